This is an optimization exercise on Yosys and OpenROAD, whose aim is small area, a short achievable clock period and few clock cycles per item, not a production implementation.
Only simulation tests tie the RTL to the original design; equivalence was not proved.
Order is by start time. A run may have started before the one above it ended, and the first run may already hold edits.
Some runs may be left out. An edit can pass the tests and still lose a function that they never use.
Power and IR drop assume default switching activity.

File: design/flow/run.sh
#!/bin/bash
# synth_recipe.tcl (not shown) runs the flow's synth.tcl, then flattens the netlist and writes it again
# the make line also repeats each setting of config.mk as NAME=value (left out here)
make -C /OpenROAD-flow-scripts/flow DESIGN_CONFIG=/design/flow/config.mk WORK_HOME=/design/flow/orfs CLKGATE_MAP_FILE= SYNTH_SCRIPT=/design/flow/synth_recipe.tcl finish
File: design/flow/constraint.sdc
create_clock -name core_clock -period 9.0 [get_ports {clk}]
set_input_delay 1.8000 -clock core_clock [delete_from_list [all_inputs] [get_ports {clk}]]
set_output_delay 1.8000 -clock core_clock [all_outputs]
set_load 0.01 [all_outputs]
File: design/flow/config.mk
export PLATFORM = sky130hd
export DESIGN_NAME = UnidadFiltrado
export DESIGN_NICKNAME = UnidadFiltrado
export VERILOG_FILES = /design/flow/design.v
export SDC_FILE = /design/flow/constraint.sdc
export NUM_CORES = 4
export LEC_CHECK = 0
export CAP_MARGIN = 20
export CORE_MARGIN = 2
export CORE_UTILIZATION = 40
export SLEW_MARGIN = 20
File: design/flow/design.v
`timescale 1ns / 1ps
module registro(
	input wire clk,reset,enable,
	input wire [28-1:0] D,
	output wire [28-1:0] Q
 );
reg [28-1:0] Q_actual,Q_next;
always@(posedge clk , posedge reset)
if(reset)
	Q_actual <=28'b0;
else
	Q_actual<= Q_next;
always @*
if(enable)
	Q_next = D;
else
	Q_next = Q_actual;
assign Q = Q_next;
endmodule
`timescale 1ns / 1ps
module registroaux(
	input wire clk,reset,
	input wire [28-1:0] D,
	output reg [28-1:0] Q
 );
always@(posedge clk,posedge reset)
if(reset)
	Q <= 0;
else
	Q <= D;
endmodule
`timescale 1ns / 1ps
module registroespecial(
	input wire clk,reset,
	input wire [2*28-1:0] D,
	output reg [2*28-1:0] Q
 );
always@(posedge clk,posedge reset)
if(reset)
	Q <= 0;
else
	Q <= D;
endmodule
`timescale 1ns / 1ps
module concatenar
(
	input wire signed [28-1:0] entrada,
	output wire signed [2*28-1:0] salida
    );
wire [31:0] aux;
wire [31:0] aux1;
assign aux = 32'h00000000;
assign aux1 = 32'hffffffff;	 
assign salida = (entrada[28-1]==0) ? {2'b00,aux[12-1:0],entrada[12+15-1:0],aux[15-1:0]}:
					  {2'b11,aux1[12-1:0],entrada[12+15-1:0],aux[15-1:0]};
endmodule
`timescale 1ns / 1ps
module multiplicador
	(
		input wire signed [28-1:0]num1,
		input wire signed [28-1:0]num2,
		output wire signed [2*28-1:0] result
    );
	assign result = num1*num2;
endmodule
`timescale 1ns / 1ps
module sumador
	(
	input wire signed [2*28-1:0]num1,
	input wire signed [2*28-1:0]num2,
	output wire signed [2*28-1:0]result
    );
wire signed [2*28-1:0]aux;
wire [65:0]aux1,aux2;
assign aux1 = 66'h00000000000000000;
assign aux2 = 66'hfffffffffffffffff;
assign aux = num1 + num2;
assign result = (num1[2*28-1]==0 && num2[2*28-1]==0 && aux[2*28-1]==1) ? {2'b00,aux2[2*28-3:0]}:
					 (num1[2*28-1]==1 && num2[2*28-1]==1 && aux[2*28-1]==0) ? {2'b11,aux1[2*28-3:0]}:
					  aux;
endmodule
`timescale 1ns / 1ps
module truncamiento
	(
	input wire signed [2*28-1:0] dato,
	output wire signed [28-1:0]resultado
    );
wire [31:0]aux1,aux0;
assign aux0 = 32'h00000000;
assign aux1 = 32'hffffffff;
assign resultado = (dato[2*28-1]==0 && dato[2*28-3:(2*15)+12]==0) ? {dato[2*28-1],dato[(2*15)+12-1:15]}:
					    (dato[2*28-1]==0 && dato[2*28-3:(2*15)+12]>0) ? {dato[2*28-1],aux1[(12+15)-1:0]}:
						 (dato[2*28-1]==1 && dato[2*28-3:(2*15)+12]==aux1[12-1:0]) ? {dato[2*28-1],dato[(2*15)+12-1:15]}:
					    {dato[2*28-1],aux0[(12+15)-1:0]};
endmodule
`timescale 1ns / 1ps
module unidadaritmetica(
	input wire [28-1:0] dato1,dato2,dato3,
	input wire clk, reset,
	output wire [28-1:0] resultado
    );
wire [2*28-1:0] resumulti,concatenado,resusuma,q4,q5,q6;
wire [28-1:0] q1,q2,q3,saltrunca;
concatenar concatenador (
    .entrada(q3), 
    .salida(concatenado)
    );
multiplicador multi (
    .num1(q1), 
    .num2(q2), 
    .result(resumulti)
    );
sumador suma (
    .num1(q4), 
    .num2(q5), 
    .result(resusuma)
    );
truncamiento trunca (
    .dato(q6), 
    .resultado(saltrunca)
    );
registroaux bloque1 (
    .clk(clk), 
    .reset(reset), 
    .D(dato1), 
    .Q(q1)
    );
registroaux bloque2 (
    .clk(clk), 
    .reset(reset), 
    .D(dato2), 
    .Q(q2)
    );
registroaux bloque3 (
    .clk(clk), 
    .reset(reset), 
    .D(dato3), 
    .Q(q3)
    );
registroespecial bloque4 (
    .clk(clk), 
    .reset(reset), 
    .D(concatenado), 
    .Q(q4)
    );
registroespecial bloque5 (
    .clk(clk), 
    .reset(reset), 
    .D(resumulti), 
    .Q(q5)
    );
registroespecial bloque6 (
    .clk(clk), 
    .reset(reset), 
    .D(resusuma), 
    .Q(q6)
    );
registroaux bloque7 (
    .clk(clk), 
    .reset(reset), 
    .D(saltrunca), 
    .Q(resultado)
    );
endmodule
`timescale 1ns / 1ps
module muxpa20(
	input wire [2:0] controlS,controlZ,
	input wire [1:0] controlC,
	input wire [28-1:0] fk,fk1,fk2,yk,Uk,acum1,acum2,acum3, 
	output wire [28-1:0] muxS,muxC,muxZ         
    );
parameter s = 28-(15+2);
localparam [28-1:0]
		  auno={{s{1'b0}},17'b01111111101111100},
		  ados={{s{1'b1}},17'b11000000010000100},
		  bcero={{s{1'b0}},17'b00111111110111110},
		  buno={{s{1'b1}},17'b10000000010000100},
		  bdos={{s{1'b0}},17'b00111111110111110},
		  cero={{s{1'b0}},17'b00000000000000000};
assign muxS = 		 (controlS == 3'b000) ?   cero : 
                   (controlS == 3'b001) ?   auno : 
						 (controlS == 3'b010) ?   ados : 
						 (controlS == 3'b011) ?   bcero : 
						 (controlS == 3'b100) ?   buno: 
						 (controlS == 3'b101) ?   bdos :						 
                      cero ;
assign muxC = 		 (controlC == 2'b00) ?   cero : 
                   (controlC == 2'b01) ?   fk1 : 
						 (controlC == 2'b10) ?   fk2  : 
						 (controlC == 2'b11) ?   fk : 						 
                      cero ;
assign muxZ = 		 (controlZ == 3'b000) ?   cero : 
                   (controlZ == 3'b001) ?   Uk : 
						 (controlZ == 3'b010) ?   yk : 
						 (controlZ == 3'b011) ?   acum1: 
						 (controlZ == 3'b100) ?   acum2: 
						 (controlZ == 3'b101) ?   acum3:
                      cero ;
endmodule
`timescale 1ns / 1ps
module muxpa200(
	input wire [2:0] controlS,controlZ,
	input wire [1:0] controlC,
	input wire [28-1:0] fk,fk1,fk2,yk,Uk,acum1,acum2,acum3, 
	output wire [28-1:0] muxS,muxC,muxZ         
    );
parameter s = 28-(15+2);
localparam [28-1:0]
		  auno={{s{1'b0}},17'b01111101011100001},
		  ados={{s{1'b1}},17'b11000010100001111},
		  bcero={{s{1'b0}},17'b01000000000000000},
		  buno={{s{1'b1}},17'b10000000000000000},
		  bdos={{s{1'b0}},17'b01000000000000000},
		  cero={{s{1'b0}},17'b00000000000000000};
assign muxS = 		 (controlS == 3'b000) ?   cero : 
                   (controlS == 3'b001) ?   auno : 
						 (controlS == 3'b010) ?   ados : 
						 (controlS == 3'b011) ?   bcero : 
						 (controlS == 3'b100) ?   buno: 
						 (controlS == 3'b101) ?   bdos :						 
                      cero ;
assign muxC = 		 (controlC == 2'b00) ?   cero : 
                   (controlC == 2'b01) ?   fk1 : 
						 (controlC == 2'b10) ?   fk2  : 
						 (controlC == 2'b11) ?   fk : 						 
                      cero ;
assign muxZ = 		 (controlZ == 3'b000) ?   cero : 
                   (controlZ == 3'b001) ?   Uk : 
						 (controlZ == 3'b010) ?   yk : 
						 (controlZ == 3'b011) ?   acum1: 
						 (controlZ == 3'b100) ?   acum2: 
						 (controlZ == 3'b101) ?   acum3:
                      cero ;
endmodule
`timescale 1ns / 1ps
module muxpa5000(
	input wire [2:0] controlS,controlZ,
	input wire [1:0] controlC,
	input wire [28-1:0] fk,fk1,fk2,yk,Uk,acum1,acum2,acum3, 
	output wire [28-1:0] muxS,muxC,muxZ         
    );
parameter s = 28-(15+2);
localparam [28-1:0]
		  auno={{s{1'b0}},17'b01000010001111010},
		  ados={{s{1'b1}},17'b11101000011101100},
		  bcero={{s{1'b0}},17'b00100110011100011},
		  buno={{s{1'b1}},17'b10110011001000110},
		  bdos={{s{1'b0}},17'b00100110011100011},
		  cero={{s{1'b0}},17'b00000000000000000};
assign muxS = 		 (controlS == 3'b000) ?   cero : 
                   (controlS == 3'b001) ?   auno : 
						 (controlS == 3'b010) ?   ados : 
						 (controlS == 3'b011) ?   bcero : 
						 (controlS == 3'b100) ?   buno: 
						 (controlS == 3'b101) ?   bdos :						 
                      cero ;
assign muxC = 		 (controlC == 2'b00) ?   cero : 
                   (controlC == 2'b01) ?   fk1 : 
						 (controlC == 2'b10) ?   fk2  : 
						 (controlC == 2'b11) ?   fk : 						 
                      cero ;
assign muxZ = 		 (controlZ == 3'b000) ?   cero : 
                   (controlZ == 3'b001) ?   Uk : 
						 (controlZ == 3'b010) ?   yk : 
						 (controlZ == 3'b011) ?   acum1: 
						 (controlZ == 3'b100) ?   acum2: 
						 (controlZ == 3'b101) ?   acum3:
                      cero ;
endmodule
`timescale 1ns / 1ps
module muxpb200(
	input wire [2:0] controlS,controlZ,
	input wire [1:0] controlC,
	input wire [28-1:0] fk,fk1,fk2,yk,Uk,acum1,acum2,acum3, 
	output wire [28-1:0] muxS,muxC,muxZ         
    );
parameter s = 28-(15+2);
localparam [28-1:0]
		  auno={{s{1'b0}},17'b01111101011100001},
		  ados={{s{1'b1}},17'b11000010100001111},
		  bcero={{s{1'b0}},17'b00000000000000110},
		  buno={{s{1'b0}},17'b00000000000001101},
		  bdos={{s{1'b0}},17'b00000000000000110},
		  cero={{s{1'b0}},17'b00000000000000000};
assign muxS = 		 (controlS == 3'b000) ?   cero : 
                   (controlS == 3'b001) ?   auno : 
						 (controlS == 3'b010) ?   ados : 
						 (controlS == 3'b011) ?   bcero : 
						 (controlS == 3'b100) ?   buno: 
						 (controlS == 3'b101) ?   bdos :						 
                      cero ;
assign muxC = 		 (controlC == 2'b00) ?   cero : 
                   (controlC == 2'b01) ?   fk1 : 
						 (controlC == 2'b10) ?   fk2  : 
						 (controlC == 2'b11) ?   fk : 						 
                      cero ;
assign muxZ = 		 (controlZ == 3'b000) ?   cero : 
                   (controlZ == 3'b001) ?   Uk : 
						 (controlZ == 3'b010) ?   yk : 
						 (controlZ == 3'b011) ?   acum1: 
						 (controlZ == 3'b100) ?   acum2: 
						 (controlZ == 3'b101) ?   acum3:
                      cero ;
endmodule
`timescale 1ns / 1ps
module muxpb20000(
	input wire [2:0] controlS,controlZ,
	input wire [1:0] controlC,
	input wire [28-1:0] fk,fk1,fk2,yk,Uk,acum1,acum2,acum3, 
	output wire [28-1:0] muxS,muxC,muxZ         
    );
parameter s = 28-(15+2);
localparam [28-1:0]
		  auno={{s{1'b1}},17'b10011010001011011},
		  ados={{s{1'b1}},17'b11010101101001110},
		  bcero={{s{1'b0}},17'b00110100000010110},
		  buno={{s{1'b0}},17'b01101000000100000},
		  bdos={{s{1'b0}},17'b00110100000010110},
		  cero={{s{1'b0}},17'b00000000000000000};
assign muxS = 		 (controlS == 3'b000) ?   cero : 
                   (controlS == 3'b001) ?   auno : 
						 (controlS == 3'b010) ?   ados : 
						 (controlS == 3'b011) ?   bcero : 
						 (controlS == 3'b100) ?   buno: 
						 (controlS == 3'b101) ?   bdos :						 
                      cero ;
assign muxC = 		 (controlC == 2'b00) ?   cero : 
                   (controlC == 2'b01) ?   fk1 : 
						 (controlC == 2'b10) ?   fk2  : 
						 (controlC == 2'b11) ?   fk : 						 
                      cero ;
assign muxZ = 		 (controlZ == 3'b000) ?   cero : 
                   (controlZ == 3'b001) ?   Uk : 
						 (controlZ == 3'b010) ?   yk : 
						 (controlZ == 3'b011) ?   acum1: 
						 (controlZ == 3'b100) ?   acum2: 
						 (controlZ == 3'b101) ?   acum3:
                      cero ;
endmodule
`timescale 1ns / 1ps
module muxpb5000(
	input wire [2:0] controlS,controlZ,
	input wire [1:0] controlC,
	input wire [28-1:0] fk,fk1,fk2,yk,Uk,acum1,acum2,acum3, 
	output wire [28-1:0] muxS,muxC,muxZ         
    );
parameter s = 28-(15+2);
localparam [28-1:0]
		  auno={{s{1'b0}},17'b01000010001111010},
		  ados={{s{1'b1}},17'b11101000011101100},
		  bcero={{s{1'b0}},17'b00000101010100100},
		  buno={{s{1'b0}},17'b00001010101001001},
		  bdos={{s{1'b0}},17'b00000101010100100},
		  cero={{s{1'b0}},17'b00000000000000000};
assign muxS = 		 (controlS == 3'b000) ?   cero : 
                   (controlS == 3'b001) ?   auno : 
						 (controlS == 3'b010) ?   ados : 
						 (controlS == 3'b011) ?   bcero : 
						 (controlS == 3'b100) ?   buno: 
						 (controlS == 3'b101) ?   bdos :						 
                      cero ;
assign muxC = 		 (controlC == 2'b00) ?   cero : 
                   (controlC == 2'b01) ?   fk1 : 
						 (controlC == 2'b10) ?   fk2  : 
						 (controlC == 2'b11) ?   fk : 						 
                      cero ;
assign muxZ = 		 (controlZ == 3'b000) ?   cero : 
                   (controlZ == 3'b001) ?   Uk : 
						 (controlZ == 3'b010) ?   yk : 
						 (controlZ == 3'b011) ?   acum1: 
						 (controlZ == 3'b100) ?   acum2: 
						 (controlZ == 3'b101) ?   acum3:
                      cero ;
endmodule
`timescale 1ns / 1ps
module filtropa20(
	input wire clk,reset,en1,en2,en3,en4,en5,en6,en7,
	input wire [2:0] selmuxS,selmuxZ,
	input wire [1:0] selmuxC,
	input wire [28-1:0] uk,
	output wire [28-1:0] yk
    );
wire [28-1:0] fk,fk1,fk2,acum,dato1,dato2,dato3,resarit,a1,a2,a3;
muxpa20 mux1 (
    .controlS(selmuxS), 
    .controlC(selmuxC), 
    .controlZ(selmuxZ), 
    .fk(fk), 
    .fk1(fk1), 
    .fk2(fk2), 
    .yk(acum), 
    .Uk(uk), 
	 .acum1(a1), 
    .acum2(a2), 
    .acum3(a3), 
    .muxS(dato1), 
    .muxC(dato2), 
    .muxZ(dato3)
    );
registro YKpa20 (
    .clk(clk), 
    .reset(reset), 
    .enable(en1), 
    .D(resarit), 
    .Q(acum)
    );
registro FKpa20 (
    .clk(clk), 
    .reset(reset), 
    .enable(en2), 
    .D(resarit), 
    .Q(fk)
    );
registro FK1pa20 (
    .clk(clk), 
    .reset(reset), 
    .enable(en3), 
    .D(fk), 
    .Q(fk1)
    );
registro FK2pa20 (
    .clk(clk), 
    .reset(reset), 
    .enable(en4), 
    .D(fk1), 
    .Q(fk2)
    );
registro acum1pa20 (
    .clk(clk), 
    .reset(reset), 
    .enable(en5), 
    .D(resarit), 
    .Q(a1)
    );
registro acum2pa20 (
    .clk(clk), 
    .reset(reset), 
    .enable(en6), 
    .D(resarit), 
    .Q(a2)
    );
registro acum3pa20 (
    .clk(clk), 
    .reset(reset), 
    .enable(en7), 
    .D(resarit), 
    .Q(a3)
    );
unidadaritmetica aritpa20 (
    .dato1(dato1), 
    .dato2(dato2), 
    .dato3(dato3), 
    .clk(clk), 
    .reset(reset), 
    .resultado(resarit)
    );
assign yk = acum;
endmodule
`timescale 1ns / 1ps
module filtropa200(
	input wire clk,reset,en1,en2,en3,en4,en5,en6,en7,
	input wire [2:0] selmuxS,selmuxZ,
	input wire [1:0] selmuxC,
	input wire [28-1:0] uk,
	output wire [28-1:0] yk
    );
wire [28-1:0] fk,fk1,fk2,acum,dato1,dato2,dato3,resarit,a1,a2,a3;
muxpa200 mux2 (
    .controlS(selmuxS), 
    .controlC(selmuxC), 
    .controlZ(selmuxZ), 
    .fk(fk), 
    .fk1(fk1), 
    .fk2(fk2), 
    .yk(acum), 
    .Uk(uk), 
	 .acum1(a1), 
    .acum2(a2), 
    .acum3(a3), 
    .muxS(dato1), 
    .muxC(dato2), 
    .muxZ(dato3)
    );
registro YKpa200 (
    .clk(clk), 
    .reset(reset), 
    .enable(en1), 
    .D(resarit), 
    .Q(acum)
    );
registro FKpa200 (
    .clk(clk), 
    .reset(reset), 
    .enable(en2), 
    .D(resarit), 
    .Q(fk)
    );
registro FK1pa200 (
    .clk(clk), 
    .reset(reset), 
    .enable(en3), 
    .D(fk), 
    .Q(fk1)
    );
registro FK2pa200 (
    .clk(clk), 
    .reset(reset), 
    .enable(en4), 
    .D(fk1), 
    .Q(fk2)
    );
registro acum1pa200 (
    .clk(clk), 
    .reset(reset), 
    .enable(en5), 
    .D(resarit), 
    .Q(a1)
    );
registro acum2pa200 (
    .clk(clk), 
    .reset(reset), 
    .enable(en6), 
    .D(resarit), 
    .Q(a2)
    );
registro acum3pa200 (
    .clk(clk), 
    .reset(reset), 
    .enable(en7), 
    .D(resarit), 
    .Q(a3)
    );
unidadaritmetica aritpa200 (
    .dato1(dato1), 
    .dato2(dato2), 
    .dato3(dato3), 
    .clk(clk), 
    .reset(reset), 
    .resultado(resarit)
    );
assign yk = acum;
endmodule
`timescale 1ns / 1ps
module filtropa5000(
	input wire clk,reset,en1,en2,en3,en4,en5,en6,en7,
	input wire [2:0] selmuxS,selmuxZ,
	input wire [1:0] selmuxC,
	input wire [28-1:0] uk,
	output wire [28-1:0] yk
    );
wire [28-1:0] fk,fk1,fk2,acum,dato1,dato2,dato3,resarit,a1,a2,a3;
muxpa5000 mux3 (
    .controlS(selmuxS), 
    .controlC(selmuxC), 
    .controlZ(selmuxZ), 
    .fk(fk), 
    .fk1(fk1), 
    .fk2(fk2), 
    .yk(acum), 
    .Uk(uk), 
	 .acum1(a1), 
    .acum2(a2), 
    .acum3(a3), 
    .muxS(dato1), 
    .muxC(dato2), 
    .muxZ(dato3)
    );
registro YKpa5k (
    .clk(clk), 
    .reset(reset), 
    .enable(en1), 
    .D(resarit), 
    .Q(acum)
    );
registro FKpa5k (
    .clk(clk), 
    .reset(reset), 
    .enable(en2), 
    .D(resarit), 
    .Q(fk)
    );
registro FK1pa5k (
    .clk(clk), 
    .reset(reset), 
    .enable(en3), 
    .D(fk), 
    .Q(fk1)
    );
registro FK2pa5k (
    .clk(clk), 
    .reset(reset), 
    .enable(en4), 
    .D(fk1), 
    .Q(fk2)
    );
registro acum1pa5k (
    .clk(clk), 
    .reset(reset), 
    .enable(en5), 
    .D(resarit), 
    .Q(a1)
    );
registro acum2pa5k (
    .clk(clk), 
    .reset(reset), 
    .enable(en6), 
    .D(resarit), 
    .Q(a2)
    );
registro acum3pa5k (
    .clk(clk), 
    .reset(reset), 
    .enable(en7), 
    .D(resarit), 
    .Q(a3)
    );
unidadaritmetica aritpa5k (
    .dato1(dato1), 
    .dato2(dato2), 
    .dato3(dato3), 
    .clk(clk), 
    .reset(reset), 
    .resultado(resarit)
    );
assign yk = acum;
endmodule
`timescale 1ns / 1ps
module filtropb200(
	input wire clk,reset,en1,en2,en3,en4,en5,en6,en7,
	input wire [2:0] selmuxS,selmuxZ,
	input wire [1:0] selmuxC,
	input wire [28-1:0] uk,
	output wire [28-1:0] yk
    );
wire [28-1:0] fk,fk1,fk2,acum,dato1,dato2,dato3,resarit,a1,a2,a3;
muxpb200 mux4 (
    .controlS(selmuxS), 
    .controlC(selmuxC), 
    .controlZ(selmuxZ), 
    .fk(fk), 
    .fk1(fk1), 
    .fk2(fk2), 
    .yk(acum), 
    .Uk(uk), 
	 .acum1(a1), 
    .acum2(a2), 
    .acum3(a3), 
    .muxS(dato1), 
    .muxC(dato2), 
    .muxZ(dato3)
    );
registro YKpb200 (
    .clk(clk), 
    .reset(reset), 
    .enable(en1), 
    .D(resarit), 
    .Q(acum)
    );
registro FKpb200 (
    .clk(clk), 
    .reset(reset), 
    .enable(en2), 
    .D(resarit), 
    .Q(fk)
    );
registro FK1pb200 (
    .clk(clk), 
    .reset(reset), 
    .enable(en3), 
    .D(fk), 
    .Q(fk1)
    );
registro FK2pb200 (
    .clk(clk), 
    .reset(reset), 
    .enable(en4), 
    .D(fk1), 
    .Q(fk2)
    );
registro acum1pb200 (
    .clk(clk), 
    .reset(reset), 
    .enable(en5), 
    .D(resarit), 
    .Q(a1)
    );
registro acum2pb200 (
    .clk(clk), 
    .reset(reset), 
    .enable(en6), 
    .D(resarit), 
    .Q(a2)
    );
registro acum3pb200 (
    .clk(clk), 
    .reset(reset), 
    .enable(en7), 
    .D(resarit), 
    .Q(a3)
    );
unidadaritmetica aritpb200 (
    .dato1(dato1), 
    .dato2(dato2), 
    .dato3(dato3), 
    .clk(clk), 
    .reset(reset), 
    .resultado(resarit)
    );
assign yk = acum;
endmodule
`timescale 1ns / 1ps
module filtropb20000(
	input wire clk,reset,en1,en2,en3,en4,en5,en6,en7,
	input wire [2:0] selmuxS,selmuxZ,
	input wire [1:0] selmuxC,
	input wire [28-1:0] uk,
	output wire [28-1:0] yk
    );
wire [28-1:0] fk,fk1,fk2,acum,dato1,dato2,dato3,resarit,a1,a2,a3;
muxpb20000 mux5 (
    .controlS(selmuxS), 
    .controlC(selmuxC), 
    .controlZ(selmuxZ), 
    .fk(fk), 
    .fk1(fk1), 
    .fk2(fk2), 
    .yk(acum), 
    .Uk(uk), 
	 .acum1(a1), 
    .acum2(a2), 
    .acum3(a3), 
    .muxS(dato1), 
    .muxC(dato2), 
    .muxZ(dato3)
    );
registro YKpb20k (
    .clk(clk), 
    .reset(reset), 
    .enable(en1), 
    .D(resarit), 
    .Q(acum)
    );
registro FKpb20k (
    .clk(clk), 
    .reset(reset), 
    .enable(en2), 
    .D(resarit), 
    .Q(fk)
    );
registro FK1pb20k (
    .clk(clk), 
    .reset(reset), 
    .enable(en3), 
    .D(fk), 
    .Q(fk1)
    );
registro FK2pb20k (
    .clk(clk), 
    .reset(reset), 
    .enable(en4), 
    .D(fk1), 
    .Q(fk2)
    );
registro acum1pb20k (
    .clk(clk), 
    .reset(reset), 
    .enable(en5), 
    .D(resarit), 
    .Q(a1)
    );
registro acum2pb20k (
    .clk(clk), 
    .reset(reset), 
    .enable(en6), 
    .D(resarit), 
    .Q(a2)
    );
registro acum3pb20k (
    .clk(clk), 
    .reset(reset), 
    .enable(en7), 
    .D(resarit), 
    .Q(a3)
    );
unidadaritmetica aritpb20k (
    .dato1(dato1), 
    .dato2(dato2), 
    .dato3(dato3), 
    .clk(clk), 
    .reset(reset), 
    .resultado(resarit)
    );
assign yk = acum;
endmodule
`timescale 1ns / 1ps
module filtropb5000(
	input wire clk,reset,en1,en2,en3,en4,en5,en6,en7,
	input wire [2:0] selmuxS,selmuxZ,
	input wire [1:0] selmuxC,
	input wire [28-1:0] uk,
	output wire [28-1:0] yk
    );
wire [28-1:0] fk,fk1,fk2,acum,dato1,dato2,dato3,resarit,a1,a2,a3;
muxpb5000 mux6 (
    .controlS(selmuxS), 
    .controlC(selmuxC), 
    .controlZ(selmuxZ), 
    .fk(fk), 
    .fk1(fk1), 
    .fk2(fk2), 
    .yk(acum), 
    .Uk(uk), 
	 .acum1(a1), 
    .acum2(a2), 
    .acum3(a3), 
    .muxS(dato1), 
    .muxC(dato2), 
    .muxZ(dato3)
    );
registro YKpb5k (
    .clk(clk), 
    .reset(reset), 
    .enable(en1), 
    .D(resarit), 
    .Q(acum)
    );
registro FKpb5k (
    .clk(clk), 
    .reset(reset), 
    .enable(en2), 
    .D(resarit), 
    .Q(fk)
    );
registro FK1pb5k (
    .clk(clk), 
    .reset(reset), 
    .enable(en3), 
    .D(fk), 
    .Q(fk1)
    );
registro FK2pb5k (
    .clk(clk), 
    .reset(reset), 
    .enable(en4), 
    .D(fk1), 
    .Q(fk2)
    );
registro acum1pb5k (
    .clk(clk), 
    .reset(reset), 
    .enable(en5), 
    .D(resarit), 
    .Q(a1)
    );
registro acum2pb5k (
    .clk(clk), 
    .reset(reset), 
    .enable(en6), 
    .D(resarit), 
    .Q(a2)
    );
registro acum3pb5k (
    .clk(clk), 
    .reset(reset), 
    .enable(en7), 
    .D(resarit), 
    .Q(a3)
    );
unidadaritmetica aritpb5k (
    .dato1(dato1), 
    .dato2(dato2), 
    .dato3(dato3), 
    .clk(clk), 
    .reset(reset), 
    .resultado(resarit)
    );
assign yk = acum;
endmodule
`timescale 1ns / 1ps
module ControlUnidadArit
(
	input wire clk,reset,  
	input wire datolisto, 
	output reg en1,en2,en3,en4,en5,en6,en7,resultadolisto, 
	output reg [2:0] muxS, muxZ, 
	output reg [1:0] muxC  
);
localparam [4:0]  
	espera = 5'b00000,
	oper1 = 5'b00001,
	wait11 = 5'b00010,
	wait12 = 5'b00011,
	wait13 = 5'b00100,
	wait14 = 5'b00101,
	oper2 = 5'b00110,
	wait21 = 5'b00111,
	wait22 = 5'b01000,
	wait23 = 5'b01001,
	wait24 = 5'b01010,
	oper3 = 5'b01011,
	wait31 = 5'b01100,
	wait32 = 5'b01101,
	wait33 = 5'b01110,
	wait34 = 5'b01111,
	oper4 = 5'b10000,
	wait41 = 5'b10001,
	wait42 = 5'b10010,
	wait43 = 5'b10011,
	wait44 = 5'b10100,
	oper5 = 5'b10101,
	wait51 = 5'b10110,
	wait52 = 5'b10111,
	wait53 = 5'b11000,
	wait54 = 5'b11001,
	oper6 = 5'b11010,
	result = 5'b11011;
reg [4:0] estadoactual, estadosig;  
always@(posedge clk, posedge reset)
begin
	if(reset)
		estadoactual <= espera;
	else
		estadoactual <= estadosig;
end
always@*
begin
	estadosig = estadoactual;
	en1 = 0;
	en2 = 0;
	en3 = 0;
	en4 = 0;
	en5 = 0;
	en6 = 0;
	en7 = 0;
	muxS = 3'b000;
	muxC = 2'b00;
	muxZ = 3'b000;
	resultadolisto = 0;
	case(estadoactual)
		espera:
			if(datolisto)
				estadosig = oper1;
		oper1:
		begin
		muxS = 3'b001;
		muxC = 2'b01;
		muxZ = 3'b001;
		estadosig = wait11;			
		end				
		wait11:
		estadosig = wait12;
		wait12:
		estadosig = wait13;
		wait13:
		estadosig = wait14;
		wait14:
		begin
		en5 = 1;
		estadosig = oper2;
		end
		oper2:
		begin
		muxS = 3'b010;
		muxC = 2'b10;
		muxZ = 3'b011;
		estadosig = wait21;
		end
		wait21:
		estadosig = wait22;
		wait22:
		estadosig = wait23;	
		wait23:
		estadosig = wait24;
		wait24:
		begin
		en2 = 1;
		estadosig = oper3;
		end
		oper3:
		begin
		muxS = 3'b011;
		muxC = 2'b11;
		muxZ = 3'b000;
		estadosig = wait31;
		end
		wait31:
		estadosig = wait32;
		wait32:
		estadosig = wait33;
		wait33:
		estadosig = wait34;
		wait34:
		begin
		en6 = 1;
		estadosig = oper4;
		end
		oper4:
		begin
		muxS = 3'b100;
		muxC = 2'b01;
		muxZ = 3'b100;
		estadosig = wait41;
		end	
		wait41:
		estadosig = wait42;
		wait42:
		estadosig = wait43;
		wait43:
		estadosig = wait44;
		wait44:
		begin
		en7 = 1;
		estadosig = oper5;
		end
		oper5:
		begin
		muxS = 3'b101;
		muxC = 2'b10;
		muxZ = 3'b101;
		estadosig = wait51;
		end	
		wait51:
		estadosig = wait52;
		wait52:
		estadosig = wait53;
		wait53:	
		estadosig = wait54;
		wait54:
		begin
		en1 = 1;		
		estadosig = oper6;
		end
		oper6:
			begin
			en4 = 1;
			estadosig = result;
			end
		result:
			begin
			estadosig = espera;
			resultadolisto = 1;
			en3 = 1;
			end
		default: 
			estadosig = espera;
	endcase
end
endmodule
`timescale 1ns / 1ps
module UnidadFiltrado(
	input wire clk,reset,datolisto,
	input wire [28-1:0] uk,
	output wire [28-1:0] yk1,yk2,yk3,
	output wire resultlisto
    );
wire nextop,enb1,enb2,enb3,enb4,enb5,enb6,enb7,ena1,ena2,ena3,ena4,ena5,ena6,ena7;
wire [2:0] muxbS,muxbZ,muxaS,muxaZ;
wire [1:0] muxbC,muxaC;
wire [28-1:0] aux1,aux2,aux3;
filtropa20 FiltroPasaAlta20Hz (
    .clk(clk), 
    .reset(reset), 
    .en1(ena1), 
    .en2(ena2), 
    .en3(ena3), 
    .en4(ena4), 
    .en5(ena5), 
    .en6(ena6), 
    .en7(ena7), 
    .selmuxS(muxaS), 
    .selmuxZ(muxaZ), 
    .selmuxC(muxaC), 
    .uk(uk), 
    .yk(aux1)
    );
filtropa200 FiltroPasaAlta200Hz (
    .clk(clk), 
    .reset(reset), 
    .en1(ena1), 
    .en2(ena2), 
    .en3(ena3), 
    .en4(ena4), 
    .en5(ena5), 
    .en6(ena6), 
    .en7(ena7), 
    .selmuxS(muxaS), 
    .selmuxZ(muxaZ), 
    .selmuxC(muxaC), 
    .uk(uk), 
    .yk(aux2)
    );
filtropa5000 FiltroPasaAlta5KHz (
    .clk(clk), 
    .reset(reset), 
    .en1(ena1), 
    .en2(ena2), 
    .en3(ena3), 
    .en4(ena4), 
    .en5(ena5), 
    .en6(ena6), 
    .en7(ena7), 
    .selmuxS(muxaS), 
    .selmuxZ(muxaZ), 
    .selmuxC(muxaC), 
    .uk(uk), 
    .yk(aux3)
    );
filtropb200 FiltroPasaBaja200Hz (
    .clk(clk), 
    .reset(reset), 
    .en1(enb1), 
    .en2(enb2), 
    .en3(enb3), 
    .en4(enb4), 
    .en5(enb5), 
    .en6(enb6), 
    .en7(enb7), 
    .selmuxS(muxbS), 
    .selmuxZ(muxbZ), 
    .selmuxC(muxbC), 
    .uk(aux1), 
    .yk(yk1)
    );
filtropb20000 FiltroPasaBaja20KHz (
    .clk(clk), 
    .reset(reset), 
    .en1(enb1), 
    .en2(enb2), 
    .en3(enb3), 
    .en4(enb4), 
    .en5(enb5), 
    .en6(enb6), 
    .en7(enb7), 
    .selmuxS(muxbS), 
    .selmuxZ(muxbZ), 
    .selmuxC(muxbC), 
    .uk(aux3), 
    .yk(yk3)
    );
filtropb5000 FiltroPasaBaja5KHz (
    .clk(clk), 
    .reset(reset), 
    .en1(enb1), 
    .en2(enb2), 
    .en3(enb3), 
    .en4(enb4), 
    .en5(enb5), 
    .en6(enb6), 
    .en7(enb7), 
    .selmuxS(muxbS), 
    .selmuxZ(muxbZ), 
    .selmuxC(muxbC), 
    .uk(aux2), 
    .yk(yk2)
    );
ControlUnidadArit ControlPB (
    .clk(clk), 
    .reset(reset), 
    .datolisto(nextop), 
    .en1(enb1), 
    .en2(enb2), 
    .en3(enb3), 
    .en4(enb4), 
    .en5(enb5), 
    .en6(enb6), 
    .en7(enb7), 
    .resultadolisto(resultlisto), 
    .muxS(muxbS), 
    .muxZ(muxbZ), 
    .muxC(muxbC)
    );
ControlUnidadArit ControlPA (
    .clk(clk), 
    .reset(reset), 
    .datolisto(datolisto), 
    .en1(ena1), 
    .en2(ena2), 
    .en3(ena3), 
    .en4(ena4), 
    .en5(ena5), 
    .en6(ena6), 
    .en7(ena7), 
    .resultadolisto(nextop), 
    .muxS(muxaS), 
    .muxZ(muxaZ), 
    .muxC(muxaC)
    );
endmodule
==> results.toml, run 1 <==
[logic_synthesis]
yosys_register_bits = 2369
synth_nets = 22593
biggest_area_contributors_in_the_synthesized_netlist = "sky130_fd_sc_hd__fa_1 31%, sky130_fd_sc_hd__dfrtp_1 30%, sky130_fd_sc_hd__ha_1 9.3%, sky130_fd_sc_hd__inv_1 6.6%, sky130_fd_sc_hd__mux2_2 4.4%"
top_ff_cell_synth = "sky130_fd_sc_hd__dfrtp_1"
ys_async_sr_fraction_pct = 100
syn_area_mm2 = 0.199
yosysSeqAreaShare_pct = 29.8
synth_cell_type_count = 102
post_synth.cell_area_avg_um2 = 11.0
synthCells = 18050
synthDominantCellAreaShare_pct = 30.6
ys_warn_count = 5
synth_enable_flop_cells = 0
netlist.top_cell.by_area = "sky130_fd_sc_hd__fa_1"

[setup_path]
worst_ep_required_time_ps = 9770
timing.setup.critical_path_class = "reg2reg"
worst_setup_path_end_kind = "flip-flop"
slowest_cell_on_crit_path = "sky130_fd_sc_hd__dfrtp_4"
critical_path.startpoint_type = "flip-flop"
worst_path_most_repeated_cell = "sky130_fd_sc_hd__fa_1"
ff2ff_setup_slack_ps = 450
worst_path_dominant_cell_family = "adder cells"
worstPathMaxFanout = 33
critPathBufInv = 4
crit_path_max_cell_delay_ps = 700
worst_ep_arrival_time_ps = 9320

[cells_and_area]
sequential_cell_area_mm2 = 0.0593
commonest_non_fill_non_tap_cell_in_the_layout = "sky130_fd_sc_hd__inv_1"
area.growth.synth_to_final_pct = 8.78
layout_cell_share_with_drive_strength_beyond_1_pct = 8.60
mostFrequentLayoutCells = "3491 x sky130_fd_sc_hd__inv_1, 3036 x sky130_fd_sc_hd__fa_1, 2351 x sky130_fd_sc_hd__dfrtp_1"
postLayoutCellArea_mm2 = 0.216
multi_input_area_mm2 = 0.124
postLayoutCoreUtil_pct = 43.6
final_nets = 22521
final_layout_fill_cell_count = 46889

[worst_hold_path]
hold_path_class = "reg2reg"

[cts]
cts_tree = "done"
clk_pin_slew_worst_paths_ps = 60
cts.sink_count = 2369
worstSkewPairLatency_ps = 950
ctsLongestPathBuffers = 4
clock_tree_root = "sky130_fd_sc_hd__clkbuf_16"
cts-buffers-inserted = 228
hold_buffers = 0
clock_tree.htree_level_count = 4

[timing]
max_freq_ghz = 0.117
report.final.slew_viol_count = 0
shortest_period_the_worst_path_allows_ps = 8550
timing.final.crit_share_pct = 95.0
timing_hold_violations_final = 0
setup-violations-final = 0
maxSlewHeadroom_pct = 25.9
worst-slew-pin-transition_ps = 1110
final.setup.tns_ps = 0
fin_worst_skew_ps = 85.3
rsz0062_at_grt = "false"

[global_routing]
globalRouteTotalUtil_pct = 20.8
first_pass_grt_wire_length_mm = 810
grt_start_max_net_pins = 189
grt_antenna_before_repair = 28
grt-ovfl-total = 0
grt_pass1_vias = 134028

[routing]
detailroute.via_count = 124735
totalWireLength_mm = 510
antenna_violating_nets_post_route = 0
detail_route.first_pass.iterations = 5
route.detailed.vias_per_inst = 5.02
drc = 0
routed_wire_length_per_instance_um = 20.5
count_of_routing_violations_after_the_opening_detailed_route_iteration = 8002

[power_and_ir_drop]
combPwrFrac_pct = 43.4
leakage_nw = 116
p_int_mw = 26.7
power_frac_clock_pct = 22.8
vdd_ir_drop_max_mv = 0.180
power.switching_mw = 17.8
power.density_cell_area_mw_per_mm2 = 205
power.share.sequential_pct = 33.7
switching_share_pct = 40.0

[floorplanning]
core_area_mm2 = 0.496
initial_utilization_pct = 40.1
die-area_mm2 = 0.503
die_w_um = 709
placement_rows = 259
io_pins = 116
die_height_um = 709

[place]
port-buffer-count = 115
finalWeightedCongestion = 0.931
detailedPlacementHpwl_mm = 405
post_dp_cell_area_mm2 = 0.208

[flow_run]
cap_viol_max_count = 0

[run_status]
run_status = "complete, no violations"
==> worst paths after layout <==
path	startpoint	to	cells past startpoint
max in group asynchronous	reset	FiltroPasaAlta20Hz.aritpa20.bloque1.Q[14]$_DFF_PP0_	4
setup reg to reg	FiltroPasaBaja200Hz.aritpb200.bloque1.Q[26]$_DFF_PP0_	FiltroPasaBaja200Hz.aritpb200.bloque5.Q[45]$_DFF_PP0_	27
hold reg to reg	FiltroPasaAlta200Hz.aritpa200.bloque3.Q[12]$_DFF_PP0_	FiltroPasaAlta200Hz.aritpa200.bloque4.Q[27]$_DFF_PP0_	0
setup / recovery	FiltroPasaBaja200Hz.aritpb200.bloque1.Q[26]$_DFF_PP0_	FiltroPasaBaja200Hz.aritpb200.bloque5.Q[45]$_DFF_PP0_	27
min in group asynchronous	reset	FiltroPasaBaja20KHz.YKpb20k.Q_actual[11]$_DFF_PP0_	2
hold / removal	FiltroPasaAlta200Hz.aritpa200.bloque3.Q[12]$_DFF_PP0_	FiltroPasaAlta200Hz.aritpa200.bloque4.Q[27]$_DFF_PP0_	0
==> state kept, by name, summed over array words and instances, names as in the netlist, 41 cells and up <==
| name | flops |
|---|---|
| FiltroPasaAlta200Hz.aritpa200.bloque5.Q | 41 |
| FiltroPasaAlta20Hz.aritpa20.bloque5.Q | 41 |
| FiltroPasaAlta5KHz.aritpa5k.bloque5.Q | 41 |
| FiltroPasaBaja200Hz.aritpb200.bloque5.Q | 41 |
| FiltroPasaBaja20KHz.aritpb20k.bloque5.Q | 41 |
| FiltroPasaBaja5KHz.aritpb5k.bloque5.Q | 41 |
==> cell families (layout without fill, tap and decap cells) <==
family / count (synthesis) / after routing / share of synthesized area [%]
adder cells (fa/ha/maj): 4512 / 4512 / 39.8
buffers and inverters: 4160 / 4276 / 7.86
AND/OR/NAND/NOR: 3210 / 3210 / 7.51
AO/OA/AOI/OAI: 2464 / 2464 / 8.07
flip-flops: 2369 / 2369 / 29.8
multiplexers: 900 / 900 / 5.01
XOR/XNOR: 434 / 434 / 1.91
other: 1 / 19 / 0.00188
==> routing by layer <==
metal | GRT usage [%] | vias up | wire (µm)
met5 | 0 | - | 13
met4 | 4.67 | 2 | 12400
met3 | 2.47 | 544 | 24200
met2 | 33.5 | 2583 | 239000
met1 | 30.1 | 64895 | 234000
li1 | - | 56711 | -
==> cell type report <==
| class | count | share of cell area [%] |
|---|---|---|
| Inverter | 3503 | 6.08 |
| Clock buffer | 324 | 3.04 |
| Antenna cell | 18 | 0.0208 |
| Timing Repair Buffer | 355 | 1.52 |
| Multi-Input combinational cell | 11521 | 57.5 |
| Clock inverter | 94 | 0.592 |
| Sequential cell | 2369 | 27.4 |
| Tap cell | 6655 | 3.85 |
==> Yosys cell counts, types with 9 or more instances <==
master / count
sky130_fd_sc_hd__inv_1: 3499
sky130_fd_sc_hd__fa_1: 3038
sky130_fd_sc_hd__dfrtp_1: 2369
sky130_fd_sc_hd__nand2_1: 1603
sky130_fd_sc_hd__ha_1: 1474
sky130_fd_sc_hd__mux2_2: 774
sky130_fd_sc_hd__and2_1: 655
sky130_fd_sc_hd__o21ai_0: 600
sky130_fd_sc_hd__clkbuf_1: 584
sky130_fd_sc_hd__a21oi_1: 579
sky130_fd_sc_hd__a21o_1: 439
sky130_fd_sc_hd__nor2_1: 421
sky130_fd_sc_hd__xnor2_1: 232
sky130_fd_sc_hd__xor2_1: 202
sky130_fd_sc_hd__mux2i_1: 126
sky130_fd_sc_hd__nor2b_1: 107
sky130_fd_sc_hd__a31oi_1: 99
sky130_fd_sc_hd__a221o_1: 93
sky130_fd_sc_hd__a22o_1: 86
sky130_fd_sc_hd__o22ai_1: 85
sky130_fd_sc_hd__nand2b_1: 81
sky130_fd_sc_hd__nand3_1: 76
sky130_fd_sc_hd__nand4_1: 74
sky130_fd_sc_hd__buf_1: 59
sky130_fd_sc_hd__nor3_1: 59
sky130_fd_sc_hd__o21a_1: 56
sky130_fd_sc_hd__o21bai_1: 54
sky130_fd_sc_hd__a22oi_1: 47
sky130_fd_sc_hd__and3_1: 43
sky130_fd_sc_hd__o21ai_1: 42
sky130_fd_sc_hd__o31ai_1: 39
sky130_fd_sc_hd__o211ai_1: 38
sky130_fd_sc_hd__a41oi_1: 32
sky130_fd_sc_hd__a31o_2: 22
sky130_fd_sc_hd__nor4_1: 22
sky130_fd_sc_hd__a211oi_1: 21
sky130_fd_sc_hd__or2_2: 16
sky130_fd_sc_hd__a221oi_1: 14
sky130_fd_sc_hd__nor3b_1: 14
sky130_fd_sc_hd__or3_1: 11
sky130_fd_sc_hd__a21boi_0: 9
==> power groups by stage <==
| stage | Sequential, mW | Clock (mW) | Combinational [mW] |
|---|---|---|---|
| 6_report | 15.0 | 10.2 | 19.3 |
| 5_1_grt | 15.2 | 10.8 | 21.8 |
| 4_1_cts | 15.0 | 10.4 | 19.4 |
| 3_5_place_dp | 15.2 | 0 | 19.1 |
| 3_3_place_gp | 15.1 | 0 | 19.0 |
| 2_1_floorplan | 14.1 | 0 | 13.8 |
==> through the flow <==
step / hold WS, ps / power, mW / setup slack [ps] / cells
after global routing: 331 / 47.8 / 18.9 / 24822
after global placement: 331 / 34.1 / 366 / 24398
final: 323 / 44.4 / 451 / 24839
after floorplan: 331 / 27.9 / -25730 / 18050
after CTS: 319 / 44.8 / 236 / 24816
after detailed placement: 335 / 34.3 / 274 / 24398
==> repair_timing <==
item                       4_1_cts  5_1_grt
setup endpoints to repair        0       19
gates resized for setup          0        6
buffers inserted                 0        3
Testbench counts, summed over its fixed seeds: cycles 69,128, samples 1,280.
--- run 2: outline of the changes from run 1 ---
design/flow/design.v: 1188 -> 19987 lines; modules unchanged: 15
  filtropa20: edited, 83 -> 3127 lines, not shown
  filtropa200: edited, 83 -> 2559 lines, not shown
  filtropa5000: edited, 83 -> 3855 lines, not shown
  filtropb200: edited, 83 -> 2765 lines, not shown
  filtropb20000: edited, 83 -> 3861 lines, shown in part
  filtropb5000: edited, 83 -> 3246 lines, not shown
  UnidadFiltrado: edited, 139 -> 23 lines
==> module filtropb20000, changes in run 2, first 93 of 3943 lines <==
@@ -1,83 +1,3861 @@
 module filtropb20000(
-	input wire clk,reset,en1,en2,en3,en4,en5,en6,en7,
-	input wire [2:0] selmuxS,selmuxZ,
-	input wire [1:0] selmuxC,
-	input wire [28-1:0] uk,
-	output wire [28-1:0] yk
-    );
-wire [28-1:0] fk,fk1,fk2,acum,dato1,dato2,dato3,resarit,a1,a2,a3;
-muxpb20000 mux5 (
-    .controlS(selmuxS), 
-    .controlC(selmuxC), 
-    .controlZ(selmuxZ), 
-    .fk(fk), 
-    .fk1(fk1), 
-    .fk2(fk2), 
-    .yk(acum), 
-    .Uk(uk), 
-	 .acum1(a1), 
-    .acum2(a2), 
-    .acum3(a3), 
-    .muxS(dato1), 
-    .muxC(dato2), 
-    .muxZ(dato3)
-    );
-registro YKpb20k (
-    .clk(clk), 
-    .reset(reset), 
-    .enable(en1), 
-    .D(resarit), 
-    .Q(acum)
-    );
-registro FKpb20k (
-    .clk(clk), 
-    .reset(reset), 
-    .enable(en2), 
-    .D(resarit), 
-    .Q(fk)
-    );
-registro FK1pb20k (
-    .clk(clk), 
-    .reset(reset), 
-    .enable(en3), 
-    .D(fk), 
-    .Q(fk1)
-    );
-registro FK2pb20k (
-    .clk(clk), 
-    .reset(reset), 
-    .enable(en4), 
-    .D(fk1), 
-    .Q(fk2)
-    );
-registro acum1pb20k (
-    .clk(clk), 
-    .reset(reset), 
-    .enable(en5), 
-    .D(resarit), 
-    .Q(a1)
-    );
-registro acum2pb20k (
-    .clk(clk), 
-    .reset(reset), 
-    .enable(en6), 
-    .D(resarit), 
-    .Q(a2)
-    );
-registro acum3pb20k (
-    .clk(clk), 
-    .reset(reset), 
-    .enable(en7), 
-    .D(resarit), 
-    .Q(a3)
-    );
-unidadaritmetica aritpb20k (
-    .dato1(dato1), 
-    .dato2(dato2), 
-    .dato3(dato3), 
-    .clk(clk), 
-    .reset(reset), 
-    .resultado(resarit)
-    );
-assign yk = acum;
+  input wire clk, reset, en,
+  input wire [27:0] u,
+  output wire [27:0] y
+);
+  reg [27:0] f1;
+  reg [28:0] A1r;
+  reg [27:0] A2r;
+wire s1=1'b1^~u[27];
+wire c2=1'b1&~u[27];
+wire p3=u[0]^A1r[0];
==> module UnidadFiltrado as of run 2 <==
module UnidadFiltrado(
	input wire clk,reset,datolisto,
	input wire [27:0] uk,
	output wire [27:0] yk1,yk2,yk3,
	output wire resultlisto
    );
reg rl;
reg [27:0] h1, h2, h3;
wire [27:0] y1, y2, y3;
always @(posedge clk, posedge reset)
  if (reset) rl <= 1'b0;
  else rl <= datolisto;
always @(posedge clk) begin
  h1 <= y1; h2 <= y2; h3 <= y3;
end
filtropa20   hp1 (.clk(clk), .reset(reset), .en(datolisto), .u(uk), .y(y1));
filtropa200  hp2 (.clk(clk), .reset(reset), .en(datolisto), .u(uk), .y(y2));
filtropa5000 hp3 (.clk(clk), .reset(reset), .en(datolisto), .u(uk), .y(y3));
filtropb200   lp1 (.clk(clk), .reset(reset), .en(rl), .u(h1), .y(yk1));
filtropb5000  lp2 (.clk(clk), .reset(reset), .en(rl), .u(h2), .y(yk2));
filtropb20000 lp3 (.clk(clk), .reset(reset), .en(rl), .u(h3), .y(yk3));
assign resultlisto = rl;
endmodule
==> run 2 against run 1 <==
  * The layout now fails its checks (negative setup slack)
  * Area after synthesis down 32%
  * Cell count shrank 8.4%
  * Via count decreased by 7.3%
  * Clock-buffer cell count fell by 193
  * Register-to-register slack worse by 5100 ps
  * Synthesized cell count decreased by 20%
  * First-iteration DRC count down 8.5%
  * Global-route usage increased by 5.5 points
  * Setup slack lost 5200 ps
  * Sequential cell count shrank 1672
  * Largest cell class unchanged
==> results.toml, run 2 <==
[cells_and_area]
mostFrequentLayoutCells = "3667 x sky130_fd_sc_hd__buf_4, 2802 x sky130_fd_sc_hd__inv_1, 2007 x sky130_fd_sc_hd__fa_1"
area.growth.synth_to_final_pct = 34.0
multi_input_area_mm2 = 0.111
final_layout_fill_cell_count = 30000
sequential_cell_area_mm2 = 0.0170
layout_cell_share_with_drive_strength_beyond_1_pct = 29.9
commonest_non_fill_non_tap_cell_in_the_layout = "sky130_fd_sc_hd__buf_4"
layout_top_registers = "lp1.A1r (29), lp2.A1r (29), lp3.A1r (29)"
final_nets = 22204

[global_routing]
grt_antenna_before_repair = 2
grt-ovfl-total = 0
grt_start_max_net_pins = 195
globalRouteTotalUtil_pct = 26.3
grt_pass1_vias = 120301
first_pass_grt_wire_length_mm = 696

[logic_synthesis]
ys_warn_count = 8
ys_async_sr_fraction_pct = 87.9
synth_common_cells = "2898 x sky130_fd_sc_hd__inv_1, 2086 x sky130_fd_sc_hd__fa_1, 1820 x sky130_fd_sc_hd__ha_1"
post-synth-top-count-cell = "sky130_fd_sc_hd__inv_1"
top_ff_cell_synth = "sky130_fd_sc_hd__dfrtp_1"
synth_cell_type_count = 101
synthCells = 14474
post_synth.cell_area_avg_um2 = 9.29
netlist.top_cell.by_area = "sky130_fd_sc_hd__fa_1"
biggest_area_contributors_in_the_synthesized_netlist = "sky130_fd_sc_hd__fa_1 31%, sky130_fd_sc_hd__ha_1 17%, sky130_fd_sc_hd__dfrtp_1 11%, sky130_fd_sc_hd__inv_1 8.1%, sky130_fd_sc_hd__a21oi_1 3.7%"
yosysSeqAreaShare_pct = 12.7
yosys_register_bits = 697
syn_area_mm2 = 0.135
synthDominantCellAreaShare_pct = 31.0
synth_enable_flop_cells = 0
synth_nets = 18411

[routing]
antenna_violating_nets_post_route = 0
drc = 0
detailroute.via_count = 115611
routed_wire_length_per_instance_um = 19.7
detail_route.first_pass.iterations = 7
route.detailed.vias_per_inst = 5.08
count_of_routing_violations_after_the_opening_detailed_route_iteration = 7318
totalWireLength_mm = 449

[floorplanning]
die_w_um = 584
placement_rows = 212
io_pins = 116
die-area_mm2 = 0.341
core_area_mm2 = 0.334
initial_utilization_pct = 40.3
die_height_um = 584

[cts]
hold_buffers = 0
cts.sink_count = 697
cts_tree = "done"
clock_tree.htree_level_count = 3
ctsLongestPathBuffers = 4
clock_tree_root = "sky130_fd_sc_hd__clkbuf_16"
worstSkewPairLatency_ps = 900
clk_pin_slew_worst_paths_ps = 70
cts-buffers-inserted = 105

[timing]
timing.final.crit_share_pct = 153
max_freq_ghz = 0.0728
rsz0062_at_grt = "true"
maxSlewHeadroom_pct = 25.7
timing_hold_violations_final = 0
shortest_period_the_worst_path_allows_ps = 13740
report.final.slew_viol_count = 0
fin_worst_skew_ps = 75.8
fin_ws_ps = -4740
setup-violations-final = 282
final.setup.tns_ps = -664920
worst-slew-pin-transition_ps = 1110

[place]
detailedPlacementHpwl_mm = 374
port-buffer-count = 115
finalWeightedCongestion = 0.947

[worst_hold_path]
whs_path_depth = 2
hold_path_class = "reg2reg"
min-delay-start = "lp2.t2d1[3]$_DFFE_PP0P_"
worstHoldEndpoint = "lp2.t2d2[3]$_DFFE_PP0P_"

[setup_path]
critical_path.reg2reg.endpoint = "h3[21]$_DFF_P_"
worst_setup_path_end_kind = "primary output"
rr_startpoint = "hp3.f2[14]$_DFFE_PP0P_"
worst_ep_required_time_ps = 7200
worst_r2r_path_depth = 59
crit_path_max_cell_delay_ps = 600
worstPathMaxFanout = 4
slowest_cell_on_crit_path = "sky130_fd_sc_hd__fa_2"
critical_path.startpoint_type = "flip-flop"
ff2ff_setup_slack_ps = -4640
worst_path_most_repeated_cell = "sky130_fd_sc_hd__a21o_1"
timing.setup.critical_path_class = "reg2out"
worst_ep_arrival_time_ps = 11940

[run_status]
run_status = "finished with violations"
check.faults = "negative setup slack"

[flow_run]
cap_viol_max_count = 0
==> run 2: changes by cell type after synthesis, sizes merged, moves of 105 or more <==
cell,delta
a21o,-105
a21oi,+403
and2,-591
clkbuf,-346
dfrtp,-1756
fa,-952
ha,+346
inv,-603
mux2,-553
nand2,-885
nor2,+330
nor3,+141
o21ai,+128
xnor2,+247
==> run 2: area by class of cell <==
cell class / count / area share [%]
Clock inverter: 61 / 0.332
Antenna cell: 2 / 0.00278
Multi-Input combinational cell: 10540 / 61.7
Clock buffer: 131 / 1.60
Inverter: 2900 / 6.05
Sequential cell: 697 / 9.45
Timing Repair Buffer: 4023 / 17.8
Tap cell: 4387 / 3.04
==> run 2: layer usage <==
layer / track usage (%) / vias to the layer above / share of wire [%]
li1: - / 55052 / -
met1: 35.8 / 56918 / 44
met2: 43.4 / 2937 / 47
met3: 2.84 / 704 / 5.1
met4: 9.42 / 0 / 4.2
met5: 0 / - / 0
==> run 2: stage by stage <==
step | instance area [µm²] | setup WS [ps] | hold WS, ps | std cells | utilization (%)
5_1_grt | 180000 | -5330 | 503 | 22741 | 54.0
3_5_place_dp | 169000 | -5100 | 463 | 22183 | 50.5
4_1_cts | 176000 | -4800 | 472 | 22601 | 52.7
3_3_place_gp | 169000 | -4990 | 460 | 22183 | 50.5
2_1_floorplan | 137000 | -4550 | 446 | 14474 | -
6_report | 180000 | -4740 | 470 | 22741 | 54.0
==> run 2: kinds of logic (layout without fill, tap and decap cells) <==
family	count (synthesis)	count (layout)	synth area share, %
AOI/OAI and AO/OA	3047	3047	14.1
xor gates and xnor gates	736	736	4.80
adders and majority gates	3906	3906	48.0
buffers and inverters	3238	7115	9.20
DFF	697	697	12.7
muxes	243	243	2.01
other	0	2	0
and+or+nand+nor	2607	2608	9.24
==> run 2: critical path, delay by kind of cell, from the launching register on <==
kind                       cells  cell delay [ps]
buffers and inverters          8              900
DFF                            1              390
and+or+nand+nor                5              510
AOI/OAI and AO/OA             29             5440
xor gates and xnor gates       2              310
adders and majority gates      8             3500
==> run 2: timing repair <==
action	4_1_cts	5_1_grt
pin swaps	315	428
resized for setup	697	699
buffers inserted	228	196
cloned	8	5
setup endpoints to repair	307	344
endpoints found under the hold margin	0	0
==> run 2: how the worst max path moves through the flow <==
stage	from	to	slack (ps)	cells after the start
2_1_floorplan	hp3.f2[8]$_DFFE_PP0P_	h3[26]$_DFF_P_	-4550	67
4_1_cts	lp2.A2r[1]$_DFFE_PP0P_	yk2[27]	-4800	50
3_5_place_dp	uk[13]	h3[15]$_DFF_P_	-5100	48
6_report	lp2.A1r[1]$_DFFE_PP0P_	yk2[27]	-4740	52
5_1_grt	lp2.A1r[1]$_DFFE_PP0P_	yk2[27]	-5330	52
3_3_place_gp	uk[13]	h3[17]$_DFF_P_	-4990	47
Testbench counts for the RTL of run 2, summed over its fixed seeds: cycles 1,288, samples 1,280.
Power of run 2 is left out: the tool's default activity adds up to more than one toggle a clock period on the data nets, which glitch-free logic cannot reach.
--- run 3: outline of the changes from run 2 ---
design/flow/design.v: 19987 -> 19973 lines; modules unchanged: 15
  filtropa20: edited, 3127 -> 2967 lines, not shown
  filtropa200: edited, 2559 -> 2573 lines, not shown
  filtropa5000: edited, 3855 -> 3997 lines, shown in part
  filtropb200: edited, 2765 -> 2665 lines, not shown
  filtropb20000: edited, 3861 -> 3903 lines, not shown
  filtropb5000: edited, 3246 -> 3291 lines, not shown
  UnidadFiltrado: edited, 23 -> 26 lines
==> module filtropa5000 as of run 3, first 51 of 3997 lines <==
module filtropa5000(
  input wire clk, reset, en, en2,
  input wire [27:0] u,
  output wire [27:0] y
);
  reg [27:0] f1, f2;
  reg [28:0] A1r;
  reg [26:0] A2r;
  reg [28:0] B1r;
  reg [27:0] B2r;
wire s1=f1[14]^f1[12];
wire c2=f1[14]&~f1[12];
wire s3=f1[15]^~f1[13]^f1[9];
wire c4=(f1[15]&~f1[13])|(f1[15]&f1[9])|(~f1[13]&f1[9]);
wire s5=f1[16]^~f1[14]^f1[10];
wire c6=(f1[16]&~f1[14])|(f1[16]&f1[10])|(~f1[14]&f1[10]);
wire s7=f1[17]^~f1[15]^f1[11];
wire c8=(f1[17]&~f1[15])|(f1[17]&f1[11])|(~f1[15]&f1[11]);
wire s9=f1[18]^~f1[16]^f1[12];
wire c10=(f1[18]&~f1[16])|(f1[18]&f1[12])|(~f1[16]&f1[12]);
wire s11=f1[19]^~f1[17]^f1[13];
wire c12=(f1[19]&~f1[17])|(f1[19]&f1[13])|(~f1[17]&f1[13]);
wire s13=f1[20]^~f1[18]^f1[14];
wire c14=(f1[20]&~f1[18])|(f1[20]&f1[14])|(~f1[18]&f1[14]);
wire s15=f1[21]^~f1[19]^f1[15];
wire c16=(f1[21]&~f1[19])|(f1[21]&f1[15])|(~f1[19]&f1[15]);
wire s17=f1[22]^~f1[20]^f1[16];
wire c18=(f1[22]&~f1[20])|(f1[22]&f1[16])|(~f1[20]&f1[16]);
wire s19=f1[23]^~f1[21]^f1[17];
wire c20=(f1[23]&~f1[21])|(f1[23]&f1[17])|(~f1[21]&f1[17]);
wire s21=f1[24]^~f1[22]^f1[18];
wire c22=(f1[24]&~f1[22])|(f1[24]&f1[18])|(~f1[22]&f1[18]);
wire s23=f1[25]^~f1[23]^f1[19];
wire c24=(f1[25]&~f1[23])|(f1[25]&f1[19])|(~f1[23]&f1[19]);
wire s25=f1[26]^~f1[24]^f1[20];
wire c26=(f1[26]&~f1[24])|(f1[26]&f1[20])|(~f1[24]&f1[20]);
wire s27=f1[27]^f1[25];
wire c28=~f1[27]|~f1[25];
wire s29=f1[21]^f1[18];
wire c30=f1[21]&f1[18];
wire s31=f1[26]^f1[22];
wire c32=~f1[26]|f1[22];
wire s33=f1[19]^f1[14];
wire c34=f1[19]&f1[14];
wire s35=f1[27]^f1[23]^f1[20];
wire c36=(f1[27]&f1[23])|(f1[27]&f1[20])|(f1[23]&f1[20]);
wire s37=f1[9]^f1[7];
wire c38=f1[9]&~f1[7];
wire s39=f1[10]^~f1[8]^f1[4];
wire c40=(f1[10]&~f1[8])|(f1[10]&f1[4])|(~f1[8]&f1[4]);
wire s41=f1[11]^~f1[9]^f1[5];
==> module UnidadFiltrado as of run 3 <==
module UnidadFiltrado(
	input wire clk,reset,datolisto,
	input wire [27:0] uk,
	output wire [27:0] yk1,yk2,yk3,
	output wire resultlisto
    );
reg d1, d2, d3;
reg [27:0] h1, h2, h3;
wire [27:0] y1, y2, y3;
always @(posedge clk, posedge reset)
  if (reset) begin
    d1 <= 1'b0; d2 <= 1'b0; d3 <= 1'b0;
  end else begin
    d1 <= datolisto; d2 <= d1; d3 <= d2;
  end
always @(posedge clk) begin
  h1 <= y1; h2 <= y2; h3 <= y3;
end
filtropa20    hp1 (.clk(clk), .reset(reset), .en(datolisto), .en2(d1), .u(uk), .y(y1));
filtropa200   hp2 (.clk(clk), .reset(reset), .en(datolisto), .en2(d1), .u(uk), .y(y2));
filtropa5000  hp3 (.clk(clk), .reset(reset), .en(datolisto), .en2(d1), .u(uk), .y(y3));
filtropb200   lp1 (.clk(clk), .reset(reset), .en(d2), .en2(d3), .u(h1), .y(yk1));
filtropb5000  lp2 (.clk(clk), .reset(reset), .en(d2), .en2(d3), .u(h2), .y(yk2));
filtropb20000 lp3 (.clk(clk), .reset(reset), .en(d2), .en2(d3), .u(h3), .y(yk3));
assign resultlisto = d3;
endmodule
==> run 3 against run 2 <==
  * The run now finishes clean
  * Highest routed layer is now met5
  * Synthesized cell count is 9.7% higher
  * Area after synthesis is 17% higher
  * Cell count is 6.3% lower
  * Utilization is 10 points lower
  * Register-to-register slack better by 6000 ps
  * Fmax is 63% higher
==> results.toml, run 3 <==
[floorplanning]
initial_utilization_pct = 40.1
die_w_um = 631
die_height_um = 631
placement_rows = 230
io_pins = 116
core_area_mm2 = 0.392
die-area_mm2 = 0.398

[setup_path]
slowest_cell_on_crit_path = "sky130_fd_sc_hd__o32a_1"
rr_startpoint = "hp3.f1[18]$_DFFE_PP0P_"
worst_setup_path_end_kind = "primary output"
timing.setup.critical_path_class = "reg2out"
critical_path.reg2reg.endpoint = "h3[25]$_DFF_P_"
path_cells = "fa_1 > fa_1 > ha_1 > a21o_1 > a21o_1 > a21o_1 > a21oi_1 > o21ai_0 > a21o_1 > o21ai_0 > o221ai_1 > o41a_1 > o2111a_1 > o32a_1 > a21boi_0 > o211ai_1 > clkdlybuf4s50_1"
worstPathMaxFanout = 18
worst_ep_arrival_time_ps = 6620
critical_path.startpoint_type = "flip-flop"
worst_r2r_path_depth = 26
crit_path_max_cell_delay_ps = 620
worst_ep_required_time_ps = 7200
worst_path_most_repeated_cell = "sky130_fd_sc_hd__a21o_1"
worst_setup_path_startpoint = "lp3.B1r[10]$_DFFE_PP0P_"
ff2ff_setup_slack_ps = 1320

[logic_synthesis]
post_synth_xor_area_fraction_pct = 4.69
ys_warn_count = 8
synth_cell_type_count = 98
yosys_register_bits = 1278
post-synth-top-count-cell = "sky130_fd_sc_hd__inv_1"
yosysSeqAreaShare_pct = 19.4
synthDominantCellAreaShare_pct = 28.4
synth_mux_area_share_pct = 3.19
post_synth_fa_ha_maj_area_fraction_pct = 43.3
synth_enable_flop_cells = 0
post_synth.cell_area_avg_um2 = 9.90
synth-compound-area-share_pct = 13.5
biggest_area_contributors_in_the_synthesized_netlist = "sky130_fd_sc_hd__fa_1 28%, sky130_fd_sc_hd__dfrtp_1 16%, sky130_fd_sc_hd__ha_1 15%, sky130_fd_sc_hd__inv_1 6.8%, sky130_fd_sc_hd__dfxtp_1 3.7%"
netlist.top_cell.by_area = "sky130_fd_sc_hd__fa_1"
synth_common_cells = "2860 x sky130_fd_sc_hd__inv_1, 2232 x sky130_fd_sc_hd__fa_1, 1873 x sky130_fd_sc_hd__ha_1"
ys_async_sr_fraction_pct = 77.5
synth_top_family_by_area = "adder cells"
synth_nets = 20018
syn_area_mm2 = 0.157
synth_simple_gate_area_share_pct = 7.89
synthCells = 15882
top_ff_cell_synth = "sky130_fd_sc_hd__dfrtp_1"

[flow_run]
cap_viol_max_count = 0

[cells_and_area]
layout_top_registers = "lp3.pr (81), lp2.pr (67), lp1.pr (56)"
registers.top_by_ff_count = "lp3.pr"
mostFrequentLayoutCells = "2859 x sky130_fd_sc_hd__inv_1, 2232 x sky130_fd_sc_hd__fa_1, 1873 x sky130_fd_sc_hd__ha_1"
commonest_non_fill_non_tap_cell_in_the_layout = "sky130_fd_sc_hd__inv_1"
final_nets = 20078
layout_cell_share_with_drive_strength_beyond_1_pct = 6.38
final_layout_fill_cell_count = 37632
postLayoutCoreUtil_pct = 43.5
area.growth.synth_to_final_pct = 8.53
largest_register_ffs = 81

[global_routing]
globalRouteTotalUtil_pct = 22.9
grt_antenna_before_repair = 16
first_pass_grt_wire_length_mm = 707
grt_start_max_net_pins = 200
grt-ovfl-total = 0
grt_pass1_vias = 114582

[cts]
cts.sink_count = 1278
cts-buffers-inserted = 167
clk_pin_slew_worst_paths_ps = 60
postCtsResizedCells = 0
post-cts-setup-buffers = 0
worstSkewPairLatency_ps = 880
clock_tree.htree_level_count = 4
ctsLongestPathBuffers = 4
clock_tree_root = "sky130_fd_sc_hd__clkbuf_16"
cts_tree = "done"
hold_buffers = 0

[timing]
maxSlewHeadroom_pct = 17.7
report.final.slew_viol_count = 0
timing.hold.ws_ps = 507
rsz0062_at_grt = "false"
fin_ws_ps = 583
shortest_period_the_worst_path_allows_ps = 8420
worst-slew-pin-transition_ps = 1230
fin_worst_skew_ps = 46.0
setup-violations-final = 0
max_freq_ghz = 0.119
timing_hold_violations_final = 0
final.setup.tns_ps = 0
timing.final.crit_share_pct = 93.5

[worst_hold_path]
hold_path_class = "reg2reg"
min-delay-start = "hp2.f2[5]$_DFFE_PP0P_"
worstHoldEndpoint = "hp2.B2r[5]$_DFFE_PP0P_"
whs_path_depth = 1

[place]
preCtsSetupSlack_ps = 1020
finalWeightedCongestion = 0.921
port-buffer-count = 115
detailedPlacementHpwl_mm = 366

[routing]
count_of_routing_violations_after_the_opening_detailed_route_iteration = 8671
detail_route.first_pass.iterations = 8
route.detailed.vias_per_inst = 5.33
drc = 0
routed_wire_length_per_instance_um = 21.2
detailroute.via_count = 113564
totalWireLength_mm = 452
antenna_violating_nets_post_route = 0

[run_status]
run_status = "complete, no violations"
## run 3: cell type report
type                            instances  area, µm²  share of cell area, %
Inverter                             2868      10800                   6.31
Tap cell                             5220       6530                   3.83
Clock buffer                          216       4730                   2.77
Antenna cell                            6       15.0                0.00880
Timing Repair Buffer                  290       2600                   1.52
Multi-Input combinational cell      11337     114000                   67.0
Clock inverter                         85       1100                  0.644
Sequential cell                      1278      30600                   17.9
## run 3: layer usage
metal  global-route usage (%)  wire [µm]  vias up
li1                         -          -    52865
met1                     35.4     222000    56931
met2                     33.5     189000     3258
met3                     3.80      31400      496
met4                     4.46       9110       14
met5                        0         91        -
## run 3: critical path: cells and delay by family (launching register included)
| kind | cells | cell delay [ps] |
|---|---|---|
| fa+ha+maj | 3 | 1360 |
| buf+inv | 1 | 560 |
| flops | 1 | 390 |
| compound gates | 13 | 3450 |
## run 3: cell families (layout without fill, tap and decap cells)
group	count (synthesis)	after routing
AO/OA/AOI/OAI	3370	3370
XOR/XNOR	841	841
adder cells (fa/ha/maj)	4106	4106
buffers and inverters	3267	3459
flip-flops	1278	1278
multiplexers	449	449
other	0	6
AND/OR/NAND/NOR	2571	2571
## run 3: metrics by stage
stage / cell area [µm²] / cells
floorplan: 157000 / 15882
global route: 171000 / 21296
detailed placement: 165000 / 20992
global placement: 165000 / 20988
CTS: 171000 / 21293
finish: 171000 / 21300
## run 3: how the worst max path moves through the flow
stage                                end  slack, ps  cells past startpoint
after CTS                        yk3[11]        550                     17
after global routing             yk3[11]        190                     19
after detailed placement  h3[25]$_DFF_P_       1020                     26
after floorplan             d1$_DFF_PP0_      -6440                      1
after global placement    h3[23]$_DFF_P_       1100                     26
final                            yk3[11]        580                     17
Testbench counts for the RTL of run 3, summed over its fixed seeds: cycles 3,848, samples 1,280.
Power of run 3 is left out for the same reason.
==> run 4: too many edits to list; what changed since run 3 <==
design/flow/design.v: 19973 -> 18174 lines; modules unchanged: 17
  filtropa200: edited, 2573 -> 1607 lines, not shown
  filtropa5000: edited, 3997 -> 3133 lines, shown in part
  filtropb200: edited, 2665 -> 1699 lines, not shown
  filtropb5000: edited, 3291 -> 2427 lines, not shown
  UnidadFiltrado: edited, 26 -> 31 lines
  prepa200: new, 979 lines, not shown
  prepa5000: new, 877 lines, not shown
==> module filtropa5000, changes in run 4, first 51 of 7078 lines <==
@@ -1,3979 +1,3115 @@
 module filtropa5000(
   input wire clk, reset, en, en2,
   input wire [27:0] u,
+  input wire [28:0] A1n,
+  input wire [26:0] A2n,
+  output wire [27:0] f1o, f2o,
   output wire [27:0] y
 );
   reg [27:0] f1, f2;
+  assign f1o = f1;
+  assign f2o = f2;
   reg [28:0] A1r;
   reg [26:0] A2r;
   reg [28:0] B1r;
   reg [27:0] B2r;
-wire s1=f1[14]^f1[12];
-wire c2=f1[14]&~f1[12];
-wire s3=f1[15]^~f1[13]^f1[9];
-wire c4=(f1[15]&~f1[13])|(f1[15]&f1[9])|(~f1[13]&f1[9]);
-wire s5=f1[16]^~f1[14]^f1[10];
-wire c6=(f1[16]&~f1[14])|(f1[16]&f1[10])|(~f1[14]&f1[10]);
-wire s7=f1[17]^~f1[15]^f1[11];
-wire c8=(f1[17]&~f1[15])|(f1[17]&f1[11])|(~f1[15]&f1[11]);
-wire s9=f1[18]^~f1[16]^f1[12];
-wire c10=(f1[18]&~f1[16])|(f1[18]&f1[12])|(~f1[16]&f1[12]);
-wire s11=f1[19]^~f1[17]^f1[13];
-wire c12=(f1[19]&~f1[17])|(f1[19]&f1[13])|(~f1[17]&f1[13]);
-wire s13=f1[20]^~f1[18]^f1[14];
-wire c14=(f1[20]&~f1[18])|(f1[20]&f1[14])|(~f1[18]&f1[14]);
-wire s15=f1[21]^~f1[19]^f1[15];
-wire c16=(f1[21]&~f1[19])|(f1[21]&f1[15])|(~f1[19]&f1[15]);
-wire s17=f1[22]^~f1[20]^f1[16];
-wire c18=(f1[22]&~f1[20])|(f1[22]&f1[16])|(~f1[20]&f1[16]);
-wire s19=f1[23]^~f1[21]^f1[17];
-wire c20=(f1[23]&~f1[21])|(f1[23]&f1[17])|(~f1[21]&f1[17]);
-wire s21=f1[24]^~f1[22]^f1[18];
-wire c22=(f1[24]&~f1[22])|(f1[24]&f1[18])|(~f1[22]&f1[18]);
-wire s23=f1[25]^~f1[23]^f1[19];
-wire c24=(f1[25]&~f1[23])|(f1[25]&f1[19])|(~f1[23]&f1[19]);
-wire s25=f1[26]^~f1[24]^f1[20];
-wire c26=(f1[26]&~f1[24])|(f1[26]&f1[20])|(~f1[24]&f1[20]);
-wire s27=f1[27]^f1[25];
-wire c28=~f1[27]|~f1[25];
-wire s29=f1[21]^f1[18];
-wire c30=f1[21]&f1[18];
-wire s31=f1[26]^f1[22];
-wire c32=~f1[26]|f1[22];
-wire s33=f1[19]^f1[14];
-wire c34=f1[19]&f1[14];
-wire s35=f1[27]^f1[23]^f1[20];
==> module UnidadFiltrado as of run 4 <==
module UnidadFiltrado(
	input wire clk,reset,datolisto,
	input wire [27:0] uk,
	output wire [27:0] yk1,yk2,yk3,
	output wire resultlisto
    );
reg d1, d2, d3;
reg [27:0] h1, h2, h3;
wire [27:0] y1, y2, y3;
always @(posedge clk, posedge reset)
  if (reset) begin
    d1 <= 1'b0; d2 <= 1'b0; d3 <= 1'b0;
  end else begin
    d1 <= datolisto; d2 <= d1; d3 <= d2;
  end
always @(posedge clk) begin
  h1 <= y1; h2 <= y2; h3 <= y3;
end
filtropa20    hp1 (.clk(clk), .reset(reset), .en(datolisto), .en2(d1), .u(uk), .y(y1));
wire [27:0] hp2f1, hp2f2, lp1f1, lp1f2, hp3f1, hp3f2, lp2f1, lp2f2;
wire [28:0] pa200A1; wire [27:0] pa200A2;
wire [28:0] pa5000A1; wire [26:0] pa5000A2;
prepa200  pre2 (.x1(d1 ? hp2f1 : lp1f1), .x2(d1 ? hp2f2 : lp1f2), .A1n(pa200A1), .A2n(pa200A2));
prepa5000 pre3 (.x1(d1 ? hp3f1 : lp2f1), .x2(d1 ? hp3f2 : lp2f2), .A1n(pa5000A1), .A2n(pa5000A2));
filtropa200   hp2 (.clk(clk), .reset(reset), .en(datolisto), .en2(d1), .u(uk), .A1n(pa200A1), .A2n(pa200A2), .f1o(hp2f1), .f2o(hp2f2), .y(y2));
filtropa5000  hp3 (.clk(clk), .reset(reset), .en(datolisto), .en2(d1), .u(uk), .A1n(pa5000A1), .A2n(pa5000A2), .f1o(hp3f1), .f2o(hp3f2), .y(y3));
filtropb200   lp1 (.clk(clk), .reset(reset), .en(d2), .en2(d3), .u(h1), .A1n(pa200A1), .A2n(pa200A2), .f1o(lp1f1), .f2o(lp1f2), .y(yk1));
filtropb5000  lp2 (.clk(clk), .reset(reset), .en(d2), .en2(d3), .u(h2), .A1n(pa5000A1), .A2n(pa5000A2), .f1o(lp2f1), .f2o(lp2f2), .y(yk2));
filtropb20000 lp3 (.clk(clk), .reset(reset), .en(d2), .en2(d3), .u(h3), .y(yk3));
assign resultlisto = d3;
endmodule
--- a/design/flow/config.mk
+++ b/design/flow/config.mk
@@ -7,5 +7,6 @@
 export LEC_CHECK = 0
 export CAP_MARGIN = 20
 export CORE_MARGIN = 2
-export CORE_UTILIZATION = 40
+export CORE_UTILIZATION = 55
+export SETUP_SLACK_MARGIN = 1.5
 export SLEW_MARGIN = 20
==> run 4 against run 3 <==
  * Still clean on timing, DRC and antenna
  * Cell count fell by 12%
  * Fmax rose by 12%
  * Worst hold slack improved by 2.0 ps
  * Sequential cell count did not move
  * Register-to-register slack improved by 350 ps
  * Highest routed layer unchanged
==> results.toml, run 4 <==
[run_status]
run_status = "complete, no violations"

[cells_and_area]
area.growth.synth_to_final_pct = 8.38
layout_cell_share_with_drive_strength_beyond_1_pct = 8.30
postLayoutCoreUtil_pct = 59.9
commonest_non_fill_non_tap_cell_in_the_layout = "sky130_fd_sc_hd__inv_1"
largest_register_ffs = 81
registers.top_by_ff_count = "lp3.pr"
final_nets = 18650
layout_top_registers = "lp3.pr (81), lp2.pr (67), lp1.pr (56)"
postLayoutCellArea_mm2 = 0.159
mostFrequentLayoutCells = "2581 x sky130_fd_sc_hd__inv_1, 1955 x sky130_fd_sc_hd__fa_1, 1661 x sky130_fd_sc_hd__ha_1"

[place]
post_dp_cell_area_mm2 = 0.152
detailedPlacementHpwl_mm = 397
finalWeightedCongestion = 1.01
preCtsSetupSlack_ps = 1070
port-buffer-count = 115

[cts]
clock_tree.htree_level_count = 4
worstSkewPairLatency_ps = 880
ctsLongestPathBuffers = 4
cts.sink_count = 1278
clk_pin_slew_worst_paths_ps = 50
clock_tree_root = "sky130_fd_sc_hd__clkbuf_16"
cts-buffers-inserted = 166
hold_buffers = 0
cts_tree = "done"

[timing]
maxSlewHeadroom_pct = 19.2
timing_hold_violations_final = 0
timing.final.crit_share_pct = 83.2
worst-slew-pin-transition_ps = 1210
max_freq_ghz = 0.134
setup-violations-final = 0
fin_worst_skew_ps = 40.0
shortest_period_the_worst_path_allows_ps = 7490
final.setup.tns_ps = 0
rsz0062_at_grt = "true"
fin_ws_ps = 1510
report.final.slew_viol_count = 0

[global_routing]
grt_start_max_net_pins = 206
grt_pass1_vias = 116051
globalRouteTotalUtil_pct = 35.8
grt_antenna_before_repair = 34
first_pass_grt_wire_length_mm = 728
grt-ovfl-total = 0

[setup_path]
critical_path.startpoint_type = "flip-flop"
ff2ff_setup_slack_ps = 1670
worst_ep_arrival_time_ps = 5690
timing.setup.critical_path_class = "reg2out"
worstPathMaxFanout = 4
worst_ep_required_time_ps = 7200
worst_setup_path_end_kind = "primary output"

[logic_synthesis]
synthDominantCellAreaShare_pct = 26.7
synth_common_cells = "2587 x sky130_fd_sc_hd__inv_1, 1955 x sky130_fd_sc_hd__fa_1, 1663 x sky130_fd_sc_hd__ha_1"
synth_nets = 18518
netlist.top_cell.by_area = "sky130_fd_sc_hd__fa_1"
syn_area_mm2 = 0.146
yosysSeqAreaShare_pct = 20.9
ys_async_sr_fraction_pct = 77.5
synth_cell_type_count = 104
yosys_register_bits = 1278
post_synth.cell_area_avg_um2 = 9.85
synthCells = 14869
synth_enable_flop_cells = 0
biggest_area_contributors_in_the_synthesized_netlist = "sky130_fd_sc_hd__fa_1 27%, sky130_fd_sc_hd__dfrtp_1 17%, sky130_fd_sc_hd__ha_1 14%, sky130_fd_sc_hd__inv_1 6.6%, sky130_fd_sc_hd__dfxtp_1 3.9%"
ys_warn_count = 8
post-synth-top-count-cell = "sky130_fd_sc_hd__inv_1"
top_ff_cell_synth = "sky130_fd_sc_hd__dfrtp_1"

[routing]
maxUsedRoutingLayer = "met5"
wl_met1_mm = 186
count_of_routing_violations_after_the_opening_detailed_route_iteration = 7941
totalWireLength_mm = 480
detail_route.first_pass.iterations = 28
route.detailed.vias_per_inst = 5.89
met2RoutedLength_mm = 230
detailroute.via_count = 110153
routed_wire_length_per_instance_um = 25.7
drc = 0
antenna_violating_nets_post_route = 0
route.met3.wl_mm = 25.6

[flow_run]
cap_viol_max_count = 0

[floorplanning]
die_height_um = 520
die-area_mm2 = 0.270
core_area_mm2 = 0.265
io_pins = 116
placement_rows = 189
initial_utilization_pct = 55.2
die_w_um = 520

[worst_hold_path]
hold_path_class = "reg2reg"
-- run 4: cell types whose count changed after synthesis, sizes merged, moves of 68 or more --
cell and change:
fa -277, inv -273, ha -210, nand2 +148
o21ai -104, a21oi -98, xnor2 -73, a21boi +68
-- run 4: layout make-up --
class	count	area, µm²
diodes	19	47.5
clock buffers	222	4700
clock inverters	84	1060
fillers	22751	106000
inverters	2590	9740
multi-input cells	10580	105000
flip-flops and latches	1278	30600
well taps	3533	4420
repair buffers	385	3280
-- run 4: cells by family (layout without fill, tap and decap cells) --
family / Yosys count / after routing / synth area share, %
compound gates: 3153 / 3153 / 13.7
xor+xnor: 719 / 719 / 4.30
fa+ha+maj: 3618 / 3618 / 40.9
buf+inv: 3012 / 3281 / 7.87
flops: 1278 / 1278 / 20.9
mux: 516 / 516 / 3.93
other cells: 0 / 19 / 0
simple gates: 2573 / 2574 / 8.42
-- run 4: worst max-delay path: stages (launching register included) --
cell and delay [ps]:
sky130_fd_sc_hd__dfrtp_1 390, sky130_fd_sc_hd__fa_1 510, sky130_fd_sc_hd__fa_1 620, sky130_fd_sc_hd__ha_4 220, sky130_fd_sc_hd__a21o_1 170, sky130_fd_sc_hd__a21o_1 160
sky130_fd_sc_hd__a21oi_2 190, sky130_fd_sc_hd__o21ai_2 90, sky130_fd_sc_hd__a21oi_2 190, sky130_fd_sc_hd__o21ai_2 110, sky130_fd_sc_hd__a2111oi_4 400, sky130_fd_sc_hd__o21ai_2 120
sky130_fd_sc_hd__o211ai_1 270, sky130_fd_sc_hd__nor4b_4 310, sky130_fd_sc_hd__a31oi_4 80, sky130_fd_sc_hd__a311oi_4 350, sky130_fd_sc_hd__buf_4 190, sky130_fd_sc_hd__buf_6 110
sky130_fd_sc_hd__buf_6 100, sky130_fd_sc_hd__a21oi_2 40, sky130_fd_sc_hd__buf_2 160
-- run 4: repair_timing --
| item | CTS | global route |
|---|---|---|
| cloned | 2 | 1 |
| buffers inserted | 23 | 26 |
| pin swaps | 16 | 25 |
| resized for setup | 69 | 116 |
| endpoints found under the setup margin | 86 | 102 |
-- run 4: worst paths after layout --
kind                       cells past startpoint                    start                 endpoint
max                                           20  lp3.B1r[10]$_DFFE_PP0P_                   yk3[3]
max in group asynchronous                      4                    reset   lp1.f2[13]$_DFFE_PP0P_
max reg2reg                                   20   lp3.A2r[1]$_DFFE_PP0P_       lp3.pr[42]$_DFF_P_
min                                            2   lp1.B1r[0]$_DFFE_PP0P_   lp1.B1r[0]$_DFFE_PP0P_
min in group asynchronous                      2                    reset  hp3.B1r[28]$_DFFE_PP0P_
min reg2reg                                    2   lp1.B1r[0]$_DFFE_PP0P_   lp1.B1r[0]$_DFFE_PP0P_
-- run 4: stage by stage --
step / hold WS, ps / instances
floorplan: 352 / 14869
global placement: 481 / 18314
detailed placement: 494 / 18314
CTS: 508 / 18645
global route: 539 / 18679
finish: 509 / 18691
-- run 4: layer usage --
metal  vias up  GRT usage [%]
met5         -              0
met1     55498           43.1
met2      3588           59.8
li1      49747              -
met4        38           23.5
met3      1282           5.34
Testbench counts for the RTL of run 4, summed over its fixed seeds: cycles 3,848, samples 1,280.
Power of run 4 is left out for the same reason.
==> run 5: too many edits to list; what changed since run 4 <==
design/flow/design.v: 18174 -> 18154 lines; modules unchanged: 18
  filtropa20: edited, 2967 -> 2967 lines, not shown
  filtropa200: edited, 1607 -> 1607 lines, not shown
  filtropa5000: edited, 3133 -> 3133 lines, not shown
  filtropb200: edited, 1699 -> 1693 lines, not shown
  filtropb20000: edited, 3903 -> 3897 lines, shown in part
  filtropb5000: edited, 2427 -> 2419 lines, not shown
==> module filtropb20000, changes in run 5, first 27 of 1809 lines <==
@@ -2984,919 +2984,913 @@
 wire c2962=(fk[26]&fk[24])|(fk[26]&~c2890)|(fk[24]&~c2890);
 wire s2963=~fk[26]^fk[27]^fk[25];
 wire c2964=(~fk[26]&fk[27])|(~fk[26]&fk[25])|(fk[27]&fk[25]);
-  reg [84:0] pr;
-  wire [84:0] prn = {1'b1, 1'b1, ~fk[27], fk[26], ~fk[26], c2964, s2963, c2962, s2961, ~c2960, ~s2959, ~c2958, ~s2957, ~c2956, ~s2955, ~c2954, ~s2953, ~c2952, ~s2951, ~c2950, ~s2949, ~c2948, ~s2947, c2946, s2945, c2944, s2943, c2942, s2941, ~c2940, ~s2939, ~c2938, ~s2937, ~c2936, ~s2935, ~c2934, ~s2933, ~c2932, ~s2931, ~c2930, ~s2929, ~c2928, ~s2927, ~c2926, ~s2925, ~c2924, ~s2923, ~c2922, ~s2921, ~c2920, ~s2919, ~c2918, ~s2917, ~c2916, ~s2915, ~c2914, ~s2913, c2912, s2911, ~c2910, ~s2909, c2908, s2907, c2906, s2905, ~c2904, ~s2903, ~c2902, ~s2901, ~c2900, ~s2899, ~c2898, ~s2897, ~c2896, ~s2895, ~c2894, ~s2893, c2892, s2891, ~fk[2], ~fk[0], fk[2], ~fk[1], ~fk[0], 1'b1};
+wire s2965=B1r[0]^c2912;
+wire c2966=B1r[0]&c2912;
+wire s2967=~B1r[1]^c2914^s2915;
+wire c2968=(~B1r[1]&c2914)|(~B1r[1]&s2915)|(c2914&s2915);
+wire s2969=~B1r[2]^c2916^s2917;
+wire c2970=(~B1r[2]&c2916)|(~B1r[2]&s2917)|(c2916&s2917);
+wire s2971=~B1r[3]^c2918^s2919;
+wire c2972=(~B1r[3]&c2918)|(~B1r[3]&s2919)|(c2918&s2919);
+wire s2973=~B1r[4]^c2920^s2921;
+wire c2974=(~B1r[4]&c2920)|(~B1r[4]&s2921)|(c2920&s2921);
+wire s2975=~B1r[5]^c2922^s2923;
+wire c2976=(~B1r[5]&c2922)|(~B1r[5]&s2923)|(c2922&s2923);
+wire s2977=~B1r[6]^c2924^s2925;
+wire c2978=(~B1r[6]&c2924)|(~B1r[6]&s2925)|(c2924&s2925);
+wire s2979=~B1r[7]^c2926^s2927;
+wire c2980=(~B1r[7]&c2926)|(~B1r[7]&s2927)|(c2926&s2927);
+wire s2981=~B1r[8]^c2928^s2929;
+wire c2982=(~B1r[8]&c2928)|(~B1r[8]&s2929)|(c2928&s2929);
+wire s2983=~B1r[9]^c2930^s2931;
+wire c2984=(~B1r[9]&c2930)|(~B1r[9]&s2931)|(c2930&s2931);
+wire s2985=~B1r[10]^c2932^s2933;
--- a/design/flow/config.mk
+++ b/design/flow/config.mk
@@ -5,8 +5,9 @@
 export SDC_FILE = /design/flow/constraint.sdc
 export NUM_CORES = 4
 export LEC_CHECK = 0
+export ABC_AREA = 1
 export CAP_MARGIN = 20
 export CORE_MARGIN = 2
 export CORE_UTILIZATION = 55
-export SETUP_SLACK_MARGIN = 1.5
+export SETUP_SLACK_MARGIN = 2.5
 export SLEW_MARGIN = 20
==> run 5 against run 4 <==
  * Setup slack gained 1100 ps
  * Fmax grew 18%
  * Clock skew grew 6.3 ps
  * Synthesized cell count grew 36%
  * Cell count grew 30%
  * Critical path type unchanged
  * Die area grew 8.8%
  * Via count grew 19%
  * Area after synthesis grew 8.9%
  * Global-route usage shrank 0.91 points
  * First-iteration DRC count grew 44%
==> results.toml, run 5 <==
[run_status]
run_status = "complete, no violations"

[global_routing]
globalRouteTotalUtil_pct = 34.9
global_route.peak_usage_layer = "met2"
grt_util_met3_pct = 5.80
grt_pass1_vias = 129009
globalRouteMet1Util_pct = 50.0
grt-ovfl-total = 0
grt_antenna_before_repair = 20
first_pass_grt_wire_length_mm = 783
met2_usage_pct = 53.1
grt_start_max_net_pins = 162

[place]
finalWeightedCongestion = 0.967
post_dp_cell_area_mm2 = 0.165
numPlacedInstances = 23794
detailedPlacementHpwl_mm = 410
port-buffer-count = 115

[floorplanning]
die_w_um = 542
die_height_um = 542
initial_utilization_pct = 55.3
core_area_mm2 = 0.288
io_pins = 116
die-area_mm2 = 0.294
placement_rows = 197

[logic_synthesis]
post-synth-top-count-cell = "sky130_fd_sc_hd__nand2_1"
yosysSeqAreaShare_pct = 20.1
biggest_area_contributors_in_the_synthesized_netlist = "sky130_fd_sc_hd__fa_1 25%, sky130_fd_sc_hd__dfrtp_1 16%, sky130_fd_sc_hd__ha_1 13%, sky130_fd_sc_hd__nand2_1 12%, sky130_fd_sc_hd__inv_1 9.3%"
synthCells = 20203
post_synth_fa_ha_maj_area_fraction_pct = 37.6
yosys_register_bits = 1351
post_synth_xor_area_fraction_pct = 2.15
synth_nets = 23852
ys_async_sr_fraction_pct = 73.4
synth_mux_area_share_pct = 0
synth_top_family_by_area = "adder cells"
synthDominantCellAreaShare_pct = 24.5
ys_warn_count = 8
netlist.top_cell.by_area = "sky130_fd_sc_hd__fa_1"
synth_simple_gate_area_share_pct = 21.4
synth_common_cells = "5108 x sky130_fd_sc_hd__nand2_1, 3964 x sky130_fd_sc_hd__inv_1, 1954 x sky130_fd_sc_hd__fa_1"
post_synth.cell_area_avg_um2 = 7.89
synth_cell_type_count = 70
top_ff_cell_synth = "sky130_fd_sc_hd__dfrtp_1"
synth_enable_flop_cells = 0
syn_area_mm2 = 0.159
synth-compound-area-share_pct = 7.88

[routing]
route.detailed.vias_per_inst = 5.42
count_of_routing_violations_after_the_opening_detailed_route_iteration = 11451
routed_wire_length_per_instance_um = 20.9
detail_route.first_pass.iterations = 6
totalWireLength_mm = 506
drc = 0
antenna_violating_nets_post_route = 0
detailroute.via_count = 131490

[setup_path]
worst_setup_path_end_kind = "primary output"
worst_ep_arrival_time_ps = 4550
critPathBufInv = 3
worst_ep_required_time_ps = 7200
path_cells = "ha_1 > nand2_1 > inv_1 > nand3_1 > nor3_1 > nand2_1 > nand2_2 > nand2_1 > nand2_4 > nand3_1 > nand2_1 > nand2_1 > nand2_2 > clkinvlp_4 > o21ai_4 > nand3_1 > nand2_1 > nand2_1 > clkdlybuf4s50_1"
timing.setup.critical_path_class = "reg2out"
slowest_cell_on_crit_path = "sky130_fd_sc_hd__clkdlybuf4s50_1"
worstPathMaxFanout = 10
critical_path.startpoint_type = "flip-flop"
worst_path_dominant_cell_family = "simple AND/OR/NAND/NOR gates"
worst_path_most_repeated_cell = "sky130_fd_sc_hd__nand2_1"
crit_path_max_cell_delay_ps = 560

[cts]
clock_tree.htree_level_count = 4
clk_pin_slew_worst_paths_ps = 70
cts-buffers-inserted = 181
cts.sink_count = 1351
cts_tree = "done"
clock_tree_root = "sky130_fd_sc_hd__clkbuf_16"
ctsLongestPathBuffers = 4
worstSkewPairLatency_ps = 900

[cells_and_area]
largest_register_ffs = 141
finalNonFillerCells = 24245
registers.top_by_ff_count = "lp3.pr"
mostFrequentLayoutCells = "5043 x sky130_fd_sc_hd__nand2_1, 3938 x sky130_fd_sc_hd__inv_1, 1949 x sky130_fd_sc_hd__fa_1"
layout_cell_share_with_drive_strength_beyond_1_pct = 4.75
postLayoutCellArea_mm2 = 0.173
commonest_non_fill_non_tap_cell_in_the_layout = "sky130_fd_sc_hd__nand2_1"
final_nets = 23953
area.growth.synth_to_final_pct = 8.24
layout_top_registers = "lp3.pr (141), lp2.pr (73), lp1.pr (62)"

[timing]
timing.final.crit_share_pct = 70.6
report.final.slew_viol_count = 0
timing.hold.ws_ps = 406
worst-slew-pin-transition_ps = 1160
shortest_period_the_worst_path_allows_ps = 6350
max_freq_ghz = 0.157
final.setup.tns_ps = 0
timing_hold_violations_final = 0
rsz0062_at_grt = "true"
fin_worst_skew_ps = 46.4
setup-violations-final = 0
maxSlewHeadroom_pct = 22.1

[flow_run]
cap_viol_max_count = 0

[worst_hold_path]
hold_path_class = "reg2reg"
-- run 5: per-stage QoR --
stage          utilization, %  setup slack, ps
2_1_floorplan               -            -6450
3_3_place_gp             57.1             2090
3_5_place_dp             57.1             2010
4_1_cts                  59.5             2500
5_1_grt                  59.9             2420
6_report                 59.9             2650
-- run 5: worst register-to-register path, cell delays in order, from the launching register on --
cell and delay [ps]:
sky130_fd_sc_hd__dfrtp_4 620, sky130_fd_sc_hd__buf_16 230, sky130_fd_sc_hd__o21ai_0 780, sky130_fd_sc_hd__inv_1 380
sky130_fd_sc_hd__fa_1 500, sky130_fd_sc_hd__fa_1 490, sky130_fd_sc_hd__inv_1 50, sky130_fd_sc_hd__fa_1 430
sky130_fd_sc_hd__ha_1 330, sky130_fd_sc_hd__inv_1 60, sky130_fd_sc_hd__nor3_1 400, sky130_fd_sc_hd__and3_1 320
sky130_fd_sc_hd__nand3_1 90, sky130_fd_sc_hd__nand2_1 350, sky130_fd_sc_hd__inv_1 110, sky130_fd_sc_hd__fa_1 390
sky130_fd_sc_hd__xor2_1 490, sky130_fd_sc_hd__o21ai_0 150
-- run 5: cell families (layout without fill, tap and decap cells) --
| group | after synthesis | after routing |
|---|---|---|
| other | 0 | 7 |
| flip-flops | 1351 | 1351 |
| AO/OA/AOI/OAI | 2247 | 2252 |
| adder cells (fa/ha/maj) | 3618 | 3618 |
| buffers and inverters | 4487 | 4734 |
| AND/OR/NAND/NOR | 8108 | 8110 |
| XOR/XNOR | 392 | 392 |
-- run 5: path summary, 6_finish.rpt --
check / from / to / slack (ps) / depth (start not counted)
max: lp3.pr[105]$_DFF_P_ / yk3[13] / 2650 / 19
min: lp2.B1r[25]$_DFFE_PP0P_ / lp2.pr[150]$_DFF_P_ / 410 / 1
max reg2reg: d1$_DFF_PP0_ / lp1.A1r[18]$_DFFE_PP0P_ / 2650 / 17
min reg2reg: lp2.B1r[25]$_DFFE_PP0P_ / lp2.pr[150]$_DFF_P_ / 410 / 1
max in group asynchronous: reset / hp2.f1[21]$_DFFE_PP0P_ / 5750 / 4
min in group asynchronous: reset / hp3.f2[19]$_DFFE_PP0P_ / 1410 / 2
-- run 5: repair_timing --
item / CTS / global route
resized for setup: 56 / 150
pin swaps: 2 / 13
buffers inserted: 31 / 65
cloned: 2 / 8
hold buffers: 0 / 0
setup endpoints to repair: 105 / 182
-- run 5: area by class of cell --
type | instances | area, µm²
antenna | 7 | 17.5
clock buffer | 246 | 5340
clock inverter | 90 | 1000
fill | 26689 | 116000
inverter | 3981 | 15000
multi-input combinational | 14372 | 111000
sequential | 1351 | 32100
tap | 3781 | 4730
timing repair buffer | 416 | 3750
timing repair inverter | 1 | 7.51
-- run 5: per-layer routing --
layer | up-vias | share of wire, % | wire length, µm
met3 | 742 | 7.5 | 37900
met5 | - | 0.013 | 66
met1 | 63376 | 45 | 226000
met4 | 10 | 4.4 | 22500
li1 | 63112 | - | -
met2 | 4250 | 43 | 220000
Testbench counts for the RTL of run 5, summed over its fixed seeds: cycles 3,848, samples 1,280.
Power of run 5 is left out for the same reason.
## Run 6: large edit since run 5, in outline
design/flow/design.v: 18154 -> 18189 lines; modules unchanged: 21
  filtropa5000: edited, 3133 -> 3154 lines, shown in part
  filtropb20000: edited, 3897 -> 3903 lines, not shown
  filtropb5000: edited, 2419 -> 2427 lines, not shown
==> module filtropa5000 as of run 6, first 59 of 3154 lines <==
module filtropa5000(
  input wire clk, reset, en, en2,
  input wire [27:0] u,
  input wire [28:0] A1n,
  input wire [26:0] A2n,
  output wire [27:0] f1o, f2o,
  output wire [27:0] y
);
  reg [27:0] f1, f2;
  assign f1o = f1;
  assign f2o = f2;
  reg [28:0] A1r;
  reg [26:0] A2r;
  reg [28:0] B1r;
  reg [27:0] B2r;
wire s1=f1[13]^f1[11];
wire c2=~f1[13]&f1[11];
wire s3=f1[14]^f1[12];
wire c4=~f1[14]|f1[12];
wire s5=f1[9]^f1[6];
wire c6=f1[9]&~f1[6];
wire s7=~f1[15]^f1[13]^f1[10];
wire c8=(~f1[15]&f1[13])|(~f1[15]&f1[10])|(f1[13]&f1[10]);
wire s9=f1[7]^f1[5];
wire c10=~f1[7]&f1[5];
wire s11=~f1[16]^f1[14]^f1[11];
wire c12=(~f1[16]&f1[14])|(~f1[16]&f1[11])|(f1[14]&f1[11]);
wire s13=f1[8]^f1[6];
wire c14=~f1[8]&f1[6];
wire s15=~f1[17]^f1[15]^f1[12];
wire c16=(~f1[17]&f1[15])|(~f1[17]&f1[12])|(f1[15]&f1[12]);
wire s17=f1[9]^f1[7];
wire c18=~f1[9]&f1[7];
wire s19=~f1[18]^f1[16]^f1[13];
wire c20=(~f1[18]&f1[16])|(~f1[18]&f1[13])|(f1[16]&f1[13]);
wire s21=f1[10]^f1[8];
wire c22=~f1[10]&f1[8];
wire s23=~f1[19]^f1[17]^f1[14];
wire c24=(~f1[19]&f1[17])|(~f1[19]&f1[14])|(f1[17]&f1[14]);
wire s25=f1[11]^f1[9];
wire c26=~f1[11]&f1[9];
wire s27=~f1[20]^f1[18]^f1[15];
wire c28=(~f1[20]&f1[18])|(~f1[20]&f1[15])|(f1[18]&f1[15]);
wire s29=f1[12]^f1[10];
wire c30=~f1[12]&f1[10];
wire s31=~f1[21]^f1[19]^f1[16];
wire c32=(~f1[21]&f1[19])|(~f1[21]&f1[16])|(f1[19]&f1[16]);
wire s33=f1[13]^f1[11];
wire c34=~f1[13]&f1[11];
wire s35=~f1[22]^f1[20]^f1[17];
wire c36=(~f1[22]&f1[20])|(~f1[22]&f1[17])|(f1[20]&f1[17]);
wire s37=f1[14]^f1[12];
wire c38=~f1[14]&f1[12];
wire s39=~f1[23]^f1[21]^f1[18];
wire c40=(~f1[23]&f1[21])|(~f1[23]&f1[18])|(f1[21]&f1[18]);
wire s41=f1[15]^f1[13];
wire c42=~f1[15]&f1[13];
wire s43=~f1[24]^f1[22]^f1[19];
wire c44=(~f1[24]&f1[22])|(~f1[24]&f1[19])|(f1[22]&f1[19]);
--- a/design/flow/config.mk
+++ b/design/flow/config.mk
@@ -9,5 +9,5 @@
 export CAP_MARGIN = 20
 export CORE_MARGIN = 2
 export CORE_UTILIZATION = 55
-export SETUP_SLACK_MARGIN = 2.5
+export SETUP_SLACK_MARGIN = 3.0
 export SLEW_MARGIN = 20
==> run 6 against run 5 <==
  * Routed wire length increased by 4.9%
  * Cell count up 2.0%
  * Global-route usage grew 0.79 points
  * Sequential share of layout area is 0.31 points higher
  * Utilization decreased by 0.14 points
  * Final area rose by 1.8%
  * Setup slack lost 79 ps
  * Register-to-register slack improved by 590 ps
  * Synthesized cell count rose by 2.0%
  * Largest cell class unchanged
==> results.toml, run 6 <==
[floorplanning]
io_pins = 116
initial_utilization_pct = 55.3
die_w_um = 548
die-area_mm2 = 0.300
placement_rows = 199
core_area_mm2 = 0.294
die_height_um = 548

[global_routing]
grt_antenna_before_repair = 7
grt-ovfl-total = 0
globalRouteTotalUtil_pct = 35.7
grt_start_max_net_pins = 163
grt_pass1_vias = 133041
first_pass_grt_wire_length_mm = 811

[setup_path]
worst_r2r_path_depth = 18
worstPathMaxFanout = 7
critical_path.startpoint_type = "flip-flop"
ff2ff_setup_slack_ps = 3240
critical_path.reg2reg.endpoint = "lp3.A2r[19]$_DFFE_PP0P_"
worst_ep_required_time_ps = 7200
rr_startpoint = "lp3.f2[9]$_DFFE_PP0P_"
worst_setup_path_end_kind = "primary output"
worst_ep_arrival_time_ps = 4630
timing.setup.critical_path_class = "reg2out"

[timing]
final.setup.tns_ps = 0
worst-slew-pin-transition_ps = 1180
setup-violations-final = 0
max_freq_ghz = 0.156
maxSlewHeadroom_pct = 21.4
timing.final.crit_share_pct = 71.4
timing.hold.ws_ps = 474
report.final.slew_viol_count = 0
timing_hold_violations_final = 0
fin_worst_skew_ps = 69.3
rsz0062_at_grt = "true"
shortest_period_the_worst_path_allows_ps = 6430
fin_ws_ps = 2570

[cts]
clock_tree.htree_level_count = 4
ctsLongestPathBuffers = 4
cts.sink_count = 1409
clock_tree_root = "sky130_fd_sc_hd__clkbuf_16"
cts-buffers-inserted = 174
clk_pin_slew_worst_paths_ps = 60
cts_tree = "done"
worstSkewPairLatency_ps = 930

[routing]
antenna_violating_nets_post_route = 0
drc = 0
count_of_routing_violations_after_the_opening_detailed_route_iteration = 11288
routed_wire_length_per_instance_um = 21.5
totalWireLength_mm = 531
detail_route.first_pass.iterations = 7
route.detailed.vias_per_inst = 5.44
detailroute.via_count = 134425

[logic_synthesis]
syn_area_mm2 = 0.163
synthDominantCellAreaShare_pct = 24.3
biggest_area_contributors_in_the_synthesized_netlist = "sky130_fd_sc_hd__fa_1 24%, sky130_fd_sc_hd__dfrtp_1 15%, sky130_fd_sc_hd__ha_1 13%, sky130_fd_sc_hd__nand2_1 12%, sky130_fd_sc_hd__inv_1 9.5%"
synth_enable_flop_cells = 0
synthCells = 20598
post_synth.cell_area_avg_um2 = 7.89
synth_nets = 24257
top_ff_cell_synth = "sky130_fd_sc_hd__dfrtp_1"
synth_cell_type_count = 71
yosysSeqAreaShare_pct = 20.4
yosys_register_bits = 1409
synth_common_cells = "5087 x sky130_fd_sc_hd__nand2_1, 4114 x sky130_fd_sc_hd__inv_1, 1971 x sky130_fd_sc_hd__fa_1"
ys_async_sr_fraction_pct = 70.3
ys_warn_count = 8
netlist.top_cell.by_area = "sky130_fd_sc_hd__fa_1"
post-synth-top-count-cell = "sky130_fd_sc_hd__nand2_1"

[worst_hold_path]
worstHoldEndpoint = "hp2.f2[17]$_DFFE_PP0P_"
min-delay-start = "hp2.f2[17]$_DFFE_PP0P_"
hold_path_class = "reg2reg"
whs_path_depth = 2

[cells_and_area]
postLayoutCoreUtil_pct = 59.8
commonest_non_fill_non_tap_cell_in_the_layout = "sky130_fd_sc_hd__nand2_1"
largest_register_ffs = 124
registers.top_by_ff_count = "hp3.pr"
final_layout_fill_cell_count = 27311
mostFrequentLayoutCells = "5010 x sky130_fd_sc_hd__nand2_1, 4084 x sky130_fd_sc_hd__inv_1, 1953 x sky130_fd_sc_hd__fa_1"
layout_cell_share_with_drive_strength_beyond_1_pct = 5.56
area.growth.synth_to_final_pct = 8.14
layout_top_registers = "hp3.pr (124), lp3.pr (81), lp2.pr (67)"
multi_input_area_mm2 = 0.113
final_nets = 24324
sequential_cell_area_mm2 = 0.0332

[place]
preCtsSetupSlack_ps = 1610
detailedPlacementHpwl_mm = 431
port-buffer-count = 115
finalWeightedCongestion = 0.970

[run_status]
run_status = "complete, no violations"

[flow_run]
cap_viol_max_count = 0
run 6: stage by stage:
step                cell area, µm²  cells
finish                      176000  24731
global route                176000  24730
floorplan                   163000  20598
global placement            167000  24271
detailed placement          167000  24271
CTS                         174000  24654
run 6: cell type report:
class | count | share of cell area, %
Clock buffer | 234 | 2.89
Tap cell | 3919 | 2.79
Inverter | 4159 | 8.92
Sequential cell | 1409 | 18.9
Timing Repair Buffer | 393 | 1.94
Antenna cell | 2 | 0.00285
Multi-Input combinational cell | 14528 | 64.0
Clock inverter | 87 | 0.557
run 6: worst max-delay path by stage:
stage	startpoint	to	slack [ps]	cells past startpoint
5_1_grt	lp3.B1r[15]$_DFFE_PP0P_	yk3[4]	2340	21
3_5_place_dp	uk[1]	hp3.pr[62]$_DFF_P_	1610	24
4_1_cts	lp3.B1r[1]$_DFFE_PP0P_	yk3[24]	2570	23
3_3_place_gp	uk[1]	hp3.pr[62]$_DFF_P_	1640	24
6_report	lp3.B1r[16]$_DFFE_PP0P_	yk3[4]	2570	21
2_1_floorplan	reset	d1$_DFF_PP0_	-6450	1
run 6: critical path: stages (launching register included):
cell and delay (ps):
sky130_fd_sc_hd__dfrtp_1 410, sky130_fd_sc_hd__fa_2 580, sky130_fd_sc_hd__fa_1 480, sky130_fd_sc_hd__ha_4 260, sky130_fd_sc_hd__inv_2 110, sky130_fd_sc_hd__o21bai_1 100
sky130_fd_sc_hd__a21oi_1 200, sky130_fd_sc_hd__nand2_2 110, sky130_fd_sc_hd__a21oi_4 160, sky130_fd_sc_hd__nand2_4 120, sky130_fd_sc_hd__nand2_4 110, sky130_fd_sc_hd__nand2_2 50
sky130_fd_sc_hd__nand2_2 70, sky130_fd_sc_hd__nand2_4 100, sky130_fd_sc_hd__buf_12 150, sky130_fd_sc_hd__o21ai_4 130, sky130_fd_sc_hd__buf_12 140, sky130_fd_sc_hd__buf_12 120
sky130_fd_sc_hd__nand3_1 100, sky130_fd_sc_hd__nand2_1 80, sky130_fd_sc_hd__nand2_1 50, sky130_fd_sc_hd__buf_2 130
run 6: per-layer routing:
layer / part of all wire, % / vias to the layer above / global-route usage [%] / routed length (µm)
met3: 5.0 / 1109 / 4.00 / 26800
met1: 41 / 65171 / 45.6 / 218000
met5: 0.0043 / - / 0 / 23
met2: 47 / 3860 / 59.4 / 251000
li1: - / 64281 / - / -
met4: 6.6 / 4 / 19.4 / 35200
run 6: cell families after synthesis:
kind of cell | share of synthesized area, %
xor+xnor | 1.95
flops | 20.4
simple gates | 21.7
fa+ha+maj | 37.0
compound gates | 7.73
buf+inv | 11.2
run 6: repair_timing:
action | CTS | global route
setup buffers | 55 | 68
gates cloned | 7 | 5
pin swaps | 68 | 85
hold buffers | 0 | 0
endpoints found under the setup margin | 199 | 262
gates resized for setup | 360 | 255
Testbench counts for the RTL of run 6, summed over its fixed seeds: cycles 3,848, samples 1,280.
Power of run 6 is left out for the same reason.
==> run 7: too many edits to list; what changed since run 6 <==
design/flow/design.v: 18189 -> 18157 lines; modules unchanged: 18
  filtropa20: edited, 2967 -> 2961 lines
  filtropa200: edited, 1607 -> 1604 lines
  filtropa5000: edited, 3154 -> 3151 lines
  filtropb200: edited, 1693 -> 1692 lines, not shown
  filtropb20000: edited, 3903 -> 3893 lines, shown in part
  filtropb5000: edited, 2427 -> 2418 lines, not shown
==> module filtropa20, changes in run 7 <==
@@ -2944,6 +2944,12 @@
   wire [27:0] b2_mx = B2r[27] ? b2_mxv : 28'h7ffffff;
   wire [27:0] b2_mn = B2r[27] ? 28'h8000000 : {1'b1, B2r[26:0]};
   assign y = ovp2461 ? b2_mx : ovn2462 ? b2_mn : s4s;
+  always @(posedge clk) begin
+    B1r <= B1n;
+    B2r <= B2n;
+    A1r <= A1n;
+    A2r <= A2n;
+  end
   always @(posedge clk, posedge reset)
     if (reset) begin
       f1 <= 28'd0;
@@ -2952,16 +2958,4 @@
       f1 <= fk;
       f2 <= f1;
     end
-  always @(posedge clk, posedge reset)
-    if (reset) begin
-      B1r <= 29'd0;
-      B2r <= 28'd0;
-      A1r <= 29'd0;
-      A2r <= 28'd0;
-    end else if (en2) begin
-      B1r <= B1n;
-      B2r <= B2n;
-      A1r <= A1n;
-      A2r <= A2n;
-    end
 endmodule
==> module filtropa200, changes in run 7 <==
@@ -1584,6 +1584,15 @@
   wire [27:0] b2_mx = B2r[27] ? b2_mxv : 28'h7ffffff;
   wire [27:0] b2_mn = B2r[27] ? 28'h8000000 : {1'b1, B2r[26:0]};
   assign y = ovp1160 ? b2_mx : ovn1161 ? b2_mn : s4s;
+  always @(posedge clk) begin
+    B1r <= B1n;
+    B2r <= B2n;
+  end
+  always @(posedge clk)
+    if (en2 | reset) begin
+      A1r <= A1n;
+      A2r <= A2n;
+    end
   always @(posedge clk, posedge reset)
     if (reset) begin
       f1 <= 28'd0;
@@ -1592,16 +1601,4 @@
       f1 <= fk;
       f2 <= f1;
     end
-  always @(posedge clk, posedge reset)
-    if (reset) begin
-      B1r <= 30'd0;
-      B2r <= 28'd0;
-      A1r <= 29'd0;
-      A2r <= 28'd0;
-    end else if (en2) begin
-      B1r <= B1n;
-      B2r <= B2n;
-      A1r <= A1n;
-      A2r <= A2n;
-    end
 endmodule
==> module filtropa5000, changes in run 7 <==
@@ -3131,6 +3131,15 @@
   wire [27:0] b2_mx = B2r[27] ? b2_mxv : 28'h7ffffff;
   wire [27:0] b2_mn = B2r[27] ? 28'h8000000 : {1'b1, B2r[26:0]};
   assign y = ovp2583 ? b2_mx : ovn2584 ? b2_mn : s4s;
+  always @(posedge clk) begin
+    B1r <= B1n;
+    B2r <= B2n;
+  end
+  always @(posedge clk)
+    if (en2 | reset) begin
+      A1r <= A1n;
+      A2r <= A2n;
+    end
   always @(posedge clk, posedge reset)
     if (reset) begin
       f1 <= 28'd0;
@@ -3139,16 +3148,4 @@
       f1 <= fk;
       f2 <= f1;
     end
-  always @(posedge clk, posedge reset)
-    if (reset) begin
-      B1r <= 29'd0;
-      B2r <= 28'd0;
-      A1r <= 29'd0;
-      A2r <= 27'd0;
-    end else if (en2) begin
-      B1r <= B1n;
-      B2r <= B2n;
-      A1r <= A1n;
-      A2r <= A2n;
-    end
 endmodule
==> module filtropb20000, changes in run 7, first 27 of 1767 lines <==
@@ -2984,902 +2984,904 @@
 wire c2962=(fk[26]&fk[24])|(fk[26]&~c2890)|(fk[24]&~c2890);
 wire s2963=~fk[26]^fk[27]^fk[25];
 wire c2964=(~fk[26]&fk[27])|(~fk[26]&fk[25])|(fk[27]&fk[25]);
-  reg [84:0] pr;
-  wire [84:0] prn = {1'b1, 1'b1, ~fk[27], fk[26], ~fk[26], c2964, s2963, c2962, s2961, ~c2960, ~s2959, ~c2958, ~s2957, ~c2956, ~s2955, ~c2954, ~s2953, ~c2952, ~s2951, ~c2950, ~s2949, ~c2948, ~s2947, c2946, s2945, c2944, s2943, c2942, s2941, ~c2940, ~s2939, ~c2938, ~s2937, ~c2936, ~s2935, ~c2934, ~s2933, ~c2932, ~s2931, ~c2930, ~s2929, ~c2928, ~s2927, ~c2926, ~s2925, ~c2924, ~s2923, ~c2922, ~s2921, ~c2920, ~s2919, ~c2918, ~s2917, ~c2916, ~s2915, ~c2914, ~s2913, c2912, s2911, ~c2910, ~s2909, c2908, s2907, c2906, s2905, ~c2904, ~s2903, ~c2902, ~s2901, ~c2900, ~s2899, ~c2898, ~s2897, ~c2896, ~s2895, ~c2894, ~s2893, c2892, s2891, ~fk[2], ~fk[0], fk[2], ~fk[1], ~fk[0], 1'b1};
+wire s2965=B1r[0]^c2912;
+wire c2966=B1r[0]&c2912;
+wire s2967=~B1r[1]^c2914^s2915;
+wire c2968=(~B1r[1]&c2914)|(~B1r[1]&s2915)|(c2914&s2915);
+wire s2969=~B1r[2]^c2916^s2917;
+wire c2970=(~B1r[2]&c2916)|(~B1r[2]&s2917)|(c2916&s2917);
+wire s2971=~B1r[3]^c2918^s2919;
+wire c2972=(~B1r[3]&c2918)|(~B1r[3]&s2919)|(c2918&s2919);
+wire s2973=~B1r[4]^c2920^s2921;
+wire c2974=(~B1r[4]&c2920)|(~B1r[4]&s2921)|(c2920&s2921);
+wire s2975=~B1r[5]^c2922^s2923;
+wire c2976=(~B1r[5]&c2922)|(~B1r[5]&s2923)|(c2922&s2923);
+wire s2977=~B1r[6]^c2924^s2925;
+wire c2978=(~B1r[6]&c2924)|(~B1r[6]&s2925)|(c2924&s2925);
+wire s2979=~B1r[7]^c2926^s2927;
+wire c2980=(~B1r[7]&c2926)|(~B1r[7]&s2927)|(c2926&s2927);
+wire s2981=~B1r[8]^c2928^s2929;
+wire c2982=(~B1r[8]&c2928)|(~B1r[8]&s2929)|(c2928&s2929);
+wire s2983=~B1r[9]^c2930^s2931;
+wire c2984=(~B1r[9]&c2930)|(~B1r[9]&s2931)|(c2930&s2931);
+wire s2985=~B1r[10]^c2932^s2933;
--- a/design/flow/config.mk
+++ b/design/flow/config.mk
@@ -9,5 +9,5 @@
 export CAP_MARGIN = 20
 export CORE_MARGIN = 2
 export CORE_UTILIZATION = 55
-export SETUP_SLACK_MARGIN = 3.0
+export SETUP_SLACK_MARGIN = 2.5
 export SLEW_MARGIN = 20
==> run 7 against run 6 <==
  * Global-route usage shrank 2.3 points
  * Via count shrank 14%
  * First-iteration DRC count shrank 30%
  * Utilization shrank 0.36 points
  * Synthesized cell count shrank 12%
  * Critical endpoint is now yk3[26]
  * Highest routed layer unchanged
==> results.toml, run 7 <==
[timing]
timing_hold_violations_final = 0
timing.final.crit_share_pct = 70.1
rsz0062_at_grt = "true"
max_freq_ghz = 0.158
report.final.slew_viol_count = 0
worst-slew-pin-transition_ps = 1100
shortest_period_the_worst_path_allows_ps = 6310
maxSlewHeadroom_pct = 26.1
timing.hold.ws_ps = 352
setup-violations-final = 0
fin_worst_skew_ps = 53.1
final.setup.tns_ps = 0

[routing]
antenna_violating_nets_post_route = 0
detailroute.via_count = 115299
totalWireLength_mm = 460
wl_met1_mm = 187
met2RoutedLength_mm = 222
maxUsedRoutingLayer = "met5"
drc = 0
route.detailed.vias_per_inst = 5.24
detail_route.first_pass.iterations = 5
routed_wire_length_per_instance_um = 20.9
count_of_routing_violations_after_the_opening_detailed_route_iteration = 7950
route.met3.wl_mm = 19.4

[cells_and_area]
layout_cell_share_with_drive_strength_beyond_1_pct = 4.20
final_nets = 21816
mostFrequentLayoutCells = "3949 x sky130_fd_sc_hd__inv_1, 3712 x sky130_fd_sc_hd__nand2_1, 1960 x sky130_fd_sc_hd__fa_1"
registers.top_by_ff_count = "hp3.pr"
sequential_cell_area_mm2 = 0.0323
postLayoutCoreUtil_pct = 59.4
final_layout_fill_cell_count = 25102
area.growth.synth_to_final_pct = 7.33
layout_top_registers = "hp3.pr (124), lp3.pr (83), lp2.pr (71)"
commonest_non_fill_non_tap_cell_in_the_layout = "sky130_fd_sc_hd__inv_1"
multi_input_area_mm2 = 0.103
largest_register_ffs = 124
finalNonFillerCells = 21989

[logic_synthesis]
synth_nets = 21767
syn_area_mm2 = 0.152
post-synth-top-count-cell = "sky130_fd_sc_hd__inv_1"
netlist.top_cell.by_area = "sky130_fd_sc_hd__fa_1"
biggest_area_contributors_in_the_synthesized_netlist = "sky130_fd_sc_hd__fa_1 26%, sky130_fd_sc_hd__ha_1 14%, sky130_fd_sc_hd__dfxtp_1 11%, sky130_fd_sc_hd__inv_1 9.8%, sky130_fd_sc_hd__nand2_1 9.2%"
synth_enable_flop_cells = 226
ys_warn_count = 8
synthDominantCellAreaShare_pct = 25.9
top_ff_cell_synth = "sky130_fd_sc_hd__dfxtp_1"
post_synth.cell_area_avg_um2 = 8.38
yosysSeqAreaShare_pct = 21.3
synth_common_cells = "3954 x sky130_fd_sc_hd__inv_1, 3714 x sky130_fd_sc_hd__nand2_1, 1960 x sky130_fd_sc_hd__fa_1"
synthCells = 18105
yosys_register_bits = 1413
ys_async_sr_fraction_pct = 24.0
synth_cell_type_count = 77

[floorplanning]
die_height_um = 529
core_area_mm2 = 0.274
die_w_um = 529
io_pins = 116
initial_utilization_pct = 55.4
placement_rows = 192
die-area_mm2 = 0.280

[place]
finalWeightedCongestion = 0.962
port-buffer-count = 115
detailedPlacementHpwl_mm = 383
numPlacedInstances = 21653

[setup_path]
rr_startpoint = "lp3.f1[9]$_DFFE_PP0P_"
worst_setup_path_end_kind = "primary output"
critical_path.startpoint_type = "flip-flop"
worstPathMaxFanout = 14
worst_setup_path_startpoint = "lp3.B2r[24]$_DFF_P_"
worst_ep_arrival_time_ps = 4510
crit_end = "yk3[26]"
critical_path.reg2reg.endpoint = "lp3.A1r[17]$_DFF_P_"
worst_r2r_path_depth = 22
worst_ep_required_time_ps = 7200
timing.setup.critical_path_class = "reg2out"
ff2ff_setup_slack_ps = 2810

[cts]
worstSkewPairLatency_ps = 890
clock_tree.htree_level_count = 4
ctsLongestPathBuffers = 4
clock_tree_root = "sky130_fd_sc_hd__clkbuf_16"
cts-buffers-inserted = 169
cts_tree = "done"
cts.sink_count = 1413
clk_pin_slew_worst_paths_ps = 60
hold_buffers = 0

[run_status]
run_status = "complete, no violations"

[worst_hold_path]
hold_path_class = "reg2reg"
whs_path_depth = 0

[global_routing]
grt_antenna_before_repair = 10
grt_start_max_net_pins = 121
grt-ovfl-total = 0
first_pass_grt_wire_length_mm = 704
globalRouteTotalUtil_pct = 33.4
grt_pass1_vias = 115534

[flow_run]
cap_viol_max_count = 0
==> run 7: timing repair <==
action                                  CTS  global route
resized for setup                        25            79
pin swaps                                 3             6
gates cloned                              1             3
endpoints found under the setup margin   29            82
setup buffers                             4             7
==> run 7: layout make-up <==
type / instances / area share, %
Antenna cell: 9 / 0.0138
Clock buffer: 232 / 3.00
Clock inverter: 79 / 0.640
Inverter: 3997 / 9.22
Multi-Input combinational cell: 12340 / 63.1
Sequential cell: 1413 / 19.8
Tap cell: 3686 / 2.83
Timing Repair Buffer: 233 / 1.34
==> run 7: stage by stage <==
step                      area, µm²  setup WS (ps)
after global placement       156000           1740
after detailed placement     156000           1700
after floorplan              152000           2670
final                        163000           2690
after global routing         163000           2480
after CTS                    162000           2490
==> run 7: critical path, cell delays in order (launching register included) <==
cell and delay, ps:
sky130_fd_sc_hd__dfxtp_1 640, sky130_fd_sc_hd__fa_1 510, sky130_fd_sc_hd__ha_1 350, sky130_fd_sc_hd__inv_1 70, sky130_fd_sc_hd__nor4_1 370, sky130_fd_sc_hd__nand2_1 80, sky130_fd_sc_hd__nor2_1 120, sky130_fd_sc_hd__nand2_2 80
sky130_fd_sc_hd__nand2_1 60, sky130_fd_sc_hd__nand2_1 80, sky130_fd_sc_hd__nand2_4 140, sky130_fd_sc_hd__nand2_4 120, sky130_fd_sc_hd__nand2_8 150, sky130_fd_sc_hd__nand2_1 70, sky130_fd_sc_hd__nand3_1 100, sky130_fd_sc_hd__nand2_1 100
sky130_fd_sc_hd__nand2_1 90, sky130_fd_sc_hd__clkdlybuf4s50_1 540
==> run 7: how the worst min path moves through the flow <==
| stage | startpoint | end | slack [ps] |
|---|---|---|---|
| after global placement | lp2.B1r[24]$_DFF_P_ | lp2.pr[73]$_DFF_P_ | 340 |
| after CTS | lp2.B1r[24]$_DFF_P_ | lp2.pr[73]$_DFF_P_ | 350 |
| final | lp2.B1r[24]$_DFF_P_ | lp2.pr[73]$_DFF_P_ | 350 |
| after detailed placement | lp2.B1r[24]$_DFF_P_ | lp2.pr[73]$_DFF_P_ | 340 |
| after floorplan | lp1.B1r[0]$_DFF_P_ | lp1.pr[28]$_DFF_P_ | 310 |
| after global routing | lp1.B1r[0]$_DFF_P_ | lp1.pr[28]$_DFF_P_ | 360 |
==> run 7: metal layers <==
layer	vias up	global-route usage [%]
met2	2817	56.9
met3	909	3.00
met5	-	0
met1	55484	41.7
met4	14	18.5
li1	56075	-
==> run 7: logic make-up (layout without fill, tap and decap cells) <==
group | count (synthesis) | in the layout | synth area share (%)
fa+ha+maj | 3631 | 3631 | 39.6
simple gates | 6128 | 6129 | 17.1
flops | 1413 | 1413 | 21.3
xor+xnor | 592 | 592 | 3.42
buf+inv | 4356 | 4541 | 11.2
other cells | 0 | 9 | 0
compound gates | 1985 | 1988 | 7.43
Testbench counts for the RTL of run 7, summed over its fixed seeds: cycles 3,848, samples 1,280.
Power of run 7 is left out for the same reason.
==> run 8: too many edits to list; what changed since run 7 <==
design/flow/design.v: 18157 -> 18070 lines; modules unchanged: 23
  filtropa200: edited, 1604 -> 1517 lines, shown in part
==> module filtropa200 as of run 8, first 91 of 1517 lines <==
module filtropa200(
  input wire clk, reset, en, en2,
  input wire [27:0] u,
  input wire [28:0] A1n,
  input wire [27:0] A2n,
  output wire [27:0] f1o, f2o,
  output wire [27:0] y
);
  reg [27:0] f1, f2;
  assign f1o = f1;
  assign f2o = f2;
  reg [28:0] A1r;
  reg [27:0] A2r;
  reg [27:0] B2r;
wire q1=f2[2]&f2[1];
wire q2=f2[4]&f2[3];
wire q3=f2[6]&f2[5];
wire q4=f2[8]&f2[7];
wire q5=f2[10]&f2[9];
wire q6=f2[12]&f2[11];
wire q7=f2[14]&f2[13];
wire q8=f2[16]&f2[15];
wire q9=f2[18]&f2[17];
wire q10=f2[20]&f2[19];
wire q11=f2[22]&f2[21];
wire q12=f2[24]&f2[23];
wire q13=f2[26]&f2[25];
wire q14=f2[3]&q1;
wire q15=q2&q1;
wire q16=f2[7]&q3;
wire q17=q4&q3;
wire q18=f2[11]&q5;
wire q19=q6&q5;
wire q20=f2[15]&q7;
wire q21=q8&q7;
wire q22=f2[19]&q9;
wire q23=q10&q9;
wire q24=f2[23]&q11;
wire q25=q12&q11;
wire q26=f2[27]&q13;
wire q27=f2[5]&q15;
wire q28=q3&q15;
wire q29=q16&q15;
wire q30=q17&q15;
wire q31=f2[13]&q19;
wire q32=q7&q19;
wire q33=q20&q19;
wire q34=q21&q19;
wire q35=f2[21]&q23;
wire q36=q11&q23;
wire q37=q24&q23;
wire q38=q25&q23;
wire q39=f2[9]&q30;
wire q40=q5&q30;
wire q41=q18&q30;
wire q42=q19&q30;
wire q43=q31&q30;
wire q44=q32&q30;
wire q45=q33&q30;
wire q46=q34&q30;
wire q47=f2[25]&q38;
wire q48=q13&q38;
wire q49=q26&q38;
wire r50=f2[0];
wire r51=f2[1];
wire r52=f2[2];
wire r53=f2[3];
wire r54=f2[4];
wire r55=f2[5];
wire r56=f2[6];
wire r57=f2[7];
wire r58=f2[8];
wire r59=f2[9];
wire r60=f2[10];
wire r61=f2[11];
wire r62=f2[12];
wire r63=f2[13];
wire r64=f2[14];
wire r65=f2[15];
wire r66=f2[16];
wire r67=f2[17];
wire r68=f2[18];
wire r69=f2[19];
wire r70=f2[20];
wire r71=f2[21];
wire r72=f2[22];
wire r73=f2[23];
wire r74=f2[24];
wire r75=f2[25];
wire r76=f2[26];
wire r77=f2[27];
--- a/design/flow/config.mk
+++ b/design/flow/config.mk
@@ -8,6 +8,6 @@
 export ABC_AREA = 1
 export CAP_MARGIN = 20
 export CORE_MARGIN = 2
-export CORE_UTILIZATION = 55
-export SETUP_SLACK_MARGIN = 2.5
+export CORE_UTILIZATION = 60
+export SETUP_SLACK_MARGIN = 3.6
 export SLEW_MARGIN = 20
==> run 8 against run 7 <==
  * Still clean on timing, DRC and antenna
  * Via count up 2.6%
  * Cell count shrank 0.53%
  * Routed wire length rose by 0.57%
  * Critical path depth is 1 higher
  * Worst hold slack got worse by 16 ps
  * Sequential share of layout area fell by 0.88 points
  * Global-route usage is 2.8 points higher
  * Clock-buffer cell count is 6 lower
  * Non-clock buffer count grew 412
  * Utilization grew 7.8 points
  * Clock skew grew 31 ps
  * Largest cell class unchanged
  * Highest routed layer unchanged
==> results.toml, run 8 <==
[timing]
timing.final.crit_share_pct = 65.6
setup-violations-final = 0
timing_hold_violations_final = 0
fin_worst_skew_ps = 84.3
maxSlewHeadroom_pct = 28.8
fin_ws_ps = 3100
report.final.slew_viol_count = 0
max_freq_ghz = 0.169
rsz0062_at_grt = "true"
shortest_period_the_worst_path_allows_ps = 5900
worst-slew-pin-transition_ps = 1070
final.setup.tns_ps = 0

[routing]
drc = 0
detailroute.via_count = 118353
detail_route.first_pass.iterations = 10
totalWireLength_mm = 462
antenna_violating_nets_post_route = 0
route.detailed.vias_per_inst = 5.41
count_of_routing_violations_after_the_opening_detailed_route_iteration = 8704
routed_wire_length_per_instance_um = 21.1

[global_routing]
grt_antenna_before_repair = 13
first_pass_grt_wire_length_mm = 702
grt-ovfl-total = 0
grt_pass1_vias = 117245
grt_start_max_net_pins = 119
globalRouteTotalUtil_pct = 36.1

[cells_and_area]
mostFrequentLayoutCells = "3744 x sky130_fd_sc_hd__inv_1, 3464 x sky130_fd_sc_hd__nand2_1, 1926 x sky130_fd_sc_hd__fa_1"
largest_register_ffs = 124
final_nets = 22055
postLayoutCellArea_mm2 = 0.169
commonest_non_fill_non_tap_cell_in_the_layout = "sky130_fd_sc_hd__inv_1"
postLayoutCoreUtil_pct = 67.2
final_layout_fill_cell_count = 21188
area.growth.synth_to_final_pct = 11.6
layout_top_registers = "hp3.pr (124), lp3.pr (83), lp2.pr (71)"
layout_cell_share_with_drive_strength_beyond_1_pct = 11.1
registers.top_by_ff_count = "hp3.pr"

[cts]
clock_tree.htree_level_count = 4
worstSkewPairLatency_ps = 890
hold_buffers = 0
clock_tree_root = "sky130_fd_sc_hd__clkbuf_16"
clk_pin_slew_worst_paths_ps = 60
cts-buffers-inserted = 175
cts_tree = "done"
cts.sink_count = 1384
ctsLongestPathBuffers = 4

[place]
detailedPlacementHpwl_mm = 373
preCtsSetupSlack_ps = 1660
port-buffer-count = 115
finalWeightedCongestion = 0.951
post_dp_cell_area_mm2 = 0.155

[flow_run]
cap_viol_max_count = 0

[logic_synthesis]
synth-compound-area-share_pct = 7.33
synth_cell_type_count = 90
synthCells = 17892
biggest_area_contributors_in_the_synthesized_netlist = "sky130_fd_sc_hd__fa_1 26%, sky130_fd_sc_hd__ha_1 14%, sky130_fd_sc_hd__dfxtp_1 11%, sky130_fd_sc_hd__inv_1 9.6%, sky130_fd_sc_hd__nand2_1 9.0%"
post_synth.cell_area_avg_um2 = 8.44
post_synth_fa_ha_maj_area_fraction_pct = 40.0
synth_top_family_by_area = "adder cells"
yosysSeqAreaShare_pct = 21.0
synth_nets = 21574
ys_warn_count = 8
netlist.top_cell.by_area = "sky130_fd_sc_hd__fa_1"
syn_area_mm2 = 0.151
post_synth_xor_area_fraction_pct = 3.66
synth_mux_area_share_pct = 0
top_ff_cell_synth = "sky130_fd_sc_hd__dfxtp_1"
ys_async_sr_fraction_pct = 24.5
synth_common_cells = "3862 x sky130_fd_sc_hd__inv_1, 3619 x sky130_fd_sc_hd__nand2_1, 1961 x sky130_fd_sc_hd__fa_1"
yosys_register_bits = 1384
synth_simple_gate_area_share_pct = 17.0
synth_enable_flop_cells = 226
post-synth-top-count-cell = "sky130_fd_sc_hd__inv_1"
synthDominantCellAreaShare_pct = 26.0

[setup_path]
critical_path.startpoint_type = "flip-flop"
worst_path_dominant_cell_family = "adder cells"
critPathBufInv = 3
worst_setup_path_startpoint = "lp3.pr[47]$_DFF_P_"
timing.setup.critical_path_class = "reg2out"
rr_startpoint = "lp3.A2r[22]$_DFF_P_"
ff2ff_setup_slack_ps = 3560
worst_r2r_path_depth = 26
slowest_cell_on_crit_path = "sky130_fd_sc_hd__fa_1"
worstPathMaxFanout = 14
critical_path.reg2reg.endpoint = "lp3.pr[56]$_DFF_P_"
crit_path_max_cell_delay_ps = 590
worst_ep_required_time_ps = 7200
worst_setup_path_end_kind = "primary output"
worst_ep_arrival_time_ps = 4100
path_cells = "fa_1 > ha_4 > a21o_1 > nand3_2 > nand2_2 > a21oi_2 > nand2_1 > a21oi_2 > nand2_4 > a21oi_2 > nor2_4 > buf_12 > o21ai_4 > buf_12 > nand3_1 > nand2_1 > nand2_1 > dlygate4sd2_1"

[floorplanning]
die_w_um = 506
placement_rows = 184
die-area_mm2 = 0.256
io_pins = 116
initial_utilization_pct = 60.2
core_area_mm2 = 0.251
die_height_um = 506

[worst_hold_path]
min-delay-start = "lp1.B1r[0]$_DFF_P_"
worstHoldEndpoint = "lp1.pr[28]$_DFF_P_"
whs_path_depth = 0
hold_path_class = "reg2reg"

[run_status]
run_status = "complete, no violations"
-- run 8: changes by cell type in the layout (fill, tap and decap cells not counted), moves of 63 or more --
cell / delta
sky130_fd_sc_hd__nand2_1: -248
sky130_fd_sc_hd__nand3_1: -72
sky130_fd_sc_hd__nand3_2: +67
sky130_fd_sc_hd__buf_4: +351
sky130_fd_sc_hd__nand2_2: +95
sky130_fd_sc_hd__nand2_4: +65
sky130_fd_sc_hd__dfrtp_1: -65
sky130_fd_sc_hd__buf_6: +78
sky130_fd_sc_hd__nor2_1: -72
sky130_fd_sc_hd__clkdlybuf4s50_1: -74
sky130_fd_sc_hd__inv_2: +63
sky130_fd_sc_hd__o21ai_0: -105
sky130_fd_sc_hd__dfxtp_1: -91
sky130_fd_sc_hd__inv_1: -205
-- run 8: worst max-delay path by stage --
stage                           end  slack, ps  cells after the start
6_report                    yk3[26]       3100                     18
5_1_grt                     yk3[15]       2920                     21
4_1_cts                     yk3[25]       3090                     17
3_5_place_dp     hp3.pr[78]$_DFF_P_       1660                     21
3_3_place_gp     hp3.pr[94]$_DFF_P_       1670                     21
2_1_floorplan  hp2.A1r[0]$_DFFE_PP_      -2340                      2
-- run 8: per-layer routing --
layer  global-route usage, %  wire length (µm)  part of all wire, %  up-vias
met2                    60.8            222000                   48     3744
met3                    3.91             24700                  5.3     1181
li1                        -                 -                    -    56383
met1                    44.8            180000                   39    57041
met4                    21.9             35600                  7.7        4
met5                       0                25               0.0054        -
-- run 8: cell type report --
cell class / instances / area, µm² / area share, %
repair inverters: 5 / 40.0 / 0.0238
clock buffers: 226 / 4880 / 2.89
repair buffers: 645 / 5530 / 3.28
well taps: 3348 / 4190 / 2.49
inverters: 3926 / 15000 / 8.91
flip-flops and latches: 1384 / 32000 / 19.0
multi-input cells: 12236 / 106000 / 62.9
clock inverters: 90 / 885 / 0.525
diodes: 13 / 32.5 / 0.0193
-- run 8: repair_timing --
action,in CTS,in global routing
buffers inserted,166,258
setup endpoints to repair,518,419
cloned,17,10
resized for setup,838,717
pin swaps,97,213
-- run 8: kinds of logic (layout without fill, tap and decap cells) --
kind of cell    Yosys count  after routing
simple gates           5988           5997
buf+inv                4288           4892
fa+ha+maj              3651           3651
compound gates         1951           1958
flops                  1384           1384
xor+xnor                630            630
other cells               0             13
-- run 8: stage by stage --
stage,hold WS (ps),cells
2_1_floorplan,310,17892
3_3_place_gp,311,21093
3_5_place_dp,315,21093
4_1_cts,337,21592
5_1_grt,350,21867
6_report,336,21873
Testbench counts for the RTL of run 8, summed over its fixed seeds: cycles 3,848, samples 1,280.
Power of run 8 is left out for the same reason.
==> run 9: changes to the inputs <==
--- a/design/flow/config.mk
+++ b/design/flow/config.mk
@@ -8,6 +8,6 @@
 export ABC_AREA = 1
 export CAP_MARGIN = 20
 export CORE_MARGIN = 2
-export CORE_UTILIZATION = 60
-export SETUP_SLACK_MARGIN = 3.6
+export CORE_UTILIZATION = 55
+export SETUP_SLACK_MARGIN = 3.2
 export SLEW_MARGIN = 20
==> run 9 against run 8 <==
  * Still clean on timing, DRC and antenna
  * Fmax is 0.69% higher
  * Worst hold slack worse by 13 ps
  * Register-to-register slack worse by 360 ps
  * Utilization is 7.0 points lower
  * Area after synthesis stayed put
  * Sequential cell count stayed put
  * Critical path depth is 2 higher
  * Sequential share of layout area is 0.37 points higher
  * Die area is 9.0% higher
  * Clock skew is 31 ps lower
  * First-iteration DRC count is 7.3% lower
  * Setup slack better by 40 ps
  * Critical endpoint is now yk3[25]
  * Largest cell class unchanged
  * Highest routed layer unchanged
==> results.toml, run 9 <==
[timing]
shortest_period_the_worst_path_allows_ps = 5860
max_freq_ghz = 0.171
final.setup.tns_ps = 0
fin_worst_skew_ps = 53.0
timing.final.crit_share_pct = 65.2
worst-slew-pin-transition_ps = 1120
rsz0062_at_grt = "true"
timing_hold_violations_final = 0
maxSlewHeadroom_pct = 24.6
report.final.slew_viol_count = 0
setup-violations-final = 0

[cells_and_area]
final_nets = 21764
layout_cell_share_with_drive_strength_beyond_1_pct = 7.28
finalNonFillerCells = 21821
registers.top_by_ff_count = "hp3.pr"
commonest_non_fill_non_tap_cell_in_the_layout = "sky130_fd_sc_hd__inv_1"
mostFrequentLayoutCells = "3819 x sky130_fd_sc_hd__inv_1, 3518 x sky130_fd_sc_hd__nand2_1, 1955 x sky130_fd_sc_hd__fa_1"
largest_register_ffs = 124
area.growth.synth_to_final_pct = 8.96
layout_top_registers = "hp3.pr (124), lp3.pr (83), lp2.pr (71)"

[floorplanning]
placement_rows = 192
die_height_um = 528
core_area_mm2 = 0.273
die_w_um = 528
die-area_mm2 = 0.279
initial_utilization_pct = 55.3
io_pins = 116

[global_routing]
grt_start_max_net_pins = 164
grt_pass1_vias = 115453
grt_antenna_before_repair = 13
globalRouteTotalUtil_pct = 32.9
grt-ovfl-total = 0
first_pass_grt_wire_length_mm = 694

[cts]
cts.sink_count = 1384
cts_tree = "done"
clock_tree_root = "sky130_fd_sc_hd__clkbuf_16"
clk_pin_slew_worst_paths_ps = 60
clock_tree.htree_level_count = 4
hold_buffers = 0
ctsLongestPathBuffers = 4
worstSkewPairLatency_ps = 890
cts-buffers-inserted = 172

[logic_synthesis]
synth_cell_type_count = 90
yosysSeqAreaShare_pct = 21.0
post-synth-top-count-cell = "sky130_fd_sc_hd__inv_1"
ys_warn_count = 8
netlist.top_cell.by_area = "sky130_fd_sc_hd__fa_1"
biggest_area_contributors_in_the_synthesized_netlist = "sky130_fd_sc_hd__fa_1 26%, sky130_fd_sc_hd__ha_1 14%, sky130_fd_sc_hd__dfxtp_1 11%, sky130_fd_sc_hd__inv_1 9.6%, sky130_fd_sc_hd__nand2_1 9.0%"
ys_async_sr_fraction_pct = 24.5
synth_common_cells = "3862 x sky130_fd_sc_hd__inv_1, 3619 x sky130_fd_sc_hd__nand2_1, 1961 x sky130_fd_sc_hd__fa_1"
top_ff_cell_synth = "sky130_fd_sc_hd__dfxtp_1"
synth_nets = 21574
synth_enable_flop_cells = 226
synthCells = 17892
yosys_register_bits = 1384
post_synth.cell_area_avg_um2 = 8.44
syn_area_mm2 = 0.151
synthDominantCellAreaShare_pct = 26.0

[routing]
detailroute.via_count = 114871
antenna_violating_nets_post_route = 0
totalWireLength_mm = 456
count_of_routing_violations_after_the_opening_detailed_route_iteration = 8065
drc = 0
routed_wire_length_per_instance_um = 20.9
detail_route.first_pass.iterations = 6
route.detailed.vias_per_inst = 5.26

[setup_path]
worst_setup_path_end_kind = "primary output"
worstPathMaxFanout = 5
slowest_cell_on_crit_path = "sky130_fd_sc_hd__fa_1"
path_cells = "fa_1 > ha_4 > a21o_1 > nand3_2 > nand2_2 > a21oi_2 > nand2_1 > a21oi_2 > nand2_2 > a21oi_2 > nor2_4 > buf_12 > o21ai_4 > buf_12 > buf_16 > buf_6 > nand3_4 > nand2_2 > nand2_2 > buf_6"
worst_ep_arrival_time_ps = 4060
worst_r2r_path_depth = 22
worst_path_most_repeated_cell = "sky130_fd_sc_hd__nand2_2"
worst_ep_required_time_ps = 7200
timing.setup.critical_path_class = "reg2out"
critical_path.startpoint_type = "flip-flop"
crit_path_max_cell_delay_ps = 580

[run_status]
run_status = "complete, no violations"

[place]
port-buffer-count = 115
finalWeightedCongestion = 0.958
numPlacedInstances = 21347
detailedPlacementHpwl_mm = 376

[worst_hold_path]
whs_path_depth = 0
hold_path_class = "reg2reg"

[flow_run]
cap_viol_max_count = 0
==> run 9: cell families after synthesis <==
kind of cell,share of synthesized area [%]
AOI/OAI and AO/OA,7.33
DFF,21.0
adders and majority gates,40.0
buffers and inverters,11.1
and+or+nand+nor,17.0
xor gates and xnor gates,3.66
==> run 9: timing repair <==
item                                    CTS  global route
gates resized for setup                 414           381
cloned                                    6            13
setup buffers                            34            97
endpoints found under the setup margin  253           331
hold endpoints to repair                  0             0
pin swaps                                48            86
==> run 9: stage by stage <==
step                      worst slack [ps]  hold slack (ps)  utilization (%)  area [µm²]
after floorplan                      -2340              310                -      151000
after global placement                1690              311             56.9      156000
after detailed placement              1690              313             56.9      156000
after CTS                             3040              327             59.5      163000
after global routing                  2970              342             60.2      165000
final                                 3140              324             60.2      165000
==> run 9: metal layers <==
layer	part of all wire, %	up-vias	global-route usage [%]
li1	-	55738	-
met1	41	55212	41.0
met2	49	2999	56.7
met3	4.7	914	3.39
met5	0.011	-	0
met4	6.2	8	16.9
==> run 9: critical path, delay by kind of cell (launching register included) <==
kind | cells | cell delay (ps)
AND/OR/NAND/NOR | 8 | 610
flip-flops | 1 | 360
AO/OA/AOI/OAI | 5 | 850
buffers and inverters | 5 | 580
adder cells (fa/ha/maj) | 2 | 810
==> run 9: layout make-up <==
cell class,count,area (µm²)
antenna,9,22.5
clock buffer,229,5020
clock inverter,86,1040
fill,24690,109000
inverter,3926,14900
multi-input combinational,12233,104000
sequential,1384,31800
tap,3589,4490
timing repair buffer,363,3170
timing repair inverter,2,11.3
==> run 9: final timing paths <==
| path | endpoint | from | slack, ps |
|---|---|---|---|
| worst min-delay path | lp1.pr[28]$_DFF_P_ | lp1.B1r[0]$_DFF_P_ | 320 |
| max in group asynchronous | lp2.f2[20]$_DFFE_PP0P_ | reset | 5450 |
| min in group asynchronous | d3$_DFF_PP0_ | reset | 1540 |
| worst min register to register | lp1.pr[28]$_DFF_P_ | lp1.B1r[0]$_DFF_P_ | 320 |
| worst max-delay path | yk3[25] | lp3.pr[48]$_DFF_P_ | 3140 |
| worst max register to register | lp3.pr[36]$_DFF_P_ | lp3.A2r[9]$_DFF_P_ | 3200 |
Power of run 9 is left out for the same reason.

-- static timing again, ports no longer ideal --
No port has a modelled driver above. Below, the same layouts with a new extraction and two added sets of constraints. Step 1 assumes that a clkbuf_16 drives the clock port and a buf_2 every other input. Step 2 times the ports against the registers' clock, not the clock port: input delays grow and output delays shrink by t, the midpoint of the rising clock arrivals with the driver on. Three values: ideal, step 1, step 2; two values: the first two.
run | shift t [ns] | setup slack, ns | worst setup path at the end | worst register clock-pin slew, ns
run 1 | 1.012 | 0.451 / 0.451 / 0.451 | register to register | 0.08 / 0.08
run 2 | 0.987 | -4.737 / -4.861 / -4.935 | input to register | 0.08 / 0.08
run 3 | 0.972 | 0.583 / 0.470 / 1.213 | input to register | 0.07 / 0.07
run 4 | 0.975 | 1.514 / 1.405 / 1.274 | input to register | 0.07 / 0.07
run 5 | 0.990 | 2.650 / 2.539 / 2.376 | input to register | 0.07 / 0.07
run 6 | 1.002 | 2.570 / 2.466 / 2.258 | input to register | 0.08 / 0.08
run 7 | 0.965 | 2.687 / 2.586 / 1.964 | input to register | 0.07 / 0.07
run 8 | 0.954 | 3.095 / 2.993 / 2.842 | input to register | 0.07 / 0.07
run 9 | 0.973 | 3.136 / 3.034 / 2.534 | input to register | 0.07 / 0.07
For run 7, which loses most, drivers alone change the setup slack by -0.101 ns; drivers and shift together by -0.723 ns.
